This design comes from an exercise in tuning for small area on the open sky130 flow, not from production work.
RTL that was checked went through simulation tests only; none was proved equivalent to the original.
Runs are listed by start time; runs that overlapped did not see each other's results, and the first one shown may already differ from the original design.
The series may have gaps, and a smaller design here may also do less where the tests do not look.
Only the layout flow was run in run 1; the RTL was not checked for function there.
In runs 6 to 8 and 10 the design's own scripts or RTL, not TritonCTS, make the clock network.
The clock input has no modelled driver; a real chip could not lean on it and would need a root buffer or a full tree.
Power figures rest on the tool's default switching activity, not on a simulated workload.

===== flow/design.v =====
`timescale 1ns / 1ps
module clock(
input wire[0:1] sw,
input clk,
input clr,
input seth,	 
input setm,	 
output reg[3:0] an,
output reg[6:0] atog,
output reg[3:0] secondLow,	 
output reg[3:0] secondHigh	 
);
reg [3:0] hourLow;	 
reg [3:0] hourHigh;	 
reg [3:0] minuteLow; 
reg [3:0] minuteHigh; 
reg [26:0] counter;	 
reg [7:0] hour;		 
reg [7:0] minute;	 
reg [7:0] hourc;	 
reg [7:0] minutec;	 
reg [7:0] second;	 
reg [3:0] digit;	 
reg [1:0] s;
integer i;			 
always@(posedge clk or posedge clr)
begin
if (clr == 1)
	begin
	counter <= 0;
	hourLow <= 0;
	hourHigh <=0;
	minuteLow <= 0;
	minuteHigh <= 0;
	secondLow <= 0;
	secondHigh <= 0;
	hour <= 0;
	minute <= 0;
	second <= 0;
	hourc <= 0;
	minutec <= 0;
	end
else if(counter == 1000)
begin
	counter <= 0;
	if (setm == 1 && sw[1] == 0)	 
	begin
		if (minute == 59)
		begin
			minute <= 0;
			if (hour == 23 && sw[0] == 0)
			begin
			hour <= 0;
			end
			else if (hour == 11 && sw[0] == 1)
			begin
			hour <= 0;
			end
			else
			begin
			hour <= hour + 1;
			end
		end
		else if(minute < 59)
		begin
		minute <= minute + 1;
		end
	end
	if (setm == 1 && sw[1] == 1)	 
	begin
		if (minutec == 59)
		begin
		minutec <= 0;
		end
		else if (minutec < 59)
		begin
		minutec <= minutec + 1;
		end
	end
	if (seth ==1 && sw[1] == 0)	 
	begin
		if (hour == 23 && sw[0] == 0)
		begin
			hour <= 0;
			minute <= 0;
			second <= 0;
		end
		else if (hour == 11 && sw[0] == 1)
		begin
			hour <= 0;
			minute <= 0;
			second <= 0;
		end
		else
		begin
		hour <= hour + 1;
		end
	end
	if (seth == 1 && sw[1] == 1)  
	begin 
		if (hourc == 23 && sw[0] == 0)
		begin
		hourc <= 0;
		end
		else if (hourc == 11 && sw[0] == 1)
		begin
		hourc <= 0;
		end
		else
		begin
		hourc <= hourc + 1;
		end
	end
	if (second == 59)
	begin
		second <= 0;
		if (minute == 59)
		begin
			minute <= 0;
			if (hour == 23 && sw[0] == 0)
			begin
				hour <= 0;
				minute <= 0;
				second <= 0;
			end
			else if (hour == 11 && sw[0] == 1)
			begin
				hour <= 0;
				minute <= 0;
				second <= 0;
			end
			else
			begin
			hour <= hour + 1;
			end
		end
		else if (minute < 59)
		begin
		minute <= minute + 1;
		end	
	end
	else if(second < 59)
	begin
	second <= second + 1;
	end
	if (sw[0] == 0)
	begin
		if (sw[1] == 0)
		begin
			for (i=0; i<3; i=i+1) 
			begin
				if ((hour-i*10)<10)
				begin
					hourLow <= hour - i*10;
					hourHigh <= i;
				end
			end
		end
		else if(sw[1] == 1)
		begin
			for (i=0; i<3; i=i+1) 
			begin
				if ((hourc-i*10)<10)
				begin
					hourLow <= hourc - i*10;
					hourHigh <= i;
				end
			end		
		end
	end
	else if (sw[0] == 1)
	begin
		if (sw[1] == 0)
		begin
			for (i=0; i<2; i=i+1) 
			begin
				if ((hour-i*10)<10)
				begin
					hourLow <= hour - i*10;
					hourHigh <= i;
				end
			end	
		end
		else if (sw[1] == 1)
		begin
			for (i=0; i<2; i=i+1) 
			begin
				if ((hourc-i*10)<10)
				begin
					hourLow <= hourc - i*10;
					hourHigh <= i;
				end
			end	
		end
	end
	for (i=0; i<6; i=i+1) 
	begin
		if (sw[1] == 0)
		begin
			if((minute-i*10) < 10)
			begin
			minuteLow <= minute - i*10;
			minuteHigh <= i;
			end
		end
		else if (sw[1] == 1)
		begin
			if((minutec-i*10) < 10)
			begin
			minuteLow <= minutec - i*10;
			minuteHigh <= i;
			end
		end		
	end	
	if (minute == 0 || (hourc == hour && minute == minutec))
	begin
		if (secondLow == 0)
		begin
			secondLow <= 4'b1111;
			secondHigh <= 4'b1111;
		end
		else if (secondLow > 0)
		begin
			secondLow <= 4'b0000;
			secondHigh <= 4'b0000;
		end
	end
	else if (minute > 0)
	begin
	for(i=0; i<6; i=i+1) 
	begin
		if((second-i*10)<10)
		begin
		secondLow <= second - i*10;
		secondHigh <= i;
		end
	end
	end
end
else
begin
	counter <= counter+1;
end
end
always@(*)
begin
	an = 4'b1111;
	s=counter[5:4];
	an[s]=0;
	case(s)
		0:digit=minuteLow;
		1:digit=minuteHigh;
		2:digit=hourLow;
		3:digit=hourHigh;
	endcase
	case(digit)
       0:atog=7'b0000001;  
       1:atog=7'b1001111;  
       2:atog=7'b0010010;       
       3:atog=7'b0000110;  
       4:atog=7'b1001100;  
       5:atog=7'b0100100;  
       6:atog=7'b0100000;  
       7:atog=7'b0001111;  
       8:atog=7'b0000000;  
       9:atog=7'b0000100;  
       default:atog=7'b0000001; 
	endcase
end
endmodule

===== flow/run.sh =====
#!/bin/bash
# synth_recipe.tcl (not shown) runs the flow's synth.tcl, then flattens the netlist and writes it again
# the make line also repeats each setting of config.mk as NAME=value (left out here)
make -C /OpenROAD-flow-scripts/flow DESIGN_CONFIG=/design/flow/config.mk WORK_HOME=/design/flow/orfs CLKGATE_MAP_FILE= SYNTH_SCRIPT=/design/flow/synth_recipe.tcl finish

===== flow/config.mk =====
export PLATFORM = sky130hd
export DESIGN_NAME = clock
export DESIGN_NICKNAME = clock
export VERILOG_FILES = /design/flow/design.v
export SDC_FILE = /design/flow/constraint.sdc
export NUM_CORES = 4
export LEC_CHECK = 0
export CAP_MARGIN = 20
export CORE_MARGIN = 2
export CORE_UTILIZATION = 40
export SLEW_MARGIN = 20

===== flow/constraint.sdc =====
create_clock -name core_clock -period 10.0 [get_ports {clk}]
set_input_delay 2.0000 -clock core_clock [delete_from_list [all_inputs] [get_ports {clk}]]
set_output_delay 2.0000 -clock core_clock [all_outputs]
set_load 0.01 [all_outputs]

==> flow_summary.yaml, run 1 <==
outcome:
  outcome: "no timing/DRC/antenna violations"
detailed_routing:
  drt_pass1_iterations: 7
  post_drt_via_cell_ratio: 5.692
  post_detailed_route_drc_marker_count: 0
  dr_total_vias: 6893
  first_iteration_detailed_routing_drc_count: 466
  routedWlPerCell_um: 16.30
  routed_wirelength_um: 19740
  drt.antenna.violating_nets: 0
floorplan:
  fp-row-count: 51
  design.portCount: 25
  core-area_sq_mm: 0.01946
  die_area_sq_mm: 0.02098
  start_util_pct: 40.77
  die_width_um: 144.8
  die_h_um: 144.8
power_and_ir_drop:
  cell_internal_pwr_mw: 0.5666
  switching_share_pct: 24.26
  static-leakage-power_nw: 3.636
  p_seq_share_pct: 49.8
  power.ir.vdd_worst_mv: 0.09182
  power-per-cell-area_mw_per_mm2: 87.19
  clkPwrFrac_pct: 45.8
  netSwitchingPower_mw: 0.1815
  power.combinational.fraction_pct: 4.4
critical_path:
  r2r-start: "minute[3]"
  cp_num_buf_inv: 1
  crit_type: "register to output pin"
  slowest_stage_cell_cp: "dfrtp_1"
  regToRegEndpoint: "minuteLow[2]"
  r2r_setup_slack_ns: 6.38
  critical-path-max-stage-delay_ns: 0.71
  crit_required_ns: 8.00
  crit_arrival_ns: 2.82
  critical_path.startpoint: "counter[4]"
  worst-path-max-fanout: 12
  crit_path_start_kind: "register"
  worst_reg2reg_path_depth: 9
  path_cells: "mux4_2 > ha_1 > nand2_1 > a21oi_1 > clkdlybuf4s50_1"
  cpLargestDelayFamily: "flip-flops"
  endpoint_kind: "output pin"
timing:
  worst_slack_on_hold_paths_ns: 0.4860
  tightestPinTransition_ns: 0.9940
  finalSetupViolations: 0
  worst_clock_skew_ns: 0.009694
  timing_hold_violations_final: 0
  fin_tns_setup_ns: 0
  max_clock_freq_mhz: 207.6
  slew_violations: 0
  post-route-min-period_ns: 4.816
  final.period_utilization_pct: 48.16
  rsz0062_at_grt: "no"
  slew-limit-headroom_pct: 33.61
yosys:
  synth.top_cells.by_count: "nand2_1 (92), dfrtp_1 (91), nor2_1 (72)"
  post_synth_num_cell_types: 79
  synthesis.instances: 961
  mean_post_synth_cell_area_sq_um: 8.257
  synth_flop_cell: "dfrtp_1"
  syn-cell-area_sq_mm: 0.007935
  yosysSeqAreaShare_pct: 28.70
  yosys.area.top_type_share_pct: 28.70
  synth.yosys.warnings: 1
  synthArstFlopShare_pct: 100.0
  synth-edff-count: 0
  yosys_register_bits: 91
  synth.most_common_cell: "nand2_1"
  synth.area.top_cells: "dfrtp_1 (29%), ha_1 (9.6%), nand2_1 (4.4%)"
  syn_nets: 1028
  synth.largest_area_cell: "dfrtp_1"
global_route:
  first_pass_grt_wire_length_um: 32920
  number_of_antenna_violations_at_the_first_check_in_global_routing: 0
  grt.overflow.total: 0
  first_global_vias: 6436
  groute.usage.overall_pct: 19.40
  largest_net_degree_at_the_start_of_global_routing: 49
job:
  drv.max_cap_violation_count: 0
worst_hold_path:
  worstHoldStart: "counter[26]"
  worstHoldPathCells: 1
  hold_end: "counter[26]"
  worst_hold_path_type: "register to register"
clock_tree:
  cts_buffer_depth: 2
  cts_num_sinks: 91
  post_cts_resize_count: 0
  clock-root-buffer: "clkbuf_16"
  h-tree-depth: 3
  post_cts_buffers: 0
  clkSlewWorstSetupHoldPaths_ns: 0.07
  postCtsHoldBufs: 0
  clk_latency_ns: 0.35
  cts_tree: "done"
  cts_buffers: 9
placement:
  dp_hpwl_um: 14110
  io_buffer_count: 24
  placement.cell_area_sq_mm: 0.008284
  gp_routability_congestion: 0.8404
  dp_cells: 1195
layout:
  nNetsFinal: 1008
  nFillCells: 1927
  area.growth.synth_to_final_pct: 8.120
  finalInstanceArea_sq_mm: 0.008579
  layout.core_utilization_pct: 44.08
  antennaDiodeCount: 0
  fin_cells: 1211
  drive_above_1_share_pct: 5.814
[layout make-up]
| type | count | area, sq um | area share (%) |
|---|---|---|---|
| multi-input combinational | 764 | 5226 | 60.92 |
| sequential | 91 | 2277 | 26.54 |
| tap | 265 | 331.6 | 3.865 |
| timing repair buffer | 28 | 270.3 | 3.150 |
| clock buffer | 11 | 252.7 | 2.946 |
| inverter | 47 | 178.9 | 2.085 |
| clock inverter | 5 | 42.54 | 0.4958 |
[worst register-to-register path, cell delays in order (launching register included)]
cell,delay (ns)
dfrtp_1,0.79
inv_1,0.28
ha_1,0.33
nor2b_1,0.17
or3_1,0.33
a211o_1,0.29
a211o_1,0.46
and3_1,0.23
or3_1,0.37
a32o_1,0.26
[cells by family (layout without fill, tap and decap cells)]
logic type | count (synthesis) | in the layout | synth area share (%)
XOR/XNOR | 63 | 63 | 6.954
multiplexers | 24 | 24 | 3.737
AO/OA/AOI/OAI | 265 | 265 | 22.19
AND/OR/NAND/NOR | 351 | 351 | 23.31
adder cells (fa/ha/maj) | 61 | 61 | 9.618
buffers and inverters | 106 | 91 | 5.503
flip-flops | 91 | 91 | 28.70
[layer usage]
| metal | vias to the layer above | track usage, % | part of all wire, % |
|---|---|---|---|
| met5 | - | 0 | 0 |
| li1 | 3434 | - | - |
| met2 | 116 | 31.08 | 46 |
| met1 | 3330 | 27.84 | 50 |
| met3 | 13 | 2.665 | 3.7 |
| met4 | 0 | 4.394 | 0.85 |
[state kept, by name, indices dropped and copies added (netlist names), 8 cells and up]
register	cells
minute	8
second	8
minutec	8
hour	8
hourc	8
counter	27
[worst max path at each step]
stage / cells after the start / end / slack, ns
2_1_floorplan: 1 / counter[0] / 5.64
3_3_place_gp: 9 / minute[1] / 5.13
3_5_place_dp: 9 / hour[5] / 5.01
4_1_cts: 5 / atog[3] / 5.15
5_1_grt: 6 / atog[3] / 5.01
6_report: 5 / atog[3] / 5.18
[metrics by stage]
step	worst slack, ns	total power, mW
6_report	5.184	0.7481
3_3_place_gp	5.129	0.4129
2_1_floorplan	5.636	0.4011
3_5_place_dp	5.006	0.4132
4_1_cts	5.153	0.7582
5_1_grt	5.014	0.7760
[power by group through the flow]
stage	logic, mW	registers, mW	clock network [mW]
2_1_floorplan	0.0235	0.378	0
3_3_place_gp	0.0334	0.380	0
3_5_place_dp	0.0336	0.380	0
4_1_cts	0.0336	0.372	0.352
5_1_grt	0.0377	0.373	0.366
6_report	0.0329	0.372	0.343
[cells in the final DEF (no fill, tap or decap), types with 11 or more instances in the layout]
| cell type | n |
|---|---|
| and2_1 | 12 |
| nand4_1 | 16 |
| o31ai_1 | 13 |
| nor2b_1 | 12 |
| dfrtp_1 | 91 |
| nor2_1 | 72 |
| o21ai_0 | 61 |
| a21o_1 | 13 |
| a21oi_1 | 65 |
| xnor2_1 | 39 |
| clkdlybuf4s50_1 | 24 |
| ha_1 | 61 |
| nand3_1 | 28 |
| xor2_1 | 24 |
| mux2i_1 | 15 |
| inv_1 | 44 |
| nand2b_1 | 18 |
| o21a_1 | 11 |
| nand2_1 | 92 |
| a31oi_1 | 13 |
| nor3_1 | 20 |
==> run 2, diff against run 1 <==
==> flow/design.v (replaced) <==
module clock(
input wire[0:1] sw,
input clk,
input clr,
input seth,
input setm,
output reg[3:0] an,
output reg[6:0] atog,
output wire[3:0] secondLow,
output wire[3:0] secondHigh
);
reg [9:0] counter;
wire step = counter[9] & counter[8] & counter[7] & counter[6] & counter[5] & counter[3];
reg [3:0] psl;
reg [2:0] psh;
reg showp, ones;
reg [3:0] ml, cl;      
reg [2:0] mh, ch;      
reg [7:0] hour, hourc;
reg [3:0] dml, dhl;    
reg [2:0] dmh;         
reg [1:0] dhh;         
wire sel = sw[1];
wire h12 = sw[0];
wire ps_l9 = (psl == 4'd9);
wire ps_58 = (psh == 3'd5) & (psl == 4'd8);    
wire m59 = (mh == 3'd5) & (ml == 4'd9);
wire c59 = (ch == 3'd5) & (cl == 4'd9);
wire wraph  = h12 ? (hour == 8'd11)  : (hour == 8'd23);
wire wraphc = h12 ? (hourc == 8'd11) : (hourc == 8'd23);
wire mroll = ps_58;                        
wire hbut  = seth & ~sel;
wire mbut  = setm & ~sel;
wire mzero = hbut & wraph & ~mroll;
wire minc  = (mroll | mbut) & ~mzero;
wire hinc  = (mbut & m59) | hbut | (mroll & m59);
wire [7:0] hsrc = sel ? hourc : hour;
wire [3:0] msl = sel ? cl : ml;
wire [2:0] msh = sel ? ch : mh;
wire hok = (hsrc < (h12 ? 8'd20 : 8'd30));
wire [1:0] hhi = (hsrc >= 8'd20) ? 2'd2 : (hsrc >= 8'd10) ? 2'd1 : 2'd0;
wire [7:0] hlo = hsrc - hhi * 8'd10;
wire blink = (mh == 3'd0 && ml == 4'd0) || (hourc == hour && mh == ch && ml == cl);
wire slz = ~ones & (~showp | (psl == 4'd0));
always @(posedge clk or posedge clr)
begin
	if (clr) begin
		counter <= 0;
		psl <= 4'd9; psh <= 3'd5;
		showp <= 0; ones <= 0;
		ml <= 0; mh <= 0; cl <= 0; ch <= 0;
		hour <= 0; hourc <= 0;
		dml <= 0; dmh <= 0; dhl <= 0; dhh <= 0;
	end else if (step) begin
		counter <= 0;
		if (ps_l9) begin
			psl <= 0;
			psh <= (psh == 3'd5) ? 3'd0 : psh + 3'd1;
		end else
			psl <= psl + 4'd1;
		if (blink) begin
			showp <= 0;
			ones <= slz;
		end else begin
			showp <= 1;
			ones <= 0;
		end
		if (mzero) begin
			ml <= 0; mh <= 0;
		end else if (minc) begin
			if (ml == 4'd9) begin
				ml <= 0;
				mh <= (mh == 3'd5) ? 3'd0 : mh + 3'd1;
			end else
				ml <= ml + 4'd1;
		end
		if (hinc)
			hour <= wraph ? 8'd0 : hour + 8'd1;
		if (setm & sel) begin
			if (cl == 4'd9) begin
				cl <= 0;
				ch <= (ch == 3'd5) ? 3'd0 : ch + 3'd1;
			end else
				cl <= cl + 4'd1;
		end
		if (seth & sel)
			hourc <= wraphc ? 8'd0 : hourc + 8'd1;
		dml <= msl; dmh <= msh;
		if (hok) begin
			dhl <= hlo[3:0];
			dhh <= hhi;
		end
	end else
		counter <= counter + 10'd1;
end
assign secondLow  = showp ? psl : {4{ones}};
assign secondHigh = showp ? {1'b0, psh} : {4{ones}};
reg [3:0] digit;
always @(*)
begin
	case (counter[5:4])
		2'd0: begin an = 4'b1110; digit = dml; end
		2'd1: begin an = 4'b1101; digit = {1'b0, dmh}; end
		2'd2: begin an = 4'b1011; digit = dhl; end
		default: begin an = 4'b0111; digit = {2'b00, dhh}; end
	endcase
	case (digit)
		4'd0: atog = 7'b0000001;
		4'd1: atog = 7'b1001111;
		4'd2: atog = 7'b0010010;
		4'd3: atog = 7'b0000110;
		4'd4: atog = 7'b1001100;
		4'd5: atog = 7'b0100100;
		4'd6: atog = 7'b0100000;
		4'd7: atog = 7'b0001111;
		4'd8: atog = 7'b0000000;
		4'd9: atog = 7'b0000100;
		default: atog = 7'b0000001;
	endcase
end
endmodule
==> flow_summary.yaml, run 2 <==
detailed_routing:
  post_drt_via_cell_ratio: 5.255
  drt.antenna.violating_nets: 0
  first_iteration_detailed_routing_drc_count: 122
  routedWlPerCell_um: 13.90
  dr_total_vias: 2901
  drt_pass1_iterations: 6
  routed_wirelength_um: 7672
  post_detailed_route_drc_marker_count: 0
yosys:
  synth.largest_area_cell: "dfrtp_1"
  synth.yosys.warnings: 1
  yosysSeqAreaShare_pct: 40.76
  synth.area.top_cells: "dfrtp_1 (38%), xnor2_1 (6.2%), nand2_1 (5.7%)"
  synthArstFlopShare_pct: 100.0
  synth_flop_cell: "dfrtp_1"
  yosys.area.top_type_share_pct: 38.01
  post_synth_num_cell_types: 58
  syn_nets: 423
  synth.top_cells.by_count: "dfrtp_1 (58), nand2_1 (58), o21ai_0 (32)"
  synth-edff-count: 0
  yosys_register_bits: 62
  mean_post_synth_cell_area_sq_um: 9.452
  syn-cell-area_sq_mm: 0.003819
  synthesis.instances: 404
job:
  drv.max_cap_violation_count: 0
global_route:
  first_global_vias: 2773
  first_pass_grt_wire_length_um: 13460
  largest_net_degree_at_the_start_of_global_routing: 63
  grt.overflow.total: 0
  number_of_antenna_violations_at_the_first_check_in_global_routing: 0
  groute.usage.overall_pct: 16.72
critical_path:
  critical-path-max-stage-delay_ns: 1.10
  endpoint_kind: "register"
  crit_type: "input port to register"
  cp_num_buf_inv: 2
  slowest_stage_cell_cp: "clkdlybuf4s50_1"
  cpLargestDelayFamily: "buffers and inverters"
  r2r_setup_slack_ns: 7.52
  worst-path-max-fanout: 20
  path_cells: "clkdlybuf4s50_1 > mux2_2 > a211o_1 > a21oi_2 > ha_1 > inv_1 > fa_1 > xor2_1 > xnor2_1 > o21ai_0"
  crit_path_start_kind: "input port"
  crit_required_ns: 10.26
  crit_arrival_ns: 5.09
timing:
  slew_violations: 0
  slew-limit-headroom_pct: 35.99
  rsz0062_at_grt: "no"
  worst_clock_skew_ns: 0.01075
  tightestPinTransition_ns: 0.9572
  final.period_utilization_pct: 48.39
  post-route-min-period_ns: 4.839
  timing_hold_violations_final: 0
  max_clock_freq_mhz: 206.7
  worst_slack_on_hold_paths_ns: 0.4770
  fin_tns_setup_ns: 0
  finalSetupViolations: 0
outcome:
  outcome: "no timing/DRC/antenna violations"
worst_hold_path:
  worst_hold_path_type: "register to register"
layout:
  finalInstanceArea_sq_mm: 0.004328
  nNetsFinal: 437
  area.growth.synth_to_final_pct: 13.34
  fin_cells: 552
  largest_reg_flops: 10
  drive_above_1_share_pct: 9.693
  reg.largest.list: "counter x10, hour x8, hourc x8"
  antennaDiodeCount: 0
  commonest_non_fill_non_tap_cells_in_the_layout: "nand2_1 (58), dfrtp_1 (58), o21ai_0 (32)"
  largest-register: "counter"
clock_tree:
  post_cts_buffers: 0
  clk_latency_ns: 0.34
  clock-root-buffer: "clkbuf_8"
  post_cts_resize_count: 0
  cts_buffer_depth: 2
  postCtsHoldBufs: 0
  clkSlewWorstSetupHoldPaths_ns: 0.08
  cts_num_sinks: 62
  cts_tree: "done"
  cts_buffers: 9
  h-tree-depth: 3
placement:
  dp_cells: 536
  io_buffer_count: 24
  dp_hpwl_um: 5575
  placement.cell_area_sq_mm: 0.004105
  gp_routability_congestion: 0.8165
floorplan:
  die_width_um: 101.7
  die_area_sq_mm: 0.01034
  core-area_sq_mm: 0.009240
  start_util_pct: 41.33
  fp-row-count: 35
  design.portCount: 25
  die_h_um: 101.7
power_and_ir_drop:
  static-leakage-power_nw: 1.939
  power.ir.vdd_worst_mv: 0.05309
  total_power_mw: 0.5298
  power-per-cell-area_mw_per_mm2: 122.4
==> run 2: cell types whose count changed after synthesis, sizes merged, moves of 17 or more <==
cell    change
a21oi      -57
ha         -49
nor2       -46
nand2      -34
dfrtp      -33
inv        -31
o21ai      -31
clkbuf     -25
xor2       -17
==> run 2: logic make-up after synthesis <==
logic type / synth area share, %
muxes: 8.519
buffers and inverters: 4.685
and+or+nand+nor: 20.91
xor gates and xnor gates: 7.798
adders and majority gates: 4.456
DFF: 40.76
AOI/OAI and AO/OA: 12.88
==> run 2: report_power, final <==
part / switching (mW) / total [mW] / internal, mW
combinational: 0.0151 / 0.0260 / 0.0109
clock: 0.101 / 0.247 / 0.146
sequential: 0.00433 / 0.257 / 0.253
==> run 2: metrics by stage <==
| step | utilization, % | setup WS [ns] |
|---|---|---|
| final | 46.84 | 5.162 |
| after global routing | 46.84 | 5.001 |
| after CTS | 46.84 | 5.177 |
| after detailed placement | 44.43 | 4.805 |
| after global placement | 44.43 | 4.921 |
| after floorplan | - | 6.119 |
==> run 2: area by class of cell <==
type / instances / area (sq um)
fillers: 885 / 4912
multi-input cells: 305 / 2083
flip-flops and latches: 62 / 1556
well taps: 129 / 161.4
inverters: 15 / 56.30
repair buffers: 25 / 247.7
clock inverters: 6 / 85.08
clock buffers: 10 / 137.6
==> run 2: worst paths after layout <==
kind / cells past startpoint / start / to
worst max-delay path: 10 / sw[1] / dhl[3]
worst min-delay path: 2 / psh[2] / psh[2]
worst max register to register: 9 / hourc[3] / dhl[3]
worst min register to register: 2 / psh[2] / psh[2]
max in group asynchronous: 3 / clr / ml[0]
min in group asynchronous: 3 / clr / dhh[0]
==> run 2: tightest hold or removal path, cell delays in order (launching register included) <==
cell     delay (ns)
dfstp_2        0.39
nand2_1        0.05
nand2_1        0.04
==> run 2: per-layer routing <==
metal | track usage, % | part of all wire [%] | vias up
met5 | 0 | 0 | -
met4 | 4.782 | 0.69 | 0
met3 | 4.555 | 3.3 | 4
met2 | 25.10 | 46 | 40
met1 | 23.70 | 50 | 1406
li1 | - | - | 1451
==> run 3, diff against run 2 <==
==> flow/design.v (replaced) <==
module clock(
input wire[0:1] sw,
input clk,
input clr,
input seth,
input setm,
output wire[3:0] an,
output wire[6:0] atog,
output wire[3:0] secondLow,
output wire[3:0] secondHigh
);
reg [9:0] c;
wire step = c[9] & c[8] & c[7] & c[6] & c[5] & c[3];
wire [9:0] ct;    
assign ct[0] = 1'b1;
genvar gi;
generate for (gi = 1; gi < 10; gi = gi + 1) begin : g_ct
	assign ct[gi] = ct[gi-1] & c[gi-1];
end endgenerate
wire [9:0] c_nx = (c ^ ct) & ~({10{step}} & 10'b1111101001);
reg [3:0] psl;
reg [2:0] psh;
reg showp, ones;
reg [3:0] ml, cl;      
reg [2:0] mh, ch;      
reg [7:0] hour, hourc;
reg [3:0] dml, dhl;    
reg [2:0] dmh;         
reg [1:0] dhh;         
wire sel = sw[1];
wire h12 = sw[0];
function [3:0] inc10;
	input [3:0] q;
	input en;
	begin
		inc10[0] = q[0] ^ en;
		inc10[1] = q[1] ^ (en & q[0] & ~q[3]);
		inc10[2] = q[2] ^ (en & q[0] & q[1]);
		inc10[3] = q[3] ^ (en & q[0] & (q[3] | (q[1] & q[2])));
	end
endfunction
function [2:0] inc6;
	input [2:0] q;
	input en;
	begin
		inc6[0] = q[0] ^ en;
		inc6[1] = q[1] ^ (en & q[0] & ~q[2]);
		inc6[2] = q[2] ^ (en & q[0] & (q[2] | q[1]));
	end
endfunction
function [7:0] inch;
	input [7:0] q;
	input en;
	input wrap;
	reg [7:0] t;
	integer k;
	begin
		t[0] = en;
		for (k = 1; k < 8; k = k + 1)
			t[k] = t[k-1] & q[k-1];
		inch = wrap ? (en ? 8'd0 : q) : (q ^ t);
	end
endfunction
wire psl9 = psl[0] & psl[3];
wire ps58 = psh[2] & psh[0] & psl[3] & ~psl[0];    
wire ml9 = ml[0] & ml[3];
wire cl9 = cl[0] & cl[3];
wire m59 = mh[2] & mh[0] & ml9;
wire wraph  = (hour[7:5] == 3'd0)  & (h12 ? (hour[4:0] == 5'd11)  : (hour[4:0] == 5'd23));
wire wraphc = (hourc[7:5] == 3'd0) & (h12 ? (hourc[4:0] == 5'd11) : (hourc[4:0] == 5'd23));
wire mroll = ps58;                         
wire hbut  = seth & ~sel;
wire mbut  = setm & ~sel;
wire mzero = hbut & wraph & ~mroll;
wire minc  = (mroll | mbut) & ~mzero;
wire hinc  = ((mbut | mroll) & m59) | hbut;
wire [7:0] hs = sel ? hourc : hour;
wire [3:0] msl = sel ? cl : ml;
wire [2:0] msh = sel ? ch : mh;
wire hok = (hs[7:5] == 3'd0) & ~(hs[4] & (h12 ? (hs[3] | hs[2]) : (hs[3] & hs[2] & hs[1])));
reg [3:0] hlo;
reg [1:0] hhi;
always @(*) begin
	case (hs[4:0])
		5'd0:  {hhi, hlo} = {2'd0, 4'd0};
		5'd1:  {hhi, hlo} = {2'd0, 4'd1};
		5'd2:  {hhi, hlo} = {2'd0, 4'd2};
		5'd3:  {hhi, hlo} = {2'd0, 4'd3};
		5'd4:  {hhi, hlo} = {2'd0, 4'd4};
		5'd5:  {hhi, hlo} = {2'd0, 4'd5};
		5'd6:  {hhi, hlo} = {2'd0, 4'd6};
		5'd7:  {hhi, hlo} = {2'd0, 4'd7};
		5'd8:  {hhi, hlo} = {2'd0, 4'd8};
		5'd9:  {hhi, hlo} = {2'd0, 4'd9};
		5'd10: {hhi, hlo} = {2'd1, 4'd0};
		5'd11: {hhi, hlo} = {2'd1, 4'd1};
		5'd12: {hhi, hlo} = {2'd1, 4'd2};
		5'd13: {hhi, hlo} = {2'd1, 4'd3};
		5'd14: {hhi, hlo} = {2'd1, 4'd4};
		5'd15: {hhi, hlo} = {2'd1, 4'd5};
		5'd16: {hhi, hlo} = {2'd1, 4'd6};
		5'd17: {hhi, hlo} = {2'd1, 4'd7};
		5'd18: {hhi, hlo} = {2'd1, 4'd8};
		5'd19: {hhi, hlo} = {2'd1, 4'd9};
		5'd20: {hhi, hlo} = {2'd2, 4'd0};
		5'd21: {hhi, hlo} = {2'd2, 4'd1};
		5'd22: {hhi, hlo} = {2'd2, 4'd2};
		5'd23: {hhi, hlo} = {2'd2, 4'd3};
		5'd24: {hhi, hlo} = {2'd2, 4'd4};
		5'd25: {hhi, hlo} = {2'd2, 4'd5};
		5'd26: {hhi, hlo} = {2'd2, 4'd6};
		5'd27: {hhi, hlo} = {2'd2, 4'd7};
		5'd28: {hhi, hlo} = {2'd2, 4'd8};
		5'd29: {hhi, hlo} = {2'd2, 4'd9};
		5'd30: {hhi, hlo} = {2'd2, 4'd10};
		default: {hhi, hlo} = {2'd2, 4'd11};
	endcase
end
wire blink = ~(mh[2] | mh[1] | mh[0] | ml[3] | ml[2] | ml[1] | ml[0]) |
             ((hourc == hour) & (mh == ch) & (ml == cl));
wire slz = ~ones & (~showp | (psl == 4'd0));
always @(posedge clk or posedge clr)
begin
	if (clr) begin
		c <= 0;
		psl <= 4'd9; psh <= 3'd5;
		showp <= 0; ones <= 0;
		ml <= 0; mh <= 0; cl <= 0; ch <= 0;
		hour <= 0; hourc <= 0;
		dml <= 0; dmh <= 0; dhl <= 0; dhh <= 0;
	end else begin
		c <= c_nx;
		psl <= inc10(psl, step);
		psh <= inc6(psh, step & psl9);
		if (step) begin
			showp <= ~blink;
			ones <= blink & slz;
		end
		if (step & mzero) begin
			ml <= 0; mh <= 0;
		end else begin
			ml <= inc10(ml, step & minc);
			mh <= inc6(mh, step & minc & ml9);
		end
		hour <= inch(hour, step & hinc, wraph);
		cl <= inc10(cl, step & setm & sel);
		ch <= inc6(ch, step & setm & sel & cl9);
		hourc <= inch(hourc, step & seth & sel, wraphc);
		if (step) begin
			dml <= msl; dmh <= msh;
		end
		if (step & hok) begin
			dhl <= hlo;
			dhh <= hhi;
		end
	end
end
assign secondLow  = {4{showp}} & psl | {4{ones}};
assign secondHigh = {ones, {3{showp}} & psh | {3{ones}}};
wire [1:0] s = c[5:4];
assign an = ~(4'b0001 << s);
wire [3:0] digit = (s == 2'd0) ? dml : (s == 2'd1) ? {1'b0, dmh} : (s == 2'd2) ? dhl : {2'b00, dhh};
wire A = digit[3], B = digit[2], C = digit[1], D = digit[0];
wire sa = A | C | (B & D) | (~B & ~D);
wire sb = ~B | (~C & ~D) | (C & D);
wire sc = B | ~C | D;
wire sd = (~B & ~D) | (C & ~B) | (B & ~C & D) | (C & ~D) | A;
wire se = (~B & ~D) | (C & ~D);
wire sf = A | (~C & ~D) | (B & ~C) | (B & ~D);
wire sg = A | (B & ~C) | (C & ~B) | (C & ~D);
assign atog = ~{sa, sb, sc, sd, se, sf, sg};
endmodule
==> flow/flow/run.sh (new file) <==
#!/bin/bash
# Layout flow: the standard ORFS flow with
#  - the standard synthesis script, but an area-oriented ABC script and no
#    full-adder extraction (registers are mapped exactly as in the standard synthesis),
#  - minimum-size port buffers,
#  - a clock tree without dummy loads.
set -euo pipefail
W=$PWD
F=$W/flow
# synthesis script: the standard flow's own, with the ABC script swapped
{
  echo 'proc abc {args} {'
  echo '  set i [lsearch $args -script]'
  echo "  if {\$i >= 0} { lset args [expr {\$i+1}] $F/abc.script }"
  echo '  yosys abc {*}$args'
  echo '}'
  cat $W/synth_recipe.tcl
} > $W/synth_area.tcl

make -C $FLOW_HOME DESIGN_CONFIG=$FLOW_CONFIG WORK_HOME=$W/orfs CLKGATE_MAP_FILE= \
  SYNTH_SCRIPT=$W/synth_area.tcl ADDER_MAP_FILE= \
  "BUFFER_PORTS_ARGS=-buffer_cell sky130_fd_sc_hd__buf_1" \
  "CTS_ARGS=-sink_clustering_enable -repair_clock_nets -dont_use_dummy_load -buf_list sky130_fd_sc_hd__clkbuf_4 -root_buf sky130_fd_sc_hd__clkbuf_4" \
  finish > $W/make.log 2>&1

R=$W/orfs/results/sky130hd/clock/base
: # left out here: write the final layout as DEF
==> flow/flow/abc.script (new file) <==
&get -n
&st
&deepsyn -T 20
&dch -f
&nf -p -F 10 -A 10 -R 1000 -C 32
&put
topo
==> flow/standard.sh (new file) <==
#!/bin/bash
# synth_recipe.tcl (not shown) runs the flow's synth.tcl, then flattens the netlist and writes it again
# the make line also repeats each setting of config.mk as NAME=value (left out here)
make -C /OpenROAD-flow-scripts/flow DESIGN_CONFIG=/design/flow/config.mk WORK_HOME=/design/flow/orfs CLKGATE_MAP_FILE= SYNTH_SCRIPT=/design/flow/synth_recipe.tcl "${@:-finish}"
removed: flow/run.sh
==> flow_summary.yaml, run 3 <==
yosys:
  synthesis.instances: 322
  mean_post_synth_cell_area_sq_um: 9.489
  yosys.area.top_type_share_pct: 47.50
  synthArstFlopShare_pct: 100.0
  synth.most_common_cell: "dfrtp_1"
  synth.top_cells.by_count: "dfrtp_1 (58), nor2_1 (43), clkinv_1 (27)"
  post_synth_num_cell_types: 42
  synth-edff-count: 0
  synth.yosys.warnings: 1
  synth.area.top_cells: "dfrtp_1 (48%), nor2_1 (5.3%), xnor2_1 (4.3%)"
  synth.largest_area_cell: "dfrtp_1"
  synth_flop_cell: "dfrtp_1"
  yosysSeqAreaShare_pct: 50.94
  syn_nets: 328
  syn-cell-area_sq_mm: 0.003055
  yosys_register_bits: 62
floorplan:
  die_area_sq_mm: 0.008354
  fp-row-count: 31
  start_util_pct: 41.68
  core-area_sq_mm: 0.007331
  design.portCount: 25
  die_width_um: 91.40
  die_h_um: 91.40
clock_tree:
  postCtsHoldBufs: 0
  clock-root-buffer: "clkbuf_4"
  cts_tree: "done"
  h-tree-depth: 3
  cts_buffers: 9
  clk_latency_ns: 0.41
  cts_buffer_depth: 2
  post_cts_buffers: 0
  post_cts_resize_count: 0
  cts_num_sinks: 62
  clkSlewWorstSetupHoldPaths_ns: 0.09
outcome:
  outcome: "no timing/DRC/antenna violations"
layout:
  layout.cells.most_common: "dfrtp_1"
  nFillCells: 719
  finalInstanceArea_sq_mm: 0.003344
  largest_reg_flops: 10
  reg.largest.list: "c x10, hour x8, hourc x8"
  drive_above_1_share_pct: 4.494
  antennaDiodeCount: 0
  commonest_non_fill_non_tap_cells_in_the_layout: "dfrtp_1 (58), nor2_1 (43), clkinv_1 (26)"
  largest-register: "c"
  layout.core_utilization_pct: 45.62
  nNetsFinal: 364
  area.growth.synth_to_final_pct: 9.460
global_route:
  groute.layer.met3.usage_pct: 2.822
  groute.usage.overall_pct: 17.25
  met2_capacity_usage_during_global_routing_pct: 24.82
  first_global_vias: 2334
  grt_met1_usage_pct: 25.32
  number_of_antenna_violations_at_the_first_check_in_global_routing: 0
  largest_net_degree_at_the_start_of_global_routing: 63
  grt_busiest_layer: "met1"
  first_pass_grt_wire_length_um: 11460
  grt.overflow.total: 0
critical_path:
  worst-path-max-fanout: 7
  crit_path_start_kind: "register"
  endpoint_kind: "output pin"
  crit_required_ns: 8.00
  crit_type: "register to output pin"
  crit_arrival_ns: 2.60
timing:
  slew_violations: 0
  rsz0062_at_grt: "no"
  timing_hold_violations_final: 0
  tightestPinTransition_ns: 0.7772
  finalSetupViolations: 0
  post-route-min-period_ns: 4.595
  worst_clock_skew_ns: 0.03966
  layout_setup_ws_ns: 5.405
  slew-limit-headroom_pct: 48.19
  max_clock_freq_mhz: 217.6
  fin_tns_setup_ns: 0
  final.period_utilization_pct: 45.95
placement:
  placement.setup.worst_slack_ns: 5.624
  io_buffer_count: 24
  dp_hpwl_um: 4731
  gp_routability_congestion: 0.8969
  placement.cell_area_sq_mm: 0.003277
detailed_routing:
  routedWlPerCell_um: 14.41
  drt_pass1_iterations: 5
  drt.antenna.violating_nets: 0
  routed_wirelength_um: 6555
  first_iteration_detailed_routing_drc_count: 133
  post_detailed_route_drc_marker_count: 0
  dr_total_vias: 2431
  post_drt_via_cell_ratio: 5.343
job:
  drv.max_cap_violation_count: 0
power_and_ir_drop:
  static-leakage-power_nw: 1.524
  power-per-cell-area_mw_per_mm2: 113.9
  power.ir.vdd_worst_mv: 0.05056
worst_hold_path:
  worst_hold_path_type: "register to register"
==> run 3: cell types whose count changed after synthesis, moves of 9 or more <==
cell      delta
xnor2_1     -12
inv_1       -14
clkinv_1    +27
o22ai_1      +9
ha_1        -12
o21ai_0     -23
mux2i_1     -12
a222oi_1     +9
a21oi_1     +16
nand3_1      -9
nand2_1     -37
nor2_1      +18
==> run 3: per-stage QoR <==
stage	hold slack [ns]	total power, mW	std cells
after floorplan	0.4527	0.2636	322
after global placement	0.4712	0.2681	446
after detailed placement	0.4834	0.2682	446
after CTS	0.5009	0.3869	455
after global routing	0.5278	0.4000	455
final	0.4949	0.3810	455
==> run 3: where the power goes <==
group / leakage, nW / internal, mW / switching (mW) / total (mW)
Clock: 0.0414 / 0.0418 / 0.0763 / 0.118
Sequential: 0.819 / 0.251 / 0.00120 / 0.252
Combinational: 0.664 / 0.00268 / 0.00779 / 0.0105
Total: 1.52 / 0.296 / 0.0853 / 0.381
==> run 3: cell families after synthesis <==
logic type / Yosys count / share of synthesized area, %
mux: 6 / 2.048
simple gates: 125 / 19.78
compound gates: 78 / 17.08
xor+xnor: 23 / 6.593
buf+inv: 28 / 3.563
flops: 62 / 50.94
==> run 3: final cells by class <==
class	instances	area [sq um]	area share, %
Timing Repair Buffer	26	105.1	3.143
Tap cell	99	123.9	3.704
Inverter	27	101.3	3.030
Multi-Input combinational cell	232	1390	41.56
Sequential cell	62	1556	46.54
Clock buffer	9	67.56	2.020
==> run 3: per-layer routing <==
metal	wire length, um	share of wire, %
met5	0	0
met2	2783	42
met3	206	3.1
met1	3446	53
met4	119	1.8
==> run 3: worst paths after layout <==
path	slack, ns	cells past startpoint	to	start
setup / recovery	5.40	9	atog[6]	c[5]
max in group asynchronous	7.67	3	hour[7]	clr
setup reg to reg	6.85	11	hour[4]	c[8]
min in group asynchronous	1.75	3	c[7]	clr
hold reg to reg	0.49	1	psh[1]	psh[1]
hold / removal	0.49	1	psh[1]	psh[1]
==> run 3: critical path, stage by stage (launching register included) <==
cell      delay (ns)
dfrtp_1         0.44
nor2b_1         0.18
clkinv_1        0.09
o22ai_1         0.08
nor3_1          0.48
xnor2_1         0.15
a21boi_0        0.31
and2_0          0.20
nor2b_1         0.13
buf_1           0.15
==> run 4, diff against run 3 <==
--- a/flow/config.mk
+++ b/flow/config.mk
@@ -8,4 +8,5 @@
 export CAP_MARGIN = 20
 export CORE_MARGIN = 2
-export CORE_UTILIZATION = 40
+export CORE_UTILIZATION = 70
+export PLACE_DENSITY = 0.85
 export SLEW_MARGIN = 20
==> flow_summary.yaml, run 4 <==
layout:
  largest-register: "c"
  multi_input_comb_area_sq_mm: 0.001390
  nFillCells: 305
  seq_area_sq_mm: 0.001556
  antennaDiodeCount: 0
  largest_reg_flops: 10
  layout.cells.most_common: "dfrtp_1"
  commonest_non_fill_non_tap_cells_in_the_layout: "dfrtp_1 (58), nor2_1 (43), clkinv_1 (26)"
  drive_above_1_share_pct: 4.225
  area.growth.synth_to_final_pct: 7.289
  reg.largest.list: "c x10, hour x8, hourc x8"
  nNetsFinal: 363
timing:
  rsz0062_at_grt: "no"
  worst_slack_on_hold_paths_ns: 0.4893
  fin_tns_setup_ns: 0
  timing_hold_violations_final: 0
  worst_clock_skew_ns: 0.02334
  finalSetupViolations: 0
  slew_violations: 0
  tightestPinTransition_ns: 0.7557
  slew-limit-headroom_pct: 49.62
  post-route-min-period_ns: 4.700
  max_clock_freq_mhz: 212.8
  final.period_utilization_pct: 47.00
detailed_routing:
  routed_wirelength_um: 6692
  post_drt_via_cell_ratio: 6.236
  first_iteration_detailed_routing_drc_count: 225
  routedWlPerCell_um: 16.44
  drt.antenna.violating_nets: 0
  drt_pass1_iterations: 5
  dr_total_vias: 2538
  post_detailed_route_drc_marker_count: 0
outcome:
  outcome: "no timing/DRC/antenna violations"
worst_hold_path:
  worst_hold_path_type: "register to register"
  worstHoldPathCells: 1
yosys:
  synthArstFlopShare_pct: 100.0
  synth.top_cells.by_count: "dfrtp_1 (58), nor2_1 (43), clkinv_1 (27)"
  syn-cell-area_sq_mm: 0.003055
  synth-edff-count: 0
  synth.largest_area_cell: "dfrtp_1"
  post_synth_num_cell_types: 42
  yosys.area.top_type_share_pct: 47.50
  synth_flop_cell: "dfrtp_1"
  syn_nets: 328
  yosysSeqAreaShare_pct: 50.94
  synthesis.instances: 322
  yosys_register_bits: 62
  synth.yosys.warnings: 1
  mean_post_synth_cell_area_sq_um: 9.489
  synth.most_common_cell: "dfrtp_1"
  synth.area.top_cells: "dfrtp_1 (48%), nor2_1 (5.3%), xnor2_1 (4.3%)"
floorplan:
  design.portCount: 25
  start_util_pct: 71.65
  core-area_sq_mm: 0.004264
  die_width_um: 70.07
  die_h_um: 70.07
  fp-row-count: 24
  die_area_sq_mm: 0.004909
global_route:
  grt.overflow.total: 0
  first_global_vias: 2372
  groute.usage.overall_pct: 29.46
  number_of_antenna_violations_at_the_first_check_in_global_routing: 0
  largest_net_degree_at_the_start_of_global_routing: 63
  first_pass_grt_wire_length_um: 11190
power_and_ir_drop:
  power.ir.vdd_worst_mv: 0.1045
  power-per-cell-area_mw_per_mm2: 115.3
  total_power_mw: 0.3781
  static-leakage-power_nw: 1.518
critical_path:
  endpoint_kind: "output pin"
  crit_arrival_ns: 2.70
  crit_path_start_kind: "register"
  worst-path-max-fanout: 7
  worst_reg2reg_path_depth: 9
  crit_type: "register to output pin"
  crit_required_ns: 8.00
clock_tree:
  clk_latency_ns: 0.39
  clock-root-buffer: "clkbuf_4"
  postCtsHoldBufs: 0
  cts_tree: "done"
  clkSlewWorstSetupHoldPaths_ns: 0.09
  post_cts_resize_count: 0
  post_cts_buffers: 0
  cts_buffers: 9
  cts_num_sinks: 62
  cts_buffer_depth: 2
  h-tree-depth: 3
placement:
  io_buffer_count: 24
  gp_routability_congestion: 0.9368
  dp_hpwl_um: 4909
job:
  drv.max_cap_violation_count: 0
## run 4: cell types whose count changed in the layout (fill, tap and decap cells not counted), sizes merged
cell  delta
buf      -1
## run 4: path summary, 6_finish.rpt
kind / start / endpoint / slack [ns]
hold / removal: c[1] / c[1] / 0.49
max in group asynchronous: clr / hour[5] / 7.69
min in group asynchronous: clr / ml[2] / 1.80
setup / recovery: c[5] / atog[6] / 5.30
hold reg to reg: c[1] / c[1] / 0.49
setup reg to reg: c[7] / hourc[7] / 6.91
## run 4: cell type report
cell class,instances,share of cell area [%]
Sequential cell,62,47.48
Inverter,27,3.092
Clock buffer,9,2.061
Multi-Input combinational cell,232,42.40
Timing Repair Buffer,25,2.977
Tap cell,52,1.985
## run 4: logic make-up after synthesis
group	Yosys count	synth area share, %
muxes	6	2.048
DFF	62	50.94
and+or+nand+nor	125	19.78
xor gates and xnor gates	23	6.593
buffers and inverters	28	3.563
AOI/OAI and AO/OA	78	17.08
## run 4: where the power goes
group	switching [mW]	internal (mW)	total, mW
sequential	0.00122	0.251	0.252
combinational	0.00764	0.00267	0.0103
clock	0.0736	0.0418	0.115
## run 4: critical path, cell delays in order, from the launching register on
cell      delay, ns
dfrtp_1        0.45
nor2b_1        0.19
clkinv_1       0.10
o22ai_1        0.09
nor3_1         0.52
xnor2_1        0.18
a21boi_0       0.33
and2_0         0.19
nor2b_1        0.12
buf_1          0.16
## run 4: layer usage
layer	routed length [um]	global-route usage, %	vias to the layer above
li1	-	-	1217
met1	2953	40.32	1222
met2	3231	46.24	81
met3	347	7.071	18
met4	160	10.90	0
met5	0	0	-
## run 4: per-stage QoR
step                      instance area, sq um  utilization, %  std cells  setup WS (ns)
after floorplan                           3055               -        322          5.940
after global placement                    3211           75.29        398          5.740
after detailed placement                  3211           75.29        398          5.648
after CTS                                 3278           76.88        407          5.302
after global routing                      3278           76.88        407          5.051
final                                     3278           76.88        407          5.300
==> run 5, diff against run 4 <==
--- a/flow/design.v
+++ b/flow/design.v
@@ -25,7 +25,7 @@
 reg [2:0] mh, ch;      
 reg [7:0] hour, hourc;
-reg [3:0] dml, dhl;    
+reg [3:0] dml;         
 reg [2:0] dmh;         
-reg [1:0] dhh;         
+reg [4:0] dh;          
 wire sel = sw[1];
 wire h12 = sw[0];
@@ -79,42 +79,4 @@
 wire [2:0] msh = sel ? ch : mh;
 wire hok = (hs[7:5] == 3'd0) & ~(hs[4] & (h12 ? (hs[3] | hs[2]) : (hs[3] & hs[2] & hs[1])));
-reg [3:0] hlo;
-reg [1:0] hhi;
-always @(*) begin
-	case (hs[4:0])
-		5'd0:  {hhi, hlo} = {2'd0, 4'd0};
-		5'd1:  {hhi, hlo} = {2'd0, 4'd1};
-		5'd2:  {hhi, hlo} = {2'd0, 4'd2};
-		5'd3:  {hhi, hlo} = {2'd0, 4'd3};
-		5'd4:  {hhi, hlo} = {2'd0, 4'd4};
-		5'd5:  {hhi, hlo} = {2'd0, 4'd5};
-		5'd6:  {hhi, hlo} = {2'd0, 4'd6};
-		5'd7:  {hhi, hlo} = {2'd0, 4'd7};
-		5'd8:  {hhi, hlo} = {2'd0, 4'd8};
-		5'd9:  {hhi, hlo} = {2'd0, 4'd9};
-		5'd10: {hhi, hlo} = {2'd1, 4'd0};
-		5'd11: {hhi, hlo} = {2'd1, 4'd1};
-		5'd12: {hhi, hlo} = {2'd1, 4'd2};
-		5'd13: {hhi, hlo} = {2'd1, 4'd3};
-		5'd14: {hhi, hlo} = {2'd1, 4'd4};
-		5'd15: {hhi, hlo} = {2'd1, 4'd5};
-		5'd16: {hhi, hlo} = {2'd1, 4'd6};
-		5'd17: {hhi, hlo} = {2'd1, 4'd7};
-		5'd18: {hhi, hlo} = {2'd1, 4'd8};
-		5'd19: {hhi, hlo} = {2'd1, 4'd9};
-		5'd20: {hhi, hlo} = {2'd2, 4'd0};
-		5'd21: {hhi, hlo} = {2'd2, 4'd1};
-		5'd22: {hhi, hlo} = {2'd2, 4'd2};
-		5'd23: {hhi, hlo} = {2'd2, 4'd3};
-		5'd24: {hhi, hlo} = {2'd2, 4'd4};
-		5'd25: {hhi, hlo} = {2'd2, 4'd5};
-		5'd26: {hhi, hlo} = {2'd2, 4'd6};
-		5'd27: {hhi, hlo} = {2'd2, 4'd7};
-		5'd28: {hhi, hlo} = {2'd2, 4'd8};
-		5'd29: {hhi, hlo} = {2'd2, 4'd9};
-		5'd30: {hhi, hlo} = {2'd2, 4'd10};
-		default: {hhi, hlo} = {2'd2, 4'd11};
-	endcase
-end
 wire blink = ~(mh[2] | mh[1] | mh[0] | ml[3] | ml[2] | ml[1] | ml[0]) |
              ((hourc == hour) & (mh == ch) & (ml == cl));
@@ -128,5 +90,5 @@
 		ml <= 0; mh <= 0; cl <= 0; ch <= 0;
 		hour <= 0; hourc <= 0;
-		dml <= 0; dmh <= 0; dhl <= 0; dhh <= 0;
+		dml <= 0; dmh <= 0; dh <= 0;
 	end else begin
 		c <= c_nx;
@@ -151,6 +113,5 @@
 		end
 		if (step & hok) begin
-			dhl <= hlo;
-			dhh <= hhi;
+			dh <= hs[4:0];
 		end
 	end
@@ -160,4 +121,27 @@
 wire [1:0] s = c[5:4];
 assign an = ~(4'b0001 << s);
+reg [1:0] dhh;
+reg [2:0] dhl3;
+always @(*) begin
+	case (dh[4:1])
+		4'd0:  {dhh, dhl3} = {2'd0, 3'd0};
+		4'd1:  {dhh, dhl3} = {2'd0, 3'd1};
+		4'd2:  {dhh, dhl3} = {2'd0, 3'd2};
+		4'd3:  {dhh, dhl3} = {2'd0, 3'd3};
+		4'd4:  {dhh, dhl3} = {2'd0, 3'd4};
+		4'd5:  {dhh, dhl3} = {2'd1, 3'd0};
+		4'd6:  {dhh, dhl3} = {2'd1, 3'd1};
+		4'd7:  {dhh, dhl3} = {2'd1, 3'd2};
+		4'd8:  {dhh, dhl3} = {2'd1, 3'd3};
+		4'd9:  {dhh, dhl3} = {2'd1, 3'd4};
+		4'd10: {dhh, dhl3} = {2'd2, 3'd0};
+		4'd11: {dhh, dhl3} = {2'd2, 3'd1};
+		4'd12: {dhh, dhl3} = {2'd2, 3'd2};
+		4'd13: {dhh, dhl3} = {2'd2, 3'd3};
+		4'd14: {dhh, dhl3} = {2'd2, 3'd4};
+		default: {dhh, dhl3} = {2'd3, 3'd0};
+	endcase
+end
+wire [3:0] dhl = {dhl3, dh[0]};
 wire [3:0] digit = (s == 2'd0) ? dml : (s == 2'd1) ? {1'b0, dmh} : (s == 2'd2) ? dhl : {2'b00, dhh};
 wire A = digit[3], B = digit[2], C = digit[1], D = digit[0];
==> flow_summary.yaml, run 5 <==
clock_tree:
  cts_buffers: 9
  cts_num_sinks: 61
  cts_buffer_depth: 2
  h-tree-depth: 3
  clk_latency_ns: 0.42
  postCtsHoldBufs: 0
  cts_tree: "done"
  post_cts_buffers: 0
  post_cts_resize_count: 0
  clkSlewWorstSetupHoldPaths_ns: 0.12
  clock-root-buffer: "clkbuf_4"
layout:
  area.growth.synth_to_final_pct: 7.510
  commonest_non_fill_non_tap_cells_in_the_layout: "dfrtp_1 (57), nor2_1 (47), nand2_1 (30)"
  nNetsFinal: 374
  antennaDiodeCount: 0
  drive_above_1_share_pct: 4.372
  reg.largest.list: "c x10, hour x8, hourc x8"
  largest_reg_flops: 10
  layout.cells.most_common: "dfrtp_1"
  largest-register: "c"
worst_hold_path:
  worst_hold_path_type: "register to register"
power_and_ir_drop:
  cell_internal_pwr_mw: 0.2964
  power.ir.vdd_worst_mv: 0.08971
  static-leakage-power_nw: 1.498
  power.combinational.fraction_pct: 5.3
  clkPwrFrac_pct: 29.9
  p_seq_share_pct: 64.8
  switching_share_pct: 23.26
  power-per-cell-area_mw_per_mm2: 117.2
  netSwitchingPower_mw: 0.08983
yosys:
  synth.top_cells.by_count: "dfrtp_1 (57), nor2_1 (47), nand2_1 (30)"
  synth-edff-count: 0
  yosysSeqAreaShare_pct: 49.96
  syn_nets: 338
  syn-cell-area_sq_mm: 0.003065
  synth.most_common_cell: "dfrtp_1"
  synth.area.top_cells: "dfrtp_1 (47%), nor2_1 (5.8%), a21oi_1 (4.7%)"
  synth.yosys.warnings: 1
  synth.largest_area_cell: "dfrtp_1"
  synthArstFlopShare_pct: 100.0
  mean_post_synth_cell_area_sq_um: 9.233
  yosys.area.top_type_share_pct: 46.53
  post_synth_num_cell_types: 42
  yosys_register_bits: 61
  synthesis.instances: 332
  synth_flop_cell: "dfrtp_1"
placement:
  gp_routability_congestion: 0.9549
  placement.setup.worst_slack_ns: 5.331
  io_buffer_count: 24
  dp_hpwl_um: 4613
floorplan:
  die_area_sq_mm: 0.004925
  design.portCount: 25
  die_h_um: 70.18
  core-area_sq_mm: 0.004294
  die_width_um: 70.18
  start_util_pct: 71.39
  fp-row-count: 24
global_route:
  largest_net_degree_at_the_start_of_global_routing: 62
  grt.overflow.total: 0
  groute.usage.overall_pct: 27.67
  first_pass_grt_wire_length_um: 10530
  first_global_vias: 2285
  number_of_antenna_violations_at_the_first_check_in_global_routing: 0
timing:
  worst_slack_on_hold_paths_ns: 0.4976
  final.period_utilization_pct: 45.76
  fin_tns_setup_ns: 0
  post-route-min-period_ns: 4.576
  tightestPinTransition_ns: 1.051
  slew_violations: 0
  finalSetupViolations: 0
  worst_clock_skew_ns: 0.04066
  layout_setup_ws_ns: 5.424
  slew-limit-headroom_pct: 28.96
  max_clock_freq_mhz: 218.5
  rsz0062_at_grt: "no"
  timing_hold_violations_final: 0
critical_path:
  endpoint_kind: "output pin"
  crit_required_ns: 8.00
  crit_arrival_ns: 2.58
  worst-path-max-fanout: 5
  crit_path_start_kind: "register"
  crit_type: "register to output pin"
detailed_routing:
  post_drt_via_cell_ratio: 6.069
  first_iteration_detailed_routing_drc_count: 179
  drt_pass1_iterations: 4
  routed_wirelength_um: 6260
  routedWlPerCell_um: 14.98
  post_detailed_route_drc_marker_count: 0
  drt.antenna.violating_nets: 0
  dr_total_vias: 2537
outcome:
  outcome: "no timing/DRC/antenna violations"
job:
  drv.max_cap_violation_count: 0
[run 5: changes by cell type after synthesis, moves of 3 or more]
| cell | before | now |
|---|---|---|
| a222oi_1 | 9 | 6 |
| and3_1 | 7 | 2 |
| a221oi_1 | 1 | 5 |
| a21oi_1 | 23 | 29 |
| o22ai_1 | 10 | 6 |
| nand3_1 | 7 | 10 |
| nand2_1 | 21 | 30 |
| or3_1 | 0 | 4 |
| nor2_1 | 43 | 47 |
| nor3_1 | 14 | 10 |
[run 5: critical path: stages (launching register included)]
cell and delay (ns):
dfrtp_1 0.42, nor2b_1 0.16, or3_1 0.30, a21oi_1 0.19
a221oi_1 0.11, or2_0 0.30, xnor2_1 0.24, nor2_1 0.09
nor3_1 0.20, buf_1 0.17
[run 5: layout make-up]
type,count,area [sq um]
Fill cell,323,998.5
Tap cell,52,65.06
Sequential cell,61,1531
Clock buffer,9,67.56
Inverter,25,93.84
Multi-Input combinational cell,245,1433
Timing Repair Buffer,26,105.1
[run 5: path summary, 6_finish.rpt]
kind	depth (start not counted)	startpoint	to	slack (ns)
min in group asynchronous	3	clr	cl[2]	1.75
setup / recovery	9	dh[3]	atog[0]	5.42
hold / removal	1	c[1]	c[1]	0.50
setup reg to reg	10	c[3]	hour[7]	6.67
max in group asynchronous	3	clr	hour[0]	7.73
hold reg to reg	1	c[1]	c[1]	0.50
[run 5: per-stage QoR]
stage / cells / util (%) / total power [mW] / instance area, sq um
final: 418 / 76.75 / 0.3862 / 3296
after global routing: 418 / 76.75 / 0.4001 / 3296
after CTS: 418 / 76.75 / 0.3883 / 3296
after detailed placement: 409 / 75.17 / 0.2756 / 3228
after global placement: 409 / 75.17 / 0.2751 / 3228
after floorplan: 332 / - / 0.2688 / 3065
[run 5: power groups by stage]
stage          Sequential (mW)  Clock (mW)  Combinational (mW)
5_1_grt                  0.250       0.126              0.0241
3_3_place_gp             0.255           0              0.0204
2_1_floorplan            0.254           0              0.0145
3_5_place_dp             0.255           0              0.0207
4_1_cts                  0.250       0.117              0.0208
6_report                 0.250       0.116              0.0206
[run 5: cells by family (layout without fill, tap and decap cells)]
kind of cell	count (synthesis)	after routing	synth area share (%)
buffers and inverters	26	60	3.306
AO/OA/AOI/OAI	81	81	17.23
XOR/XNOR	23	23	6.571
flip-flops	61	61	49.96
multiplexers	5	5	1.714
AND/OR/NAND/NOR	136	136	21.22
[run 5: per-layer routing]
metal | GRT usage, % | part of all wire [%] | vias to the layer above
met5 | 0 | 0 | -
met4 | 10.68 | 1.9 | 0
met3 | 6.782 | 4.8 | 15
met2 | 42.43 | 46 | 74
met1 | 38.51 | 47 | 1194
li1 | - | - | 1254
==> run 6, diff against run 5 <==
--- a/flow/flow/run.sh
+++ b/flow/flow/run.sh
@@ -21,5 +21,5 @@
   SYNTH_SCRIPT=$W/synth_area.tcl ADDER_MAP_FILE= \
   "BUFFER_PORTS_ARGS=-buffer_cell sky130_fd_sc_hd__buf_1" \
-  "CTS_ARGS=-sink_clustering_enable -repair_clock_nets -dont_use_dummy_load -buf_list sky130_fd_sc_hd__clkbuf_4 -root_buf sky130_fd_sc_hd__clkbuf_4" \
+  PRE_CTS_TCL=$F/manual_cts.tcl MCTS_CELL=sky130_fd_sc_hd__clkbuf_8 MCTS_NBUF=4 MCTS_NX=2 \
   finish > $W/make.log 2>&1
 
==> flow/flow/manual_cts.tcl (new file) <==
# Manual clock tree: the clock port drives NBUF clock buffers (cell CLKCELL), each
# driving the flip-flops nearest to it (split by x coordinate).
proc manual_clock_tree {} {
  set cell [expr {[info exists ::env(MCTS_CELL)] ? $::env(MCTS_CELL) : "sky130_fd_sc_hd__clkbuf_16"}]
  set nbuf [expr {[info exists ::env(MCTS_NBUF)] ? $::env(MCTS_NBUF) : 1}]
  set block [ord::get_db_block]
  set master [[ord::get_db] findMaster $cell]
  set clknet [$block findNet clk]
  set sinks {}
  foreach it [$clknet getITerms] {
    set inst [$it getInst]
    set b [$inst getBBox]
    lappend sinks [list $it [expr {([$b xMin] + [$b xMax]) / 2}] [expr {([$b yMin] + [$b yMax]) / 2}]]
  }
  # groups: split by x into NX columns, each column by y into NY rows
  set nx [expr {[info exists ::env(MCTS_NX)] ? $::env(MCTS_NX) : 1}]
  set ny [expr {$nbuf / $nx}]
  set sinks [lsort -integer -index 1 $sinks]
  set n [llength $sinks]
  set groups {}
  for {set i 0} {$i < $nx} {incr i} {
    set col [lsort -integer -index 2 [lrange $sinks [expr {$i * $n / $nx}] [expr {($i + 1) * $n / $nx - 1}]]]
    set m [llength $col]
    for {set j 0} {$j < $ny} {incr j} {
      lappend groups [lrange $col [expr {$j * $m / $ny}] [expr {($j + 1) * $m / $ny - 1}]]
    }
  }
  set k 0
  foreach grp $groups {
    set buf [odb::dbInst_create $block $master "clkbuf_m_$k"]
    set net [odb::dbNet_create $block "clknet_m_$k"]
    $net setSigType CLOCK
    set sx 0; set sy 0
    foreach s $grp {
      set it [lindex $s 0]
      $it disconnect
      $it connect $net
      incr sx [lindex $s 1]; incr sy [lindex $s 2]
    }
    [$buf findITerm A] connect $clknet
    [$buf findITerm X] connect $net
    set g [llength $grp]
    $buf setLocation [expr {$sx / $g}] [expr {$sy / $g}]
    $buf setPlacementStatus PLACED
    incr k
  }
  set_propagated_clock [all_clocks]
}
# replace TritonCTS for this run: the cts step calls clock_tree_synthesis after this file is sourced
rename clock_tree_synthesis triton_clock_tree_synthesis
proc clock_tree_synthesis {args} { manual_clock_tree }
==> flow_summary.yaml, run 6 <==
outcome:
  outcome: "no timing/DRC/antenna violations"
global_route:
  grt_met1_usage_pct: 39.09
  number_of_antenna_violations_at_the_first_check_in_global_routing: 0
  groute.layer.met3.usage_pct: 1.876
  first_pass_grt_wire_length_um: 10560
  grt.overflow.total: 0
  groute.usage.overall_pct: 26.05
  met2_capacity_usage_during_global_routing_pct: 42.43
  grt_busiest_layer: "met2"
  first_global_vias: 2291
  largest_net_degree_at_the_start_of_global_routing: 62
yosys:
  post_synth_num_cell_types: 42
  synth_flop_cell: "dfrtp_1"
  synth.most_common_cell: "dfrtp_1"
  synth.top_cells.by_count: "dfrtp_1 (57), nor2_1 (47), nand2_1 (30)"
  synth.largest_area_cell: "dfrtp_1"
  synth-edff-count: 0
  yosysSeqAreaShare_pct: 49.96
  mean_post_synth_cell_area_sq_um: 9.233
  synthArstFlopShare_pct: 100.0
  synth.yosys.warnings: 1
  syn-cell-area_sq_mm: 0.003065
  syn_nets: 338
  yosys_register_bits: 61
  synth.area.top_cells: "dfrtp_1 (47%), nor2_1 (5.8%), a21oi_1 (4.7%)"
  yosys.area.top_type_share_pct: 46.53
  synthesis.instances: 332
placement:
  gp_routability_congestion: 0.9549
  dp_hpwl_um: 4613
  placement.setup.worst_slack_ns: 5.331
  dp_cells: 409
  io_buffer_count: 24
  placement.cell_area_sq_mm: 0.003228
layout:
  commonest_non_fill_non_tap_cells_in_the_layout: "dfrtp_1 (57), nor2_1 (47), nand2_1 (30)"
  layout.core_utilization_pct: 76.46
  drive_above_1_share_pct: 3.047
  largest-register: "c"
  reg.largest.list: "c x10, hour x8, hourc x8"
  finalInstanceArea_sq_mm: 0.003283
  nNetsFinal: 369
  area.growth.synth_to_final_pct: 7.102
  largest_reg_flops: 10
  fin_cells: 413
  layout.cells.most_common: "dfrtp_1"
  antennaDiodeCount: 0
detailed_routing:
  drt.antenna.violating_nets: 0
  drt_pass1_iterations: 4
  routedWlPerCell_um: 14.96
  post_detailed_route_drc_marker_count: 0
  first_iteration_detailed_routing_drc_count: 181
  post_drt_via_cell_ratio: 6.039
  dr_total_vias: 2494
  routed_wirelength_um: 6180
critical_path:
  worst-path-max-fanout: 11
  path_cells: "buf_1 > o21ai_0 > nand3_1 > nor2_1 > nand2_1 > o21a_1 > nor3_1 > nand2_1 > nor3_1 > nand3_1 > xnor2_1"
  critical-path-max-stage-delay_ns: 0.45
  r2r-start: "c[5]"
  endpoint_kind: "register"
  crit_arrival_ns: 4.56
  worst_reg2reg_path_depth: 10
  r2r_setup_slack_ns: 6.71
  crit_required_ns: 10.04
  slowest_stage_cell_cp: "nor3_1"
  regToRegEndpoint: "hour[7]"
  crit_path_start_kind: "input port"
  crit_type: "input port to register"
clock_tree:
  postCtsHoldBufs: 0
  clk_latency_ns: 0.15
  post_cts_buffers: 0
  clkSlewWorstSetupHoldPaths_ns: 0.09
  post_cts_resize_count: 0
power_and_ir_drop:
  p_seq_share_pct: 68.4
  clkPwrFrac_pct: 26.0
  power.ir.vdd_worst_mv: 0.08920
  power.combinational.fraction_pct: 5.6
  power-per-cell-area_mw_per_mm2: 111.3
  static-leakage-power_nw: 1.486
  total_power_mw: 0.3654
  cell_internal_pwr_mw: 0.2916
  netSwitchingPower_mw: 0.07382
  switching_share_pct: 20.20
timing:
  final.period_utilization_pct: 45.21
  layout_setup_ws_ns: 5.479
  finalSetupViolations: 0
  timing_hold_violations_final: 0
  max_clock_freq_mhz: 221.2
  fin_tns_setup_ns: 0
  worst_slack_on_hold_paths_ns: 0.4933
  slew-limit-headroom_pct: 30.10
  rsz0062_at_grt: "no"
  slew_violations: 0
  tightestPinTransition_ns: 1.034
  worst_clock_skew_ns: 0.003270
  post-route-min-period_ns: 4.521
worst_hold_path:
  hold_end: "c[1]"
  worst_hold_path_type: "register to register"
  worstHoldStart: "c[1]"
  worstHoldPathCells: 1
floorplan:
  design.portCount: 25
  die_area_sq_mm: 0.004925
  core-area_sq_mm: 0.004294
  start_util_pct: 71.39
  fp-row-count: 24
  die_h_um: 70.18
  die_width_um: 70.18
job:
  drv.max_cap_violation_count: 0
run 6: cell counts after synthesis:
No cell type changed its count.
run 6: kinds of logic after synthesis:
group | after synthesis | share of synthesized area (%)
muxes | 5 | 1.714
and+or+nand+nor | 136 | 21.22
DFF | 61 | 49.96
buffers and inverters | 26 | 3.306
xor gates and xnor gates | 23 | 6.571
AOI/OAI and AO/OA | 81 | 17.23
run 6: power groups by stage:
stage                     registers [mW]  logic [mW]  clock network, mW
after floorplan                    0.254      0.0145                  0
after global placement             0.255      0.0204                  0
after detailed placement           0.255      0.0207                  0
after CTS                          0.250      0.0208             0.0963
after global routing               0.250      0.0240              0.105
final                              0.250      0.0206             0.0948
run 6: how the worst max path moves through the flow:
stage | to | start | slack [ns]
floorplan | hour[6] | setm | 5.86
global placement | hour[6] | sw[1] | 5.43
detailed placement | hour[7] | sw[1] | 5.33
CTS | hour[6] | sw[1] | 5.49
global route | hour[6] | sw[1] | 5.19
finish | hour[7] | sw[1] | 5.48
run 6: cell type report:
class | instances | area (sq um)
multi-input cells | 245 | 1433
repair buffers | 26 | 105.1
well taps | 52 | 65.06
flip-flops and latches | 61 | 1531
plain buffers | 4 | 55.05
fillers | 325 | 1011
inverters | 25 | 93.84
run 6: worst max-delay path: cells and delay by family:
kind / cells / cell delay, ns
simple gates: 7 / 1.68
compound gates: 2 / 0.51
buf+inv: 1 / 0.22
xor+xnor: 1 / 0.15
run 6: per-layer routing:
metal	share of wire [%]	vias to the layer above
li1	-	1243
met4	1.5	0
met2	47	66
met3	4.6	9
met1	47	1176
met5	0	-
==> run 7, diff against run 6 <==
==> flow/flow/run.sh (replaced) <==
#!/bin/bash
# Layout flow: the standard ORFS flow with
#  - the standard synthesis script (registers mapped exactly as there), but no
#    full-adder extraction and area-oriented ABC runs: the logic is mapped with each
#    flow/abc*.script and the smallest result is kept,
#  - minimum-size port buffers,
#  - a clock tree of four clkbuf_8, each driving the flip-flops of one quadrant
#    (flow/manual_cts.tcl), in place of TritonCTS.
set -euo pipefail
W=$PWD
F=$W/flow
LIB=$FLOW_HOME/platforms/sky130hd/lib/sky130_fd_sc_hd__tt_025C_1v80.lib
# synthesis script: the standard flow's own, with ABC run once per script and the smallest mapping kept
{
  cat <<'EOT'
proc abc {args} {
  set i [lsearch $args -script]
  set best_area 1e18
  yosys design -save pre_abc
  foreach s [lsort [glob $::env(MY_ABC_DIR)/abc*.script]] {
    yosys design -load pre_abc
    set a $args
    lset a [expr {$i+1}] $s
    yosys abc {*}$a
    set st [yosys tee -q -s result.string stat -liberty $::env(MY_LIB)]
    regexp {Chip area for module '\\clock': ([0-9.]+)} $st -> area
    puts "ABCTRY $s $area"
    if {$area < $best_area} { set best_area $area; yosys design -save best_abc }
  }
  puts "ABCBEST $best_area"
  yosys design -load best_abc
}
EOT
  cat $W/synth_recipe.tcl
} > $W/synth_area.tcl

export MY_ABC_DIR=$F MY_LIB=$LIB
make -C $FLOW_HOME DESIGN_CONFIG=$FLOW_CONFIG WORK_HOME=$W/orfs CLKGATE_MAP_FILE= \
  SYNTH_SCRIPT=$W/synth_area.tcl ADDER_MAP_FILE= \
  "BUFFER_PORTS_ARGS=-buffer_cell sky130_fd_sc_hd__buf_1" \
  PRE_CTS_TCL=$F/manual_cts.tcl MCTS_CELL=sky130_fd_sc_hd__clkbuf_8 MCTS_NBUF=4 MCTS_NX=2 \
  finish > $W/make.log 2>&1

R=$W/orfs/results/sky130hd/clock/base
: # left out here: write the final layout as DEF
==> flow/flow/abc1.script (new file) <==
&get -n
&st
&deepsyn -T 20
&dch -f
&nf -p -F 10 -A 10 -R 1000 -C 32
&put
topo
==> flow/flow/abc2.script (new file) <==
&get -n
&st
&deepsyn -T 20
&dch -f -C 32
&nf -p -F 10 -A 10 -R 1000 -C 32 -E 50
&put
topo
==> flow/flow/abc3.script (new file) <==
&get -n
&st
&deepsyn -T 20 -S 7
&dch -f
&nf -p -F 10 -A 10 -R 1000 -C 32
&put
topo
==> flow/flow/abc4.script (new file) <==
&get -n
&st
&deepsyn -T 20 -S 3
&dch -f -C 32
&nf -p -F 10 -A 10 -R 1000 -C 32 -E 50
&put
topo
==> flow/flow/abc5.script (new file) <==
&get -n
&st
&dch -f
&nf -a -R 1000
&st
&syn2
&dch -f
&nf -a -R 1000
&st
&syn2
&dch -f
&nf -a -R 1000
&put
topo
removed: flow/flow/abc.script
==> flow_summary.yaml, run 7 <==
global_route:
  grt.overflow.total: 0
  largest_net_degree_at_the_start_of_global_routing: 62
  number_of_antenna_violations_at_the_first_check_in_global_routing: 0
  groute.usage.overall_pct: 26.32
  first_global_vias: 2355
  first_pass_grt_wire_length_um: 10880
critical_path:
  crit_arrival_ns: 2.46
  regToRegEndpoint: "hour[6]"
  crit_required_ns: 8.00
  r2r-start: "c[5]"
  critical_path.startpoint: "dh[3]"
  worst_reg2reg_path_depth: 9
  r2r_setup_slack_ns: 6.52
  endpoint_kind: "output pin"
  worst-path-max-fanout: 4
  crit_type: "register to output pin"
  timing.critical_path.to: "atog[0]"
  crit_path_start_kind: "register"
clock_tree:
  clkSlewWorstSetupHoldPaths_ns: 0.09
  clk_latency_ns: 0.15
  postCtsHoldBufs: 0
  post_cts_resize_count: 0
  post_cts_buffers: 0
yosys:
  post_synth_num_cell_types: 46
  synthesis.instances: 330
  yosysSeqAreaShare_pct: 50.39
  synth.largest_area_cell: "dfrtp_1"
  synth.most_common_cell: "dfrtp_1"
  yosys.area.top_type_share_pct: 46.93
  synth.top_cells.by_count: "dfrtp_1 (57), nor2_1 (42), nand2_1 (31)"
  yosys_register_bits: 61
  synth.yosys.warnings: 1
  synthArstFlopShare_pct: 100.0
  mean_post_synth_cell_area_sq_um: 9.210
  syn-cell-area_sq_mm: 0.003039
  syn_nets: 336
  synth-edff-count: 0
  synth_flop_cell: "dfrtp_1"
  synth.area.top_cells: "dfrtp_1 (47%), nor2_1 (5.2%), a21oi_1 (4.3%)"
power_and_ir_drop:
  static-leakage-power_nw: 1.466
  power-per-cell-area_mw_per_mm2: 109.4
  switching_share_pct: 19.30
  power.ir.vdd_worst_mv: 0.1082
  p_seq_share_pct: 69.9
  power.combinational.fraction_pct: 3.1
  total_power_mw: 0.3553
  netSwitchingPower_mw: 0.06856
  clkPwrFrac_pct: 27.1
  cell_internal_pwr_mw: 0.2867
floorplan:
  die_h_um: 69.89
  fp-row-count: 23
  core-area_sq_mm: 0.004086
  start_util_pct: 74.37
  die_area_sq_mm: 0.004885
  die_width_um: 69.89
  design.portCount: 25
timing:
  finalSetupViolations: 0
  slew_violations: 0
  final.period_utilization_pct: 44.63
  timing_hold_violations_final: 0
  rsz0062_at_grt: "no"
  worst_clock_skew_ns: 0.006833
  slew-limit-headroom_pct: 51.59
  fin_tns_setup_ns: 0
  tightestPinTransition_ns: 0.7262
  post-route-min-period_ns: 4.463
  max_clock_freq_mhz: 224.0
detailed_routing:
  first_iteration_detailed_routing_drc_count: 285
  drt.antenna.violating_nets: 0
  post_drt_via_cell_ratio: 6.449
  routedWlPerCell_um: 15.87
  routed_wirelength_um: 6476
  dr_total_vias: 2631
  drt_pass1_iterations: 5
  post_detailed_route_drc_marker_count: 0
layout:
  drive_above_1_share_pct: 2.793
  largest-register: "c"
  largest_reg_flops: 10
  commonest_non_fill_non_tap_cells_in_the_layout: "dfrtp_1 (57), nor2_1 (42), nand2_1 (31)"
  area.growth.synth_to_final_pct: 6.834
  antennaDiodeCount: 0
  nNetsFinal: 366
  layout.cells.most_common: "dfrtp_1"
  layout.core_utilization_pct: 79.46
  reg.largest.list: "c x10, hour x8, hourc x8"
placement:
  io_buffer_count: 24
  gp_routability_congestion: 0.9053
  dp_hpwl_um: 4578
outcome:
  outcome: "no timing/DRC/antenna violations"
worst_hold_path:
  worst_hold_path_type: "register to register"
job:
  drv.max_cap_violation_count: 0
==> run 7: how the worst min path moves through the flow <==
| stage | from | endpoint | slack (ns) | cells past startpoint |
|---|---|---|---|---|
| detailed placement | dh[0] | dh[0] | 0.48 | 1 |
| floorplan | c[1] | c[1] | 0.45 | 1 |
| global route | psh[1] | psh[1] | 0.53 | 1 |
| global placement | c[2] | c[2] | 0.47 | 2 |
| CTS | psh[1] | psh[1] | 0.51 | 1 |
| finish | psh[1] | psh[1] | 0.51 | 1 |
==> run 7: metrics by stage <==
stage | worst slack (ns) | area, sq um | std cells | hold slack [ns]
6_report | 5.537 | 3247 | 408 | 0.5054
5_1_grt | 5.160 | 3247 | 408 | 0.5295
4_1_cts | 5.544 | 3247 | 408 | 0.5050
3_5_place_dp | 5.488 | 3192 | 404 | 0.4763
3_3_place_gp | 5.595 | 3192 | 404 | 0.4702
2_1_floorplan | 5.930 | 3039 | 330 | 0.4527
==> run 7: cell families after synthesis <==
| group | count (synthesis) | share of synthesized area, % |
|---|---|---|
| AO/OA/AOI/OAI | 86 | 18.77 |
| AND/OR/NAND/NOR | 133 | 20.91 |
| multiplexers | 2 | 0.7410 |
| buffers and inverters | 29 | 3.705 |
| flip-flops | 61 | 50.39 |
| XOR/XNOR | 19 | 5.476 |
==> run 7: metal layers <==
layer	GRT usage, %	wire length, um	vias to the layer above
met5	0	0	-
met4	4.274	85	0
met3	1.154	487	7
met2	42.96	3051	125
met1	40.47	2851	1251
li1	-	-	1248
==> run 7: power groups by stage <==
stage	sequential, mW	combinational [mW]	clock, mW
CTS	0.248	0.0111	0.0977
detailed placement	0.253	0.0111	0
finish	0.248	0.0109	0.0962
global placement	0.253	0.0108	0
global route	0.248	0.0127	0.107
floorplan	0.253	0.00694	0
==> run 7: critical path: stages, from the launching register on <==
cell,delay [ns]
dfrtp_1,0.38
clkinv_1,0.12
nor2_1,0.18
o21ai_0,0.17
o21a_1,0.14
a31oi_1,0.14
o221ai_1,0.20
or2_0,0.31
xnor2_1,0.23
nor2_1,0.08
nor3_1,0.20
buf_1,0.17
==> run 7: area by class of cell <==
class | instances | area, sq um
buffer | 4 | 55.05
fill | 290 | 839.6
sequential | 61 | 1531
timing repair buffer | 25 | 97.59
multi-input combinational | 240 | 1395
tap | 50 | 62.56
inverter | 28 | 105.1
==> run 8, diff against run 7 <==
--- a/flow/design.v
+++ b/flow/design.v
@@ -19,6 +19,8 @@
 end endgenerate
 wire [9:0] c_nx = (c ^ ct) & ~({10{step}} & 10'b1111101001);
-reg [3:0] psl;
-reg [2:0] psh;
+reg [3:0] psl_r;
+reg [2:0] psh_r;
+wire [3:0] psl = psl_r ^ 4'b1001;
+wire [2:0] psh = psh_r ^ 3'b101;
 reg showp, ones;
 reg [3:0] ml, cl;      
@@ -59,5 +61,5 @@
 		for (k = 1; k < 8; k = k + 1)
 			t[k] = t[k-1] & q[k-1];
-		inch = wrap ? (en ? 8'd0 : q) : (q ^ t);
+		inch = (q ^ t) & ~({8{en & wrap}} & 8'b00011100);    
 	end
 endfunction
@@ -75,8 +77,9 @@
 wire minc  = (mroll | mbut) & ~mzero;
 wire hinc  = ((mbut | mroll) & m59) | hbut;
-wire [7:0] hs = sel ? hourc : hour;
+wire [4:0] hs = sel ? hourc[4:0] : hour[4:0];
+wire hz = sel ? (hourc[7:5] == 3'd0) : (hour[7:5] == 3'd0);
 wire [3:0] msl = sel ? cl : ml;
 wire [2:0] msh = sel ? ch : mh;
-wire hok = (hs[7:5] == 3'd0) & ~(hs[4] & (h12 ? (hs[3] | hs[2]) : (hs[3] & hs[2] & hs[1])));
+wire hok = hz & ~(hs[4] & (h12 ? (hs[3] | hs[2]) : (hs[3] & hs[2] & hs[1])));
 wire blink = ~(mh[2] | mh[1] | mh[0] | ml[3] | ml[2] | ml[1] | ml[0]) |
              ((hourc == hour) & (mh == ch) & (ml == cl));
@@ -86,5 +89,5 @@
 	if (clr) begin
 		c <= 0;
-		psl <= 4'd9; psh <= 3'd5;
+		psl_r <= 4'd0; psh_r <= 3'd0;
 		showp <= 0; ones <= 0;
 		ml <= 0; mh <= 0; cl <= 0; ch <= 0;
@@ -93,6 +96,6 @@
 	end else begin
 		c <= c_nx;
-		psl <= inc10(psl, step);
-		psh <= inc6(psh, step & psl9);
+		psl_r <= inc10(psl, step) ^ 4'b1001;
+		psh_r <= inc6(psh, step & psl9) ^ 3'b101;
 		if (step) begin
 			showp <= ~blink;
--- a/flow/flow/run.sh
+++ b/flow/flow/run.sh
@@ -2,6 +2,7 @@
 # Layout flow: the standard ORFS flow with
 #  - the standard synthesis script (registers mapped exactly as there), but no
-#    full-adder extraction and area-oriented ABC runs: the logic is mapped with each
-#    flow/abc*.script and the smallest result is kept,
+#    full-adder extraction and area-oriented ABC runs: the logic is mapped with 24
+#    ABC scripts (two mapping recipes after &deepsyn with 12 seeds each) and the
+#    smallest result is kept,
 #  - minimum-size port buffers,
 #  - a clock tree of four clkbuf_8, each driving the flip-flops of one quadrant
@@ -11,4 +12,10 @@
 F=$W/flow
 LIB=$FLOW_HOME/platforms/sky130hd/lib/sky130_fd_sc_hd__tt_025C_1v80.lib
+# the ABC scripts
+mkdir -p $W/abc
+for S in 1 2 3 4 5 6 7 8 9 10 11 12; do
+  printf '&get -n\n&st\n&deepsyn -T 10 -S %d\n&dch -f\n&nf -p -F 10 -A 10 -R 1000 -C 32\n&put\ntopo\n' $S > $W/abc/abc_d$S.script
+  printf '&get -n\n&st\n&deepsyn -T 10 -S %d\n&dch -f -C 32\n&nf -p -F 10 -A 10 -R 1000 -C 32 -E 50\n&put\ntopo\n' $S > $W/abc/abc_e$S.script
+done
 # synthesis script: the standard flow's own, with ABC run once per script and the smallest mapping kept
 {
@@ -35,5 +42,5 @@
 } > $W/synth_area.tcl
 
-export MY_ABC_DIR=$F MY_LIB=$LIB
+export MY_ABC_DIR=$W/abc MY_LIB=$LIB
 make -C $FLOW_HOME DESIGN_CONFIG=$FLOW_CONFIG WORK_HOME=$W/orfs CLKGATE_MAP_FILE= \
   SYNTH_SCRIPT=$W/synth_area.tcl ADDER_MAP_FILE= \
removed: flow/flow/abc1.script
removed: flow/flow/abc2.script
removed: flow/flow/abc3.script
removed: flow/flow/abc4.script
removed: flow/flow/abc5.script
==> flow_summary.yaml, run 8 <==
clock_tree:
  post_cts_buffers: 0
  post_cts_resize_count: 0
  clk_latency_ns: 0.15
  clkSlewWorstSetupHoldPaths_ns: 0.09
  postCtsHoldBufs: 0
yosys:
  yosysSeqAreaShare_pct: 50.79
  synth_flop_cell: "dfrtp_1"
  synth.most_common_cell: "dfrtp_1"
  synth.top_cells.by_count: "dfrtp_1 (61), nor2_1 (41), a21oi_1 (33)"
  mean_post_synth_cell_area_sq_um: 9.107
  synth-edff-count: 0
  syn_nets: 336
  synth.largest_area_cell: "dfrtp_1"
  synthesis.instances: 330
  post_synth_num_cell_types: 38
  yosys.area.top_type_share_pct: 50.79
  syn-cell-area_sq_mm: 0.003005
  synth.yosys.warnings: 1
  yosys_register_bits: 61
  synthArstFlopShare_pct: 100.0
  synth.area.top_cells: "dfrtp_1 (51%), a21oi_1 (5.5%), nor2_1 (5.1%)"
detailed_routing:
  drt_pass1_iterations: 4
  drt.antenna.violating_nets: 0
  dr_total_vias: 2573
  post_drt_via_cell_ratio: 6.291
  post_detailed_route_drc_marker_count: 0
  first_iteration_detailed_routing_drc_count: 227
  routed_wirelength_um: 6643
  routedWlPerCell_um: 16.24
critical_path:
  path_cells: "clkinv_1 > nor2_1 > o21ai_0 > o21a_1 > a31oi_1 > o221ai_1 > nor2_1 > xor2_1 > nor2_1 > nor3_1 > buf_1"
  r2r_setup_slack_ns: 6.91
  critical_path.most_common_cell: "nor2_1"
  crit_path_start_kind: "register"
  r2r-start: "psh_r[2]"
  timing.critical_path.to: "atog[0]"
  crit_required_ns: 8.00
  critical-path-max-stage-delay_ns: 0.39
  cpLargestDelayFamily: "compound AO/OA/AOI/OAI gates"
  slowest_stage_cell_cp: "dfrtp_1"
  crit_arrival_ns: 2.37
  cp_num_buf_inv: 2
  worst-path-max-fanout: 4
  regToRegEndpoint: "hour[6]"
  crit_type: "register to output pin"
  count_of_cell_instances_traversed_by_the_critical_path: 11
  critical_path.startpoint: "dh[3]"
  endpoint_kind: "output pin"
  worst_reg2reg_path_depth: 10
global_route:
  largest_net_degree_at_the_start_of_global_routing: 62
  first_pass_grt_wire_length_um: 11580
  first_global_vias: 2404
  grt.overflow.total: 0
  groute.usage.overall_pct: 28.83
  number_of_antenna_violations_at_the_first_check_in_global_routing: 0
timing:
  slew_violations: 0
  rsz0062_at_grt: "no"
  finalSetupViolations: 0
  slew-limit-headroom_pct: 42.59
  timing_hold_violations_final: 0
  max_clock_freq_mhz: 228.9
  post-route-min-period_ns: 4.369
  fin_tns_setup_ns: 0
  tightestPinTransition_ns: 0.8539
  final.period_utilization_pct: 43.69
  worst_clock_skew_ns: 0.007966
layout:
  seq_area_sq_mm: 0.001526
  largest_reg_flops: 10
  layout.core_utilization_pct: 79.37
  area.growth.synth_to_final_pct: 7.161
  multi_input_comb_area_sq_mm: 0.001370
  antennaDiodeCount: 0
  largest-register: "c"
  nFillCells: 288
  reg.largest.list: "c x10, hour x8, hourc x8"
  layout.cells.most_common: "dfrtp_1"
  drive_above_1_share_pct: 1.950
  commonest_non_fill_non_tap_cells_in_the_layout: "dfrtp_1 (61), nor2_1 (41), a21oi_1 (33)"
  nNetsFinal: 367
floorplan:
  core-area_sq_mm: 0.004058
  design.portCount: 25
  die_h_um: 69.53
  start_util_pct: 74.07
  die_width_um: 69.53
  fp-row-count: 23
  die_area_sq_mm: 0.004834
power_and_ir_drop:
  netSwitchingPower_mw: 0.06501
  power.combinational.fraction_pct: 2.7
  power-per-cell-area_mw_per_mm2: 108.9
  total_power_mw: 0.3508
  power.ir.vdd_worst_mv: 0.1235
  static-leakage-power_nw: 1.401
  cell_internal_pwr_mw: 0.2858
  p_seq_share_pct: 70.6
  clkPwrFrac_pct: 26.7
  switching_share_pct: 18.53
worst_hold_path:
  worst_hold_path_type: "register to register"
  worstHoldPathCells: 1
outcome:
  outcome: "no timing/DRC/antenna violations"
placement:
  io_buffer_count: 24
  gp_routability_congestion: 0.9242
  dp_hpwl_um: 5036
job:
  drv.max_cap_violation_count: 0
-- run 8: power groups by stage --
stage | registers [mW] | logic (mW) | clock network [mW]
CTS | 0.248 | 0.00983 | 0.0966
finish | 0.248 | 0.00955 | 0.0936
global route | 0.248 | 0.0112 | 0.106
global placement | 0.253 | 0.00954 | 0
floorplan | 0.252 | 0.00587 | 0
detailed placement | 0.253 | 0.00975 | 0
-- run 8: kinds of logic (layout without fill, tap and decap cells) --
kind of cell / Yosys count / after routing / synth area share [%]
AO/OA/AOI/OAI: 84 / 84 / 17.03
XOR/XNOR: 20 / 20 / 5.829
flip-flops: 61 / 61 / 50.79
multiplexers: 3 / 3 / 1.041
AND/OR/NAND/NOR: 134 / 134 / 21.69
buffers and inverters: 28 / 57 / 3.622
-- run 8: worst register-to-register path, stage by stage (launching register included) --
cell,delay [ns]
dfrtp_1,0.43
or4_1,0.59
o21ai_0,0.13
and3_1,0.29
and2_0,0.28
a32oi_1,0.19
nor2_1,0.26
and3_1,0.28
and3_1,0.26
nand3_1,0.13
nor2b_1,0.15
-- run 8: per-layer routing --
metal,vias to the layer above,part of all wire [%],GRT usage [%]
met5,-,0,0
met4,0,1.6,3.704
met3,10,6.2,1.744
met2,100,47,45.83
met1,1223,45,45.65
li1,1240,-,-
-- run 8: layout make-up --
cell class                      instances  area share (%)
Timing Repair Buffer                   26           3.263
Multi-Input combinational cell        241           42.54
Buffer                                  4           1.709
Sequential cell                        61           47.40
Tap cell                               50           1.943
Inverter                               27           3.147
-- run 8: per-stage QoR --
step | cell area [sq um] | setup WS [ns] | hold slack, ns | instances
floorplan | 3005 | 6.075 | 0.4467 | 330
global placement | 3166 | 5.743 | 0.4578 | 405
detailed placement | 3166 | 5.579 | 0.4714 | 405
CTS | 3221 | 5.629 | 0.4884 | 409
global route | 3221 | 5.270 | 0.5324 | 409
finish | 3221 | 5.631 | 0.4863 | 409
-- run 8: worst min path at each step --
stage,slack [ns],start,to
floorplan,0.45,ch[1],ch[2]
detailed placement,0.47,c[1],c[1]
global route,0.53,dh[0],dh[0]
CTS,0.49,c[1],c[1]
global placement,0.46,ch[1],ch[2]
finish,0.49,c[1],c[1]
==> run 9, diff against run 8 <==
--- a/flow/design.v
+++ b/flow/design.v
@@ -19,8 +19,6 @@
 end endgenerate
 wire [9:0] c_nx = (c ^ ct) & ~({10{step}} & 10'b1111101001);
-reg [3:0] psl_r;
-reg [2:0] psh_r;
-wire [3:0] psl = psl_r ^ 4'b1001;
-wire [2:0] psh = psh_r ^ 3'b101;
+reg [3:0] psl;
+reg [2:0] psh;
 reg showp, ones;
 reg [3:0] ml, cl;      
@@ -61,5 +59,5 @@
 		for (k = 1; k < 8; k = k + 1)
 			t[k] = t[k-1] & q[k-1];
-		inch = (q ^ t) & ~({8{en & wrap}} & 8'b00011100);    
+		inch = wrap ? (en ? 8'd0 : q) : (q ^ t);
 	end
 endfunction
@@ -77,9 +75,8 @@
 wire minc  = (mroll | mbut) & ~mzero;
 wire hinc  = ((mbut | mroll) & m59) | hbut;
-wire [4:0] hs = sel ? hourc[4:0] : hour[4:0];
-wire hz = sel ? (hourc[7:5] == 3'd0) : (hour[7:5] == 3'd0);
+wire [7:0] hs = sel ? hourc : hour;
 wire [3:0] msl = sel ? cl : ml;
 wire [2:0] msh = sel ? ch : mh;
-wire hok = hz & ~(hs[4] & (h12 ? (hs[3] | hs[2]) : (hs[3] & hs[2] & hs[1])));
+wire hok = (hs[7:5] == 3'd0) & ~(hs[4] & (h12 ? (hs[3] | hs[2]) : (hs[3] & hs[2] & hs[1])));
 wire blink = ~(mh[2] | mh[1] | mh[0] | ml[3] | ml[2] | ml[1] | ml[0]) |
              ((hourc == hour) & (mh == ch) & (ml == cl));
@@ -89,5 +86,5 @@
 	if (clr) begin
 		c <= 0;
-		psl_r <= 4'd0; psh_r <= 3'd0;
+		psl <= 4'd9; psh <= 3'd5;
 		showp <= 0; ones <= 0;
 		ml <= 0; mh <= 0; cl <= 0; ch <= 0;
@@ -96,6 +93,6 @@
 	end else begin
 		c <= c_nx;
-		psl_r <= inc10(psl, step) ^ 4'b1001;
-		psh_r <= inc6(psh, step & psl9) ^ 3'b101;
+		psl <= inc10(psl, step);
+		psh <= inc6(psh, step & psl9);
 		if (step) begin
 			showp <= ~blink;
==> flow/flow/run.sh (replaced) <==
#!/bin/bash
# Layout flow: the standard ORFS flow with
#  - the standard synthesis script (registers mapped exactly as there), but no
#    full-adder extraction and area-oriented ABC runs: the logic is mapped with each
#    flow/abc*.script and the smallest result is kept,
#  - minimum-size port buffers,
#  - a clock tree of four clkbuf_8, each driving the flip-flops of one quadrant
#    (flow/manual_cts.tcl), in place of TritonCTS.
set -euo pipefail
W=$PWD
F=$W/flow
LIB=$FLOW_HOME/platforms/sky130hd/lib/sky130_fd_sc_hd__tt_025C_1v80.lib
# synthesis script: the standard flow's own, with ABC run once per script and the smallest mapping kept
{
  cat <<'EOT'
proc abc {args} {
  set i [lsearch $args -script]
  set best_area 1e18
  yosys design -save pre_abc
  foreach s [lsort [glob $::env(MY_ABC_DIR)/abc*.script]] {
    yosys design -load pre_abc
    set a $args
    lset a [expr {$i+1}] $s
    yosys abc {*}$a
    set st [yosys tee -q -s result.string stat -liberty $::env(MY_LIB)]
    regexp {Chip area for module '\\clock': ([0-9.]+)} $st -> area
    puts "ABCTRY $s $area"
    if {$area < $best_area} { set best_area $area; yosys design -save best_abc }
  }
  puts "ABCBEST $best_area"
  yosys design -load best_abc
}
EOT
  cat $W/synth_recipe.tcl
} > $W/synth_area.tcl

export MY_ABC_DIR=$F MY_LIB=$LIB
make -C $FLOW_HOME DESIGN_CONFIG=$FLOW_CONFIG WORK_HOME=$W/orfs CLKGATE_MAP_FILE= \
  SYNTH_SCRIPT=$W/synth_area.tcl ADDER_MAP_FILE= \
  "BUFFER_PORTS_ARGS=-buffer_cell sky130_fd_sc_hd__buf_1" \
  PRE_CTS_TCL=$F/manual_cts.tcl MCTS_CELL=sky130_fd_sc_hd__clkbuf_4 MCTS_NBUF=4 MCTS_NX=2 \
  finish > $W/make.log 2>&1

R=$W/orfs/results/sky130hd/clock/base
: # left out here: write the final layout as DEF
==> flow/flow/abc1.script (new file) <==
&get -n
&st
&deepsyn -T 20
&dch -f
&nf -p -F 10 -A 10 -R 1000 -C 32
&put
topo
==> flow/flow/abc2.script (new file) <==
&get -n
&st
&deepsyn -T 20
&dch -f -C 32
&nf -p -F 10 -A 10 -R 1000 -C 32 -E 50
&put
topo
==> flow/flow/abc3.script (new file) <==
&get -n
&st
&deepsyn -T 20 -S 7
&dch -f
&nf -p -F 10 -A 10 -R 1000 -C 32
&put
topo
==> flow/flow/abc4.script (new file) <==
&get -n
&st
&deepsyn -T 20 -S 3
&dch -f -C 32
&nf -p -F 10 -A 10 -R 1000 -C 32 -E 50
&put
topo
==> flow/flow/abc5.script (new file) <==
&get -n
&st
&dch -f
&nf -a -R 1000
&st
&syn2
&dch -f
&nf -a -R 1000
&st
&syn2
&dch -f
&nf -a -R 1000
&put
topo
--- a/flow/config.mk
+++ b/flow/config.mk
@@ -8,5 +8,5 @@
 export CAP_MARGIN = 20
 export CORE_MARGIN = 2
-export CORE_UTILIZATION = 70
-export PLACE_DENSITY = 0.85
+export CORE_UTILIZATION = 85
+export PLACE_DENSITY = 0.92
 export SLEW_MARGIN = 20
==> flow_summary.yaml, run 9 <==
outcome:
  outcome: "did not finish"
  stage_at_which_the_run_stopped: "3_1_place_gp_skip_io"
  error_line: "[ERROR GPL-0301] Utilization 100.881 % exceeds 100%."
floorplan:
  start_util_pct: 89.66
  fp-row-count: 21
  die_h_um: 63.80
  die_width_um: 63.80
yosys:
  syn_nets: 336
  mean_post_synth_cell_area_sq_um: 9.210
  synth.most_common_cell: "dfrtp_1"
  synth-edff-count: 0
  synth.top_cells.by_count: "dfrtp_1 (57), nor2_1 (42), nand2_1 (31)"
  syn-cell-area_sq_mm: 0.003039
  yosysSeqAreaShare_pct: 50.39
  yosys_register_bits: 61
  synthesis.instances: 330
  synth.yosys.warnings: 1
  post_synth_num_cell_types: 46
  yosys.area.top_type_share_pct: 46.93
  synthArstFlopShare_pct: 100.0
  synth.largest_area_cell: "dfrtp_1"
  synth.area.top_cells: "dfrtp_1 (47%), nor2_1 (5.2%), a21oi_1 (4.3%)"
  synth_flop_cell: "dfrtp_1"
## run 9: cell count changes after synthesis, moves of 4 or more
cell	before	now
a31oi_1	6	10
a21o_1	1	6
dfstp_2	0	4
a221oi_1	6	2
a21oi_1	33	26
nor3b_1	5	1
o22ai_1	15	6
dfrtp_1	61	57
nand2_1	25	31
a222oi_1	0	8
## run 9: cells by family after synthesis
group	synth area share, %
AND/OR/NAND/NOR	20.91
flip-flops	50.39
AO/OA/AOI/OAI	18.77
XOR/XNOR	5.476
multiplexers	0.7410
buffers and inverters	3.705
==> run 10, diff against run 9 <==
--- a/flow/design.v
+++ b/flow/design.v
@@ -19,6 +19,8 @@
 end endgenerate
 wire [9:0] c_nx = (c ^ ct) & ~({10{step}} & 10'b1111101001);
-reg [3:0] psl;
-reg [2:0] psh;
+reg [3:0] psl_r;
+reg [2:0] psh_r;
+wire [3:0] psl = psl_r ^ 4'b1001;
+wire [2:0] psh = psh_r ^ 3'b101;
 reg showp, ones;
 reg [3:0] ml, cl;      
@@ -28,4 +30,5 @@
 reg [2:0] dmh;         
 reg [4:0] dh;          
+reg shown;             
 wire sel = sw[1];
 wire h12 = sw[0];
@@ -59,5 +62,5 @@
 		for (k = 1; k < 8; k = k + 1)
 			t[k] = t[k-1] & q[k-1];
-		inch = wrap ? (en ? 8'd0 : q) : (q ^ t);
+		inch = (q ^ t) & ~({8{en & wrap}} & 8'b00011100);    
 	end
 endfunction
@@ -75,8 +78,9 @@
 wire minc  = (mroll | mbut) & ~mzero;
 wire hinc  = ((mbut | mroll) & m59) | hbut;
-wire [7:0] hs = sel ? hourc : hour;
+wire [4:0] hs = sel ? hourc[4:0] : hour[4:0];
+wire hz = sel ? (hourc[7:5] == 3'd0) : (hour[7:5] == 3'd0);
 wire [3:0] msl = sel ? cl : ml;
 wire [2:0] msh = sel ? ch : mh;
-wire hok = (hs[7:5] == 3'd0) & ~(hs[4] & (h12 ? (hs[3] | hs[2]) : (hs[3] & hs[2] & hs[1])));
+wire hok = hz & ~(hs[4] & (h12 ? (hs[3] | hs[2]) : (hs[3] & hs[2] & hs[1])));
 wire blink = ~(mh[2] | mh[1] | mh[0] | ml[3] | ml[2] | ml[1] | ml[0]) |
              ((hourc == hour) & (mh == ch) & (ml == cl));
@@ -86,13 +90,13 @@
 	if (clr) begin
 		c <= 0;
-		psl <= 4'd9; psh <= 3'd5;
+		psl_r <= 4'd0; psh_r <= 3'd0;
 		showp <= 0; ones <= 0;
 		ml <= 0; mh <= 0; cl <= 0; ch <= 0;
 		hour <= 0; hourc <= 0;
-		dml <= 0; dmh <= 0; dh <= 0;
+		shown <= 0;
 	end else begin
 		c <= c_nx;
-		psl <= inc10(psl, step);
-		psh <= inc6(psh, step & psl9);
+		psl_r <= inc10(psl, step) ^ 4'b1001;
+		psh_r <= inc6(psh, step & psl9) ^ 3'b101;
 		if (step) begin
 			showp <= ~blink;
@@ -109,11 +113,18 @@
 		ch <= inc6(ch, step & setm & sel & cl9);
 		hourc <= inch(hourc, step & seth & sel, wraphc);
-		if (step) begin
-			dml <= msl; dmh <= msh;
-		end
-		if (step & hok) begin
-			dh <= hs[4:0];
-		end
+		if (step)
+			shown <= 1;
 	end
+end
+wire ldm_c = step & sel;
+wire ldm_m = step & ~sel;
+wire ldh = step & hok;
+wire ldh_c = ldh & sel;
+wire ldh_m = ldh & ~sel;
+always @(posedge clk)
+begin
+	dml <= ({4{ldm_c}} & cl) | ({4{ldm_m}} & ml) | ({4{~step}} & dml);
+	dmh <= ({3{ldm_c}} & ch) | ({3{ldm_m}} & mh) | ({3{~step}} & dmh);
+	dh <= ({5{ldh_c}} & hourc[4:0]) | ({5{ldh_m}} & hour[4:0]) | ({5{~ldh}} & dh);
 end
 assign secondLow  = {4{showp}} & psl | {4{ones}};
@@ -121,28 +132,36 @@
 wire [1:0] s = c[5:4];
 assign an = ~(4'b0001 << s);
-reg [1:0] dhh;
-reg [2:0] dhl3;
-always @(*) begin
-	case (dh[4:1])
-		4'd0:  {dhh, dhl3} = {2'd0, 3'd0};
-		4'd1:  {dhh, dhl3} = {2'd0, 3'd1};
-		4'd2:  {dhh, dhl3} = {2'd0, 3'd2};
-		4'd3:  {dhh, dhl3} = {2'd0, 3'd3};
-		4'd4:  {dhh, dhl3} = {2'd0, 3'd4};
-		4'd5:  {dhh, dhl3} = {2'd1, 3'd0};
-		4'd6:  {dhh, dhl3} = {2'd1, 3'd1};
-		4'd7:  {dhh, dhl3} = {2'd1, 3'd2};
-		4'd8:  {dhh, dhl3} = {2'd1, 3'd3};
-		4'd9:  {dhh, dhl3} = {2'd1, 3'd4};
-		4'd10: {dhh, dhl3} = {2'd2, 3'd0};
-		4'd11: {dhh, dhl3} = {2'd2, 3'd1};
-		4'd12: {dhh, dhl3} = {2'd2, 3'd2};
-		4'd13: {dhh, dhl3} = {2'd2, 3'd3};
-		4'd14: {dhh, dhl3} = {2'd2, 3'd4};
-		default: {dhh, dhl3} = {2'd3, 3'd0};
-	endcase
-end
+wire [3:0] dv = dh[4:1];
+wire [1:0] dhh;    
+wire [2:0] dhl3;   
+assign dhl3[0] = (~dv[3] & ~dv[2] & ~dv[1] & dv[0]) |
+	(~dv[3] & ~dv[2] & dv[1] & dv[0]) |
+	(~dv[3] & dv[2] & dv[1] & ~dv[0]) |
+	(dv[3] & ~dv[2] & ~dv[1] & ~dv[0]) |
+	(dv[3] & ~dv[2] & dv[1] & dv[0]) |
+	(dv[3] & dv[2] & ~dv[1] & dv[0]);
+assign dhl3[1] = (~dv[3] & ~dv[2] & dv[1] & ~dv[0]) |
+	(~dv[3] & ~dv[2] & dv[1] & dv[0]) |
+	(~dv[3] & dv[2] & dv[1] & dv[0]) |
+	(dv[3] & ~dv[2] & ~dv[1] & ~dv[0]) |
+	(dv[3] & dv[2] & ~dv[1] & ~dv[0]) |
+	(dv[3] & dv[2] & ~dv[1] & dv[0]);
+assign dhl3[2] = (~dv[3] & dv[2] & ~dv[1] & ~dv[0]) |
+	(dv[3] & ~dv[2] & ~dv[1] & dv[0]) |
+	(dv[3] & dv[2] & dv[1] & ~dv[0]);
+assign dhh[0] = (~dv[3] & dv[2] & ~dv[1] & dv[0]) |
+	(~dv[3] & dv[2] & dv[1] & ~dv[0]) |
+	(~dv[3] & dv[2] & dv[1] & dv[0]) |
+	(dv[3] & ~dv[2] & ~dv[1] & ~dv[0]) |
+	(dv[3] & ~dv[2] & ~dv[1] & dv[0]) |
+	(dv[3] & dv[2] & dv[1] & dv[0]);
+assign dhh[1] = (dv[3] & ~dv[2] & dv[1] & ~dv[0]) |
+	(dv[3] & ~dv[2] & dv[1] & dv[0]) |
+	(dv[3] & dv[2] & ~dv[1] & ~dv[0]) |
+	(dv[3] & dv[2] & ~dv[1] & dv[0]) |
+	(dv[3] & dv[2] & dv[1] & ~dv[0]) |
+	(dv[3] & dv[2] & dv[1] & dv[0]);
 wire [3:0] dhl = {dhl3, dh[0]};
-wire [3:0] digit = (s == 2'd0) ? dml : (s == 2'd1) ? {1'b0, dmh} : (s == 2'd2) ? dhl : {2'b00, dhh};
+wire [3:0] digit = ~shown ? 4'd0 : (s == 2'd0) ? dml : (s == 2'd1) ? {1'b0, dmh} : (s == 2'd2) ? dhl : {2'b00, dhh};
 wire A = digit[3], B = digit[2], C = digit[1], D = digit[0];
 wire sa = A | C | (B & D) | (~B & ~D);
--- a/flow/flow/run.sh
+++ b/flow/flow/run.sh
@@ -2,6 +2,7 @@
 # Layout flow: the standard ORFS flow with
 #  - the standard synthesis script (registers mapped exactly as there), but no
-#    full-adder extraction and area-oriented ABC runs: the logic is mapped with each
-#    flow/abc*.script and the smallest result is kept,
+#    full-adder extraction and area-oriented ABC runs: the logic is mapped with 24
+#    ABC scripts (two mapping recipes after &deepsyn with 12 seeds each) and the
+#    smallest result is kept,
 #  - minimum-size port buffers,
 #  - a clock tree of four clkbuf_8, each driving the flip-flops of one quadrant
@@ -11,4 +12,10 @@
 F=$W/flow
 LIB=$FLOW_HOME/platforms/sky130hd/lib/sky130_fd_sc_hd__tt_025C_1v80.lib
+# the ABC scripts
+mkdir -p $W/abc
+for S in 1 2 3 4 5 6 7 8 9 10 11 12; do
+  printf '&get -n\n&st\n&deepsyn -T 10 -S %d\n&dch -f\n&nf -p -F 10 -A 10 -R 1000 -C 32\n&put\ntopo\n' $S > $W/abc/abc_d$S.script
+  printf '&get -n\n&st\n&deepsyn -T 10 -S %d\n&dch -f -C 32\n&nf -p -F 10 -A 10 -R 1000 -C 32 -E 50\n&put\ntopo\n' $S > $W/abc/abc_e$S.script
+done
 # synthesis script: the standard flow's own, with ABC run once per script and the smallest mapping kept
 {
@@ -35,9 +42,9 @@
 } > $W/synth_area.tcl
 
-export MY_ABC_DIR=$F MY_LIB=$LIB
+export MY_ABC_DIR=$W/abc MY_LIB=$LIB
 make -C $FLOW_HOME DESIGN_CONFIG=$FLOW_CONFIG WORK_HOME=$W/orfs CLKGATE_MAP_FILE= \
   SYNTH_SCRIPT=$W/synth_area.tcl ADDER_MAP_FILE= \
   "BUFFER_PORTS_ARGS=-buffer_cell sky130_fd_sc_hd__buf_1" \
-  PRE_CTS_TCL=$F/manual_cts.tcl MCTS_CELL=sky130_fd_sc_hd__clkbuf_4 MCTS_NBUF=4 MCTS_NX=2 \
+  PRE_CTS_TCL=$F/manual_cts.tcl MCTS_CELL=sky130_fd_sc_hd__clkbuf_8 MCTS_NBUF=4 MCTS_NX=2 \
   finish > $W/make.log 2>&1
 
--- a/flow/config.mk
+++ b/flow/config.mk
@@ -8,5 +8,5 @@
 export CAP_MARGIN = 20
 export CORE_MARGIN = 2
-export CORE_UTILIZATION = 85
-export PLACE_DENSITY = 0.92
+export CORE_UTILIZATION = 70
+export PLACE_DENSITY = 0.85
 export SLEW_MARGIN = 20
removed: flow/flow/abc1.script
removed: flow/flow/abc2.script
removed: flow/flow/abc3.script
removed: flow/flow/abc4.script
removed: flow/flow/abc5.script
==> flow_summary.yaml, run 10 <==
power_and_ir_drop:
  static-leakage-power_nw: 1.422
  power-per-cell-area_mw_per_mm2: 112.4
  switching_share_pct: 19.56
  cell_internal_pwr_mw: 0.2907
  total_power_mw: 0.3613
  power.ir.vdd_worst_mv: 0.1082
  clkPwrFrac_pct: 27.2
  power.combinational.fraction_pct: 2.9
  netSwitchingPower_mw: 0.07066
  p_seq_share_pct: 69.9
layout:
  layout.cells.most_common: "dfrtp_1"
  nNetsFinal: 365
  commonest_non_fill_non_tap_cells_in_the_layout: "dfrtp_1 (50), nor2_1 (36), a21oi_1 (27)"
  antennaDiodeCount: 0
  largest-register: "c"
  area.growth.synth_to_final_pct: 7.217
  drive_above_1_share_pct: 1.961
  reg.largest.list: "c x10, hour x8, hourc x8"
  largest_reg_flops: 10
  nFillCells: 305
critical_path:
  path_cells: "nor2b_1 > nor2_1 > nor2_1 > a21oi_1 > o32ai_1 > a21boi_0 > nor2b_1 > nor3b_1 > and2_0 > buf_1"
  critical-path-max-stage-delay_ns: 0.45
  crit_type: "register to output pin"
  crit_arrival_ns: 2.45
  r2r-start: "c[5]"
  crit_required_ns: 8.00
  crit_path_start_kind: "register"
  critical_path.startpoint: "dh[2]"
  endpoint_kind: "output pin"
  slowest_stage_cell_cp: "o32ai_1"
  worst-path-max-fanout: 4
detailed_routing:
  routedWlPerCell_um: 15.81
  drt_pass1_iterations: 5
  routed_wirelength_um: 6433
  post_drt_via_cell_ratio: 6.273
  post_detailed_route_drc_marker_count: 0
  met2_length_um: 2937
  metal3_wl_um: 448
  dr_total_vias: 2553
  first_iteration_detailed_routing_drc_count: 223
  drt.antenna.violating_nets: 0
  highest-signal-layer: "met4"
  routedLengthMet1_um: 2995
floorplan:
  fp-row-count: 23
  die_h_um: 69.46
  core-area_sq_mm: 0.004058
  design.portCount: 25
  start_util_pct: 73.91
  die_area_sq_mm: 0.004824
  die_width_um: 69.46
clock_tree:
  post_cts_buffers: 0
  clk_latency_ns: 0.16
  clkSlewWorstSetupHoldPaths_ns: 0.10
  postCtsHoldBufs: 0
  post_cts_resize_count: 0
global_route:
  largest_net_degree_at_the_start_of_global_routing: 51
  groute.usage.overall_pct: 27.39
  first_global_vias: 2459
  grt.overflow.total: 0
  number_of_antenna_violations_at_the_first_check_in_global_routing: 0
  first_pass_grt_wire_length_um: 11230
yosys:
  synthArstFlopShare_pct: 80.65
  synth.most_common_cell: "dfrtp_1"
  synth-edff-count: 0
  yosys.area.top_type_share_pct: 41.72
  synth.largest_area_cell: "dfrtp_1"
  synth_flop_cell: "dfrtp_1"
  synth.yosys.warnings: 1
  synth.top_cells.by_count: "dfrtp_1 (50), nor2_1 (36), a21oi_1 (27)"
  mean_post_synth_cell_area_sq_um: 9.144
  syn-cell-area_sq_mm: 0.002999
  syn_nets: 334
  post_synth_num_cell_types: 41
  synth.area.top_cells: "dfrtp_1 (42%), dfxtp_1 (8.0%), a21oi_1 (4.5%)"
  yosys_register_bits: 62
  synthesis.instances: 328
  yosysSeqAreaShare_pct: 49.73
placement:
  dp_hpwl_um: 4738
  gp_routability_congestion: 0.9684
  io_buffer_count: 24
timing:
  post-route-min-period_ns: 4.445
  final.period_utilization_pct: 44.45
  slew-limit-headroom_pct: 41.95
  timing_hold_violations_final: 0
  fin_tns_setup_ns: 0
  tightestPinTransition_ns: 0.8707
  worst_slack_on_hold_paths_ns: 0.4754
  rsz0062_at_grt: "no"
  finalSetupViolations: 0
  worst_clock_skew_ns: 0.008847
  slew_violations: 0
  max_clock_freq_mhz: 224.9
worst_hold_path:
  worstHoldStart: "dh[0]"
  worst_hold_path_type: "register to register"
outcome:
  outcome: "no timing/DRC/antenna violations"
job:
  drv.max_cap_violation_count: 0
-- run 10: layer usage --
layer	vias up	track usage, %
met5	-	0
met4	0	4.357
met3	11	2.616
met2	100	44.44
met1	1200	41.19
li1	1242	-
-- run 10: logic make-up after synthesis --
| logic type | Yosys count | synth area share, % |
|---|---|---|
| AO/OA/AOI/OAI | 83 | 17.27 |
| buffers and inverters | 23 | 3.004 |
| flip-flops | 62 | 49.73 |
| XOR/XNOR | 21 | 6.133 |
| AND/OR/NAND/NOR | 134 | 22.11 |
| multiplexers | 5 | 1.752 |
-- run 10: final timing paths --
path                            to  slack (ns)  cells after the start
hold reg to reg              dh[0]        0.48                      2
setup / recovery           atog[6]        5.55                     10
hold / removal               dh[0]        0.48                      2
setup reg to reg           hour[6]        6.80                      9
min in group asynchronous     c[6]        1.95                      2
max in group asynchronous    ch[2]        7.52                      2
-- run 10: power groups by stage --
stage | registers (mW) | logic, mW | clock network (mW)
floorplan | 0.257 | 0.00694 | 0
global placement | 0.257 | 0.0104 | 0
detailed placement | 0.258 | 0.0107 | 0
CTS | 0.252 | 0.0107 | 0.0986
global route | 0.253 | 0.0122 | 0.107
finish | 0.252 | 0.0106 | 0.0983
-- run 10: critical path: cells and delay by family (launching register included) --
family	cells	cell delay, ns
compound gates	3	0.77
flops	1	0.36
simple gates	6	1.02
buf+inv	1	0.14
-- run 10: cell type report --
class                      instances  area, sq um  area share (%)
inverter                          22        83.83           2.607
tap                               50        62.56           1.946
sequential                        62         1491           46.38
multi-input combinational        243         1418           44.09
buffer                             4        55.05           1.712
timing repair buffer              26        105.1           3.268
-- run 10: stage by stage --
step | cells | worst slack [ns] | instance area, sq um | utilization [%]
6_report | 407 | 5.555 | 3216 | 79.25
5_1_grt | 407 | 5.223 | 3216 | 79.25
4_1_cts | 407 | 5.558 | 3214 | 79.22
3_5_place_dp | 403 | 5.588 | 3159 | 77.86
3_3_place_gp | 403 | 5.785 | 3159 | 77.86
2_1_floorplan | 328 | 5.807 | 2999 | -

==> what the ideal ports hide <==
The results above use ideal ports. As a check the final layouts listed here were re-extracted and re-timed, cells and wires unchanged.
Step 1: set_driving_cell puts a clkbuf_16 on clk and a buf_2 on each other input, an assumption about the parent block.
Step 2 times the ports against the registers' clock, not the clock port: input delays grow and output delays shrink by t, the midpoint of the rising clock arrivals with the driver on.
Three values: ideal, step 1, step 2; two values: the first two.
run | shift t [ns] | slack for setup (ns) | worst data-port slew with drivers (ns)
run 1 | 0.390 | 5.184 / 5.140 / 4.949 | 0.04
run 2 | 0.369 | 5.162 / 5.171 / 4.802 | 0.04
run 3 | 0.420 | 5.405 / 5.376 / 5.582 | 0.03
run 4 | 0.406 | 5.300 / 5.273 / 5.568 | 0.04
run 5 | 0.428 | 5.424 / 5.398 / 5.284 | 0.03
run 6 | 0.205 | 5.479 / 5.516 / 5.311 | 0.03
run 7 | 0.207 | 5.537 / 5.478 / 5.385 | 0.03
run 8 | 0.207 | 5.631 / 5.572 / 5.527 | 0.03
run 10 | 0.208 | 5.555 / 5.497 / 5.548 | 0.03
After both steps setup and hold are still met in every run listed. For run 2, which loses most, drivers alone change the setup slack by +0.009 ns; drivers and shift together by -0.360 ns.
